This is an optimization exercise on Yosys and OpenROAD, whose aim is small area, not a production implementation.
The RTL was checked by simulation tests, not by an equivalence proof against the original design.
The runs stand in the order in which they began. Some may have run side by side, so a run need not build on the results above it, and the first need not be the original design.
Some runs may be left out. An edit can pass the tests and still lose a function that they never use.
The clock cells of runs 9 to 14 come from the design's own scripts or RTL, not from TritonCTS.
No driver is modelled on the clock port, so clock power and skew are understated where the tree is cut down; a real chip needs a root buffer or a tree.
Power and IR drop assume default switching activity.

==> flow/design.v <==
`timescale 1ns / 1ps
module MyFIFO(  input wire clk,                                 
                input wire rst,
                input wire enable_read,                          
                input wire enable_write,                         
                input wire [8-1:0] value_to_write,      
                output reg [8-1:0] value_to_read        
                );
    reg [8-1:0]                FIFO_array [7-1:0];
    reg [3-1:0]    FIFO_tail_index;                 
    (*mark_debug = "true"*) wire [3-1:0] FIFO_tail_index_probe = FIFO_tail_index;
    (*mark_debug = "true"*) wire [8-1:0] FIFO_array_probe_0 = FIFO_array[0];
    (*mark_debug = "true"*) wire [8-1:0] FIFO_array_probe_1 = FIFO_array[1];
    (*mark_debug = "true"*) wire [8-1:0] FIFO_array_probe_2 = FIFO_array[2];
    (*mark_debug = "true"*) wire [8-1:0] FIFO_array_probe_3 = FIFO_array[3];
    (*mark_debug = "true"*) wire [8-1:0] FIFO_array_probe_4 = FIFO_array[4];
    (*mark_debug = "true"*) wire [8-1:0] FIFO_array_probe_5 = FIFO_array[5];
    (*mark_debug = "true"*) wire [8-1:0] FIFO_array_probe_6 = FIFO_array[6];
    genvar i;   
    generate                                                         
        for (i=1; i < 7; i=i+1) begin                   
            always @(posedge clk) begin                           
                if (rst) begin
                    FIFO_array[i] <= 8'd0;
                end
                else begin                                           
                    if (enable_read) begin
                        if (FIFO_tail_index > i+1)
                            FIFO_array[i] <= FIFO_array[i+1];        
                        if (enable_write) begin
                            if (FIFO_tail_index == i+1)
                                FIFO_array[i] <= value_to_write;     
                        end
                        else begin       
                            if (FIFO_tail_index == i+1)
                                FIFO_array[i] <= 8'd0;      
                        end                            
                    end      
                    else begin       
                        if (enable_write & (FIFO_tail_index == i))
                            FIFO_array[i] <= value_to_write;
                    end  
                end
            end  
        end  
    endgenerate
    always @(posedge clk) begin         
        if (rst) begin
            FIFO_array[0] <= 8'd0;
        end
        else begin                                           
            if (enable_read) begin
                if (FIFO_tail_index > 1)
                    FIFO_array[0] <= FIFO_array[1];        
                if (enable_write) begin
                    if (FIFO_tail_index <= 1)                   
                        FIFO_array[0] <= value_to_write;     
                end
                else begin       
                    if (FIFO_tail_index == 1)
                        FIFO_array[0] <= 8'd0;      
                end                            
            end      
            else begin       
                if (enable_write & (FIFO_tail_index == 0))
                    FIFO_array[0] <= value_to_write;
            end  
        end
    end  
    always @(posedge clk, posedge rst) begin                 
        if (rst) begin
            FIFO_tail_index <= 3'd0;
            value_to_read <= 8'd0;
        end 
        else begin                                           
            if (enable_read) begin
                value_to_read <= FIFO_array[0];              
                if (enable_write) begin
                    if (FIFO_tail_index == 0) begin
                        FIFO_tail_index <= FIFO_tail_index + 1;
                    end
                end                  
                else begin           
                    if (FIFO_tail_index != 0) begin
                        FIFO_tail_index <= FIFO_tail_index - 3'd1;
                    end
                end                  
            end                      
            else begin               
                if (enable_write) begin
                    if (FIFO_tail_index < 7) begin
                        FIFO_tail_index <= FIFO_tail_index + 3'd1;
                    end
                end                  
            end                      
        end
    end       
endmodule
module uart_rx(
input  wire       clk          ,
input  wire       resetn       ,  
input  wire       uart_rxd     ,  
input  wire       uart_rx_en   ,  
output wire       uart_rx_break,  
output wire       uart_rx_valid,  
output reg  [PAYLOAD_BITS-1:0] uart_rx_data    
);
parameter   BIT_RATE        = 9600;  
localparam  BIT_P           = 1_000_000_000 * 1/BIT_RATE;  
parameter   CLK_HZ          =    100_000_000;
localparam  CLK_P           = 1_000_000_000 * 1/CLK_HZ;  
parameter   PAYLOAD_BITS    = 8;
parameter   STOP_BITS       = 1;
localparam       CYCLES_PER_BIT     = BIT_P / CLK_P;
localparam       COUNT_REG_LEN      = 1+$clog2(CYCLES_PER_BIT);
reg rxd_reg;
reg rxd_reg_0;
reg [PAYLOAD_BITS-1:0] recieved_data;
reg [COUNT_REG_LEN-1:0] cycle_counter;
reg [3:0] bit_counter;
reg bit_sample;
reg [2:0] fsm_state;         
reg [2:0] n_fsm_state;       
localparam FSM_IDLE = 0;     
localparam FSM_START= 1;     
localparam FSM_RECV = 2;     
localparam FSM_STOP = 3;     
assign uart_rx_break = uart_rx_valid && ~|recieved_data;                     
assign uart_rx_valid = fsm_state == FSM_STOP && n_fsm_state == FSM_IDLE;     
always @(posedge clk) begin
    if(!resetn) begin
        uart_rx_data  <= {PAYLOAD_BITS{1'b0}};
    end else if (fsm_state == FSM_STOP) begin
        uart_rx_data  <= recieved_data;              
    end
end
wire next_bit     = cycle_counter == CYCLES_PER_BIT ||              
                        fsm_state       == FSM_STOP && 
                        cycle_counter   == CYCLES_PER_BIT/2;
wire payload_done = bit_counter   == PAYLOAD_BITS;                   
always @(*) begin : p_n_fsm_state        
    case(fsm_state)
        FSM_IDLE : n_fsm_state = rxd_reg      ? FSM_IDLE : FSM_START;        
        FSM_START: n_fsm_state = next_bit     ? FSM_RECV : FSM_START;        
        FSM_RECV : n_fsm_state = payload_done ? FSM_STOP : FSM_RECV;         
        FSM_STOP : n_fsm_state = next_bit     ? FSM_IDLE : FSM_STOP;         
        default  : n_fsm_state = FSM_IDLE;                                   
    endcase
end
integer i;
always @(posedge clk) begin : p_recieved_data
    if(!resetn) begin
        recieved_data <= {PAYLOAD_BITS{1'b0}};
    end else if(fsm_state == FSM_IDLE             ) begin
        recieved_data <= {PAYLOAD_BITS{1'b0}};
    end else if(fsm_state == FSM_RECV && next_bit ) begin        
        recieved_data[PAYLOAD_BITS-1] <= bit_sample;
        for ( i = PAYLOAD_BITS-2; i >= 0; i = i - 1) begin
            recieved_data[i] <= recieved_data[i+1];
        end
    end
end
always @(posedge clk) begin : p_bit_counter
    if(!resetn) begin
        bit_counter <= 4'b0;
    end else if(fsm_state != FSM_RECV) begin
        bit_counter <= {COUNT_REG_LEN{1'b0}};
    end else if(fsm_state == FSM_RECV && next_bit) begin
        bit_counter <= bit_counter + 1'b1;
    end
end
always @(posedge clk) begin : p_bit_sample
    if(!resetn) begin
        bit_sample <= 1'b0;
    end else if (cycle_counter == CYCLES_PER_BIT/2) begin
        bit_sample <= rxd_reg;
    end
end
always @(posedge clk) begin : p_cycle_counter
    if(!resetn) begin
        cycle_counter <= {COUNT_REG_LEN{1'b0}};
    end else if(next_bit) begin
        cycle_counter <= {COUNT_REG_LEN{1'b0}};
    end else if(fsm_state == FSM_START || 
                fsm_state == FSM_RECV  || 
                fsm_state == FSM_STOP   ) begin
        cycle_counter <= cycle_counter + 1'b1;
    end
end
always @(posedge clk) begin : p_fsm_state
    if(!resetn) begin
        fsm_state <= FSM_IDLE;
    end else begin
        fsm_state <= n_fsm_state;
    end
end
always @(posedge clk) begin : p_rxd_reg
    if(!resetn) begin
        rxd_reg     <= 1'b1;
        rxd_reg_0   <= 1'b1;
    end else if(uart_rx_en) begin
        rxd_reg     <= rxd_reg_0;
        rxd_reg_0   <= uart_rxd;
    end
end
endmodule
module uart_tx 
#(  parameter CLK_FREQ = 100_000_000,        
    BAUD_RATE = 9600                         
)
(
    input clk,
    input rst_n,             
    input start,             
    input [7:0]data,         
    output reg q              
);
localparam TICKS_PER_PULSE = CLK_FREQ/BAUD_RATE;         
localparam CNT_WIDTH = $clog2(TICKS_PER_PULSE+1);        
reg [CNT_WIDTH-1:0]cnt;                       
reg [3:0]bit_num;                    
wire bit_start = (cnt == TICKS_PER_PULSE);      
wire idle = (bit_num == 4'hF);       
reg [7:0] data_buffer;               
always @(posedge clk, negedge rst_n) begin
    if (!rst_n)
        data_buffer <= 8'd0;
    else begin
        if (bit_num == 4'hF)
            data_buffer <= data;
        else
            data_buffer <= data_buffer;
    end
end
always @(posedge clk, negedge rst_n) begin
    if (!rst_n) begin
        cnt <= 'd0;
    end
    else begin
        if (start && idle)
            cnt <= 'd0;
        else if (bit_start || idle)
            cnt <= 'd0;
        else
            cnt <= cnt + 'd1;
    end
end
always @(posedge clk, negedge rst_n) begin
    if (!rst_n) begin
        bit_num <= 4'hF;
        q <= 1'b1;
    end
    else begin
        if (start && idle) begin
            bit_num <= 4'h0;
            q <= 1'b0;  
        end
        else if (bit_start) begin
            case (bit_num)
            4'h0: begin bit_num <= 4'h1; q <= data_buffer[0]; end
            4'h1: begin bit_num <= 4'h2; q <= data_buffer[1]; end
            4'h2: begin bit_num <= 4'h3; q <= data_buffer[2]; end
            4'h3: begin bit_num <= 4'h4; q <= data_buffer[3]; end
            4'h4: begin bit_num <= 4'h5; q <= data_buffer[4]; end
            4'h5: begin bit_num <= 4'h6; q <= data_buffer[5]; end
            4'h6: begin bit_num <= 4'h7; q <= data_buffer[6]; end
            4'h7: begin bit_num <= 4'h8; q <= data_buffer[7]; end
            4'h8: begin bit_num <= 4'h9; q <= 1'b1; end              
            default: begin bit_num <= 4'hF; end
            endcase
        end
    end
end
endmodule
`timescale 1ns / 1ps
module uart_top(
    input wire          clk,
    input wire          rst_n,                     
    input wire          tx_start,        
    input wire [7:0]    tx_data,         
    output wire          tx,              
    input  wire         rx,       
    output wire         rx_valid,      
    output wire  [7:0]   rx_data        
    );
    uart_tx tx_module (
        .clk(clk),
        .rst_n(rst_n),             
        .start(tx_start),    
        .data(tx_data),         
        .q(tx)
    );  
    uart_rx rx_module (
        .clk(clk), 
        .resetn(rst_n), 
        .uart_rxd(rx), 
        .uart_rx_en(1'b1), 
        .uart_rx_valid(rx_valid), 
        .uart_rx_data(rx_data)
    );
endmodule
`timescale 1ns / 1ps
module UART_service(
    input wire clk,
    input wire rst,
    input wire [7:0] value_to_read,             
    output reg [7:0] tx_symbol,                 
    output reg tx_start,                        
    output reg [7:0] value_to_write,            
    input wire [7:0] rx_symbol,                  
    input wire rx_valid,                         
    output reg enable_read,                     
    output reg enable_write
    );
    localparam EMPTY = 3'd0;         
    localparam INSTRUCTION = 3'd1;   
    localparam DECODE = 3'd2;        
    localparam DATA = 3'd3;          
    localparam EXECUTE = 3'd4;          
    localparam RETURN = 3'd5;          
    localparam WAIT_READ = 3'd6;       
    reg [2:0] fsm_state;                   
    (*mark_debug = "true"*) wire [2:0] service_fsm_probe = fsm_state; 
    reg [7:0] instruction;             
    reg [7:0] data;                      
    always @ (posedge clk) begin
        if (rst) begin
            fsm_state <= EMPTY;
        end
        else begin
            case (fsm_state)
            EMPTY: begin
                if (rx_valid) 
                    fsm_state <= INSTRUCTION;
            end
            INSTRUCTION: fsm_state <= DECODE;
            DECODE: begin
                if (instruction == 8'h31)
                    fsm_state <= EXECUTE;
                else begin
                    if (rx_valid)
                        fsm_state <= DATA;
                end
            end
            DATA: fsm_state <= EXECUTE;
            EXECUTE: fsm_state <= WAIT_READ;
            WAIT_READ: fsm_state <= RETURN;
            RETURN: fsm_state <= EMPTY;
            default: fsm_state <= EMPTY;
            endcase
        end
    end
    always @ (posedge clk) begin
        if (rst) begin
            instruction <= 8'd0;
        end
        else begin
            if(fsm_state == INSTRUCTION)
                instruction <= rx_symbol;
        end
    end
    always @ (posedge clk) begin
        if (rst)
            data <= 8'd0;
        else begin
            if (fsm_state == DATA)
                data <= rx_symbol;
        end
    end
    always @ (posedge clk) begin
        if (rst) begin
            enable_read <= 1'b0;
            enable_write <= 1'b0;
            value_to_write <= 8'b0;
        end
        else begin
            if (fsm_state == EXECUTE) begin
                case (instruction)
                8'h30: begin enable_read <= 1'b0; enable_write <= 1'b1; value_to_write <= data; end  
                8'h31: begin enable_read <= 1'b1; enable_write <= 1'b0; end  
                8'h32: begin enable_read <= 1'b1; enable_write <= 1'b1; value_to_write <= data; end  
                default: begin enable_read <= 1'b0; enable_write <= 1'b0; value_to_write <= 8'b0; end
                endcase
            end
            else begin
                enable_read <= 1'b0;
                enable_write <= 1'b0;
                value_to_write <= 8'b0;
            end
        end
    end  
    always @ (posedge clk) begin
        if (rst) begin
            tx_start <= 1'b0;
            tx_symbol <= 8'd0;
        end 
        else begin
            if (fsm_state == RETURN) begin
                if (instruction == 8'h31 | instruction == 8'h32) begin
                    tx_start <= 1'b1;
                    tx_symbol <= value_to_read;
                end
            end
            else begin
                tx_start <= 1'b0;
                tx_symbol <= 8'd0;
            end
        end
    end
endmodule
`timescale 1ns / 1ps
module Top_FIFO_UART(
    input wire          clk,
    input wire          rst,
    output wire          tx,
    input  wire         rx
    );
    (*mark_debug = "true"*) wire rst_n = !rst;
    wire tx_start;
    wire [7:0] tx_data;
    wire rx_valid;
    wire [7:0] rx_data;
    uart_top uart (
    .clk(clk),
    .rst_n(rst_n),                     
    .tx_start(tx_start),        
    .tx_data(tx_data),         
    .tx(tx),              
    .rx(rx),       
    .rx_valid(rx_valid),      
    .rx_data(rx_data)        
    );
    wire [7:0] value_to_read;
    wire [7:0] value_to_write;
    wire enable_read;
    wire enable_write;
    UART_service Service (
    .clk(clk),
    .rst(rst),
    .value_to_read(value_to_read),             
    .tx_symbol(tx_data),                 
    .tx_start(tx_start),                        
    .value_to_write(value_to_write),            
    .rx_symbol(rx_data),                  
    .rx_valid(rx_valid),                         
    .enable_read(enable_read),                     
    .enable_write(enable_write)
    );
    MyFIFO FIFO (  
                .clk(clk),                                 
                .rst(rst),
                .enable_read(enable_read),                          
                .enable_write(enable_write),                         
                .value_to_write(value_to_write),      
                .value_to_read(value_to_read)        
                );
endmodule
==> flow/run.sh <==
#!/bin/bash
# synth_recipe.tcl (not shown) runs the flow's synth.tcl, then flattens the netlist and writes it again
# the make line also repeats each setting of config.mk as NAME=value (left out here)
make -C /OpenROAD-flow-scripts/flow DESIGN_CONFIG=/design/flow/config.mk WORK_HOME=/design/flow/orfs CLKGATE_MAP_FILE= SYNTH_SCRIPT=/design/flow/synth_recipe.tcl finish
==> flow/config.mk <==
export PLATFORM = sky130hd
export DESIGN_NAME = Top_FIFO_UART
export DESIGN_NICKNAME = Top_FIFO_UART
export VERILOG_FILES = /design/flow/design.v
export SDC_FILE = /design/flow/constraint.sdc
export NUM_CORES = 4
export LEC_CHECK = 0
export CAP_MARGIN = 20
export CORE_MARGIN = 2
export CORE_UTILIZATION = 40
export SLEW_MARGIN = 20
==> flow/constraint.sdc <==
create_clock -name core_clock -period 10.0 [get_ports {clk}]
set_input_delay 2.0000 -clock core_clock [delete_from_list [all_inputs] [get_ports {clk}]]
set_output_delay 2.0000 -clock core_clock [all_outputs]
set_load 0.01 [all_outputs]
==> results of run 1 <==
==> tightest hold or removal path, cell delays in order (launching register included) <==
cell     delay (ns)
dfxtp_1        0.31
nand2_1        0.05
a21oi_1        0.05
==> per-layer routing <==
| layer | part of all wire (%) | global-route usage [%] | vias up |
|---|---|---|---|
| li1 | - | - | 2904 |
| met1 | 50 | 24.1 | 2764 |
| met2 | 46 | 26.8 | 76 |
| met3 | 2.9 | 3.36 | 16 |
| met4 | 1.2 | 5.21 | 0 |
| met5 | 0 | 0 | - |
==> metrics by stage <==
stage / power (mW) / instances
2_1_floorplan: 0.723 / 813
3_3_place_gp: 0.728 / 1003
3_5_place_dp: 0.728 / 1003
4_1_cts: 1.38 / 1035
5_1_grt: 1.42 / 1035
6_report: 1.37 / 1035
==> final cells by class <==
cell class | instances | area share [%]
Sequential cell | 172 | 43.4
Timing Repair Buffer | 7 | 0.657
Clock buffer | 20 | 5.33
Clock inverter | 12 | 1.63
Multi-Input combinational cell | 569 | 44.6
Tap cell | 234 | 3.49
Inverter | 21 | 0.940
==> worst max path at each step <==
stage	startpoint	endpoint	slack, ns	depth (start not counted)
2_1_floorplan	rst	Service.tx_symbol[0]	6.03	4
3_3_place_gp	rst	Service.tx_symbol[4]	5.80	5
3_5_place_dp	rst	Service.tx_symbol[0]	5.79	5
4_1_cts	rst	Service.tx_start	6.24	5
5_1_grt	rst	Service.tx_start	6.03	5
6_report	rst	Service.tx_symbol[0]	6.29	5
==> cells in the mapped netlist (9+ instances only) <==
| master | instances | area (um^2) |
|---|---|---|
| dfxtp_1 | 134 | 2680 |
| nor2_1 | 98 | 368 |
| a21oi_1 | 63 | 315 |
| nand2_1 | 62 | 233 |
| clkbuf_1 | 46 | 173 |
| mux2i_1 | 41 | 410 |
| nand3_1 | 35 | 175 |
| dfrtp_1 | 33 | 826 |
| a222oi_1 | 29 | 290 |
| mux2_2 | 24 | 270 |
| inv_1 | 19 | 71.3 |
| xnor2_1 | 17 | 149 |
| o21ai_0 | 16 | 80.1 |
| nand2b_1 | 13 | 81.3 |
| nor3_1 | 13 | 65.1 |
| ha_1 | 12 | 150 |
| xor2_1 | 12 | 105 |
| nand4_1 | 11 | 68.8 |
| a22o_1 | 10 | 87.6 |
| a22oi_1 | 9 | 67.6 |
==> logic make-up after synthesis <==
logic type      count (synthesis)  synth area share, %
fa+ha+maj                      13                 2.09
flops                         172                 47.6
simple gates                  287                 18.5
xor+xnor                       29                 3.32
buf+inv                        72                 3.55
compound gates                173                 15.5
mux                            67                 9.49
==> report_power, final <==
part	switching (mW)	leakage, nW	total (mW)	internal [mW]
Combinational	0.0154	1.26	0.0205	0.00504
Sequential	0.00276	1.58	0.692	0.689
Clock	0.275	0.283	0.653	0.377
==> cell usage in the layout (no fill, tap or decap), types with 7 or more instances in the layout <==
cell type,n
a21oi_1,63
a222oi_1,29
a22o_1,10
a22oi_1,9
clkbuf_16,17
dfrtp_1,33
dfxtp_1,134
ha_1,12
inv_1,19
mux2_2,24
mux2i_1,41
nand2_1,62
nand2b_1,13
nand3_1,35
nand4_1,11
nor2_1,98
nor3_1,13
nor4_1,8
o21ai_0,16
o22ai_1,7
xnor2_1,17
xor2_1,12
==> run_results.csv, run 1 <==
group,metric,value,unit
flow_run,cap_viol_max_count,0,
route,drc,0,
grt,grt_first_pass_wirelength,28.2,mm
logic_synthesis,ys_seq_area_share,47.6,%
timing,max_freq,0.270,GHz
worst_setup_path,slowest_delay,0.68,ns
clocking,post_cts_resized,0,
worst_setup_path,worst_r2r_path_depth,6,
place,dp_hpwl,10.5,mm
die,ioPinCount,4,
finish,layout.nets,803,
finish,multi_input_area,3740,um^2
place,place.gp.congestion,0.808,
route,drt-total-wl,16.4,mm
timing,fin_worst_skew,0.00888,ns
clocking,cts_root_buf,"clkbuf_16",
grt,grt_pass1_vias,5481,
pwr,cellLeakagePower,3.12,nW
logic_synthesis,yosysUniqueCellTypes,64,
logic_synthesis,async_flop_share,22.1,%
route,wl_per_cell,15.8,um
worst_setup_path,start_kind,"input pin",
logic_synthesis,ys_ff_latch,172,
timing,layout_min_cycle_time,3.71,ns
route,first_iter_violations,438,
die,die_w,142,um
route,first_pass_iters,5,
grt,grt_max_degree,88,
logic_synthesis,synth_top_flop_cell,"dfxtp_1",
logic_synthesis,syn-instance-count,813,
clocking,post_cts_buffers,0,
worst_setup_path,timing.critical_path.to_type,"flip-flop",
finish,largest-register,"FIFO.FIFO_array",
timing,setup-tns-final,0,ns
route,vias,5760,
clocking,cts_sinks,172,
pwr,ir_drop,0.204,mV
worst_setup_path,cpMaxStageDelayCell,"buf_4",
die,core,18700,um^2
timing,post-route-period-util,37.1,%
place,placed_cell_area,7800,um^2
logic_synthesis,synth.yosys.warnings,5,
finish,largest_reg_flops,56,
die,rows,50,
place,dp_slack,5.79,ns
worst_setup_path,worstPathMaxFanout,87,
finish,syn_to_final_growth,9.65,%
worst_setup_path,r2r_slack,7.47,ns
logic_synthesis,syn_area,7650,um^2
finish,drive_gt1_share,9.11,%
worst_setup_path,required,10.30,ns
clocking,cts_tree,"done",
logic_synthesis,syn_avg_cell_area,9.41,um^2
finish,final_util,44.8,%
timing,layout_setup_ws,6.29,ns
timing,slew_violations,0,
timing,setup_viol,0,
route,routed_via_density,5.57,
route,ant_nets,0,
worst_setup_path,worstReg2RegEnd,"uart.rx_module.cycle_counter[8]",
timing,hold_viol_final,0,
run_status,status,"timing/DRC/antenna clean",
place,numPortBuffers,3,
timing,max_slew_margin,32.0,%
clocking,clock_path_buffers,2,
worst_setup_path,crit_family,"buffers and inverters",
grt,grt_use_total,17.2,%
clocking,path_clk_slew,0.06,ns
die,initial_core_util,40.9,%
worst_setup_path,crit_path_cell_trace,"buf_2 -> buf_4 -> inv_2 -> nand4_1 -> nor2_1",
clocking,cts_buffers,17,
timing,grt_setup_unrepaired,"false",
min_path,min_path_type,"reg2reg",
pwr,p_per_area,163,nW/um^2
die,die_h,142,um
finish,antenna_cells,0,
clocking,postCtsHoldBufs,0,
grt,grt-ovfl-total,0,
clocking,htree_levels,4,
worst_setup_path,critPathKind,"in2reg",
logic_synthesis,synth_nets,828,
timing,hold_slack,0.451,ns
min_path,hold-path-endpoint,"FIFO.FIFO_array[6][6]",
min_path,hold_start,"FIFO.FIFO_array[6][6]",
grt,antenna_found_initial,0,
timing,worst_pin_slew,1.01,ns
finish,design_area,8390,um^2
min_path,holdPathStages,2,
worst_setup_path,reg2reg_from,"uart.rx_module.cycle_counter[0]",
finish,fillCellCount,1824,
finish,top_regs,"FIFO.FIFO_array (56), uart.rx_module.cycle_counter (15), uart.tx_module.cnt (14)",
worst_setup_path,path_buf_inv,3,
clocking,worstSkewPairLatency,0.42,ns
finish,seq_area,3640,um^2
logic_synthesis,synth_edf_count,0,
worst_setup_path,cp.arrival,4.01,ns
die,dieArea,20200,um^2
==> run 2, diff against run 1 <==
==> flow/design.v (replaced) <==
module Top_FIFO_UART(
    input  wire clk,
    input  wire rst,
    output wire tx,
    input  wire rx
    );
    localparam [13:0] BIT_LAST = 14'd10416;    
    reg [63:0] ring;
    reg [5:0]  p;         
    reg [13:0] c;         
    reg [3:0]  k;         
    reg [2:0]  n;         
    reg        txm;       
    reg        dph;       
    reg        b0, b1;    
    reg        m;         
    reg        tx_r;
    reg        pf;        
    wire tap  = ring[63];
    wire c0   = (c == 14'd0);
    wire cmax = (c == BIT_LAST);
    wire idle = c0 & (k == 4'd0);
    wire fin  = c0 & k[3] & (txm ? k[1] : k[0]);         
    wire win  = k[3] ? (k[2:0] == 3'd0) : (k[2:0] != 3'd0);  
    wire [2:0] j = k[2:0] - 3'd1;
    wire hit  = (p[2:0] == j) & (p[5:3] == (txm ? 3'd0 : n));
    wire is0  = m & ~b0 & ~b1;
    wire is1  = m &  b0 & ~b1;
    wire is2  = m & ~b0 &  b1;
    wire full = (n == 3'd7);
    wire nz   = (n != 3'd0);
    wire ins   = ~txm & dph & win & hit & (is2 | (is0 & ~full));
    wire chain = fin & ~txm & (dph ? is2 : is1);         
    wire adv   = fin & txm & nz;                         
    always @(posedge clk)
        ring <= {ring[62:0], ins ? rx : tap};
    always @(posedge clk)
        if (txm & win & hit)
            pf <= tap;
    always @(posedge clk) begin
        if (rst)
            p <= 6'd0;
        else
            p <= p + (adv ? 6'd57 : 6'd1);
    end
    always @(posedge clk) begin
        if (rst) begin
            c <= 14'd0;
            k <= 4'd0;
        end else if (cmax) begin
            c <= 14'd0;
            k <= k + 4'd1;
        end else if (fin) begin
            c <= chain ? 14'd1 : 14'd0;
            k <= chain ? 4'd1 : 4'd0;
        end else if (!(idle & rx)) begin
            c <= c + 14'd1;
        end
    end
    always @(posedge clk) begin
        if (idle & ~rx & ~dph)
            m <= 1'b1;
        else if (~txm & ~dph & win) begin
            if (k == 4'd1) b0 <= rx;
            if (k == 4'd2) b1 <= rx;
            if (k[3] | (k[2] | (k[1] & k[0])))  
                if (rx != (k == 4'd5 || k == 4'd6))
                    m <= 1'b0;
        end
    end
    always @(posedge clk) begin
        if (rst) begin
            txm  <= 1'b0;
            dph  <= 1'b0;
            n    <= 3'd0;
            tx_r <= 1'b1;
        end else if (fin) begin
            if (txm) begin
                txm  <= 1'b0;
                tx_r <= 1'b1;
                if (nz) begin
                    if (b0) n <= n - 3'd1;      
                end else if (~b0)
                    n <= 3'd1;                  
            end else begin
                if (dph & is0 & ~full)
                    n <= n + 3'd1;
                if (chain) begin
                    txm  <= 1'b1;
                    tx_r <= 1'b0;               
                end
                dph <= ~dph & ~is1;
            end
        end else if (txm & c0)
            tx_r <= pf & nz;
    end
    assign tx = tx_r;
endmodule
==> run 2 against run 1 <==
Compared with the run above:
- still clean
- die area is 55% lower
- register-to-register slack gained 0.27 ns
- design area is 56% lower
- sequential share of layout area rose by 11 points
- synthesized cell count shrank 63%
- combinational power rose by 46%
- power fell by 51%
- critical endpoint is now c[2]
==> run_results.csv, run 2 <==
group,metric,value,unit
run_status,status,"timing/DRC/antenna clean",
route,first_pass_iters,4,
route,drt-total-wl,5.30,mm
timing,post-route-period-util,32.6,%
logic_synthesis,synth_top_family_by_area,"simple AND/OR/NAND/NOR gates",
logic_synthesis,synth-simple-area-share,17.8,%
logic_synthesis,synth_edf_count,3,
route,first_iter_violations,84,
logic_synthesis,netlist_top_cells_count,"dfxtp_1 (95), nor2_1 (37), ha_1 (14)",
clocking,cts_sinks,98,
route,routed_via_density,4.78,
logic_synthesis,synth_top_flop_cell,"dfxtp_1",
timing,worst_pin_slew,0.762,ns
worst_setup_path,cpMaxStageDelayCell,"clkdlybuf4s50_1",
worst_setup_path,slowest_delay,0.80,ns
pwr,p_comb_share,4.4,%
logic_synthesis,syn_avg_cell_area,11.2,um^2
logic_synthesis,syn-instance-count,298,
timing,grt_setup_unrepaired,"false",
clocking,cts_tree,"done",
timing,layout_min_cycle_time,3.26,ns
clocking,path_clk_slew,0.11,ns
finish,mostFrequentLayoutCell,"dfxtp_1",
timing,max_freq,0.307,GHz
timing,setup_viol,0,
logic_synthesis,synth_nets,315,
clocking,clock_path_buffers,2,
logic_synthesis,netlist_top_cells_area,"dfxtp_1 (57%), ha_1 (5.3%), nor2_1 (4.2%)",
finish,syn_to_final_growth,10.2,%
finish,layout.nets,324,
clocking,cts_buffers,9,
worst_setup_path,crit_path_cell_trace,"clkdlybuf4s50_1 -> or2_2 -> nor2_1",
finish,largest-register,"ring",
place,numPortBuffers,3,
die,rows,33,
timing,fin_worst_skew,0.0173,ns
worst_setup_path,required,10.30,ns
logic_synthesis,yosysTopAreaCellShare,57.1,%
timing,setup-tns-final,0,ns
logic_synthesis,syn_area,3330,um^2
finish,final_util,45.1,%
logic_synthesis,synthXorXnorAreaFrac,6.57,%
pwr,internal_power,505,uW
die,die_w,95.3,um
grt,antenna_found_initial,0,
place,place.gp.congestion,0.723,
grt,grt_use_total,13.1,%
grt,grt_max_degree,21,
finish,antenna_cells,0,
timing,hold_viol_final,0,
logic_synthesis,async_flop_share,0,%
flow_run,cap_viol_max_count,0,
worst_setup_path,cp.arrival,3.56,ns
logic_synthesis,synth_adder_area_share,5.26,%
min_path,min_path_type,"reg2reg",
worst_setup_path,timing.critical_path.to_type,"flip-flop",
worst_setup_path,start_kind,"input pin",
logic_synthesis,synth_top_area_cell,"dfxtp_1",
clocking,cts_root_buf,"clkbuf_8",
pwr,power,676,uW
logic_synthesis,yosysMostFrequentCell,"dfxtp_1",
clocking,post_cts_buffers,0,
logic_synthesis,synth.yosys.warnings,1,
timing,slew_violations,0,
finish,final_cell_mix,"dfxtp_1 (95), nor2_1 (37), ha_1 (14)",
route,wl_per_cell,12.7,um
die,ioPinCount,4,
die,dieArea,9080,um^2
die,initial_core_util,41.0,%
timing,max_slew_margin,49.0,%
finish,largest_reg_flops,64,
finish,drive_gt1_share,8.33,%
clocking,worstSkewPairLatency,0.37,ns
logic_synthesis,synth_compound_area_share,4.84,%
clocking,htree_levels,3,
pwr,switching_power,171,uW
logic_synthesis,synth_mux_area_share,3.76,%
die,core,8130,um^2
route,ant_nets,0,
logic_synthesis,ys_seq_area_share,59.8,%
grt,grt_first_pass_wirelength,9.04,mm
worst_setup_path,worstPathMaxFanout,20,
route,vias,1994,
logic_synthesis,ys_ff_latch,98,
worst_setup_path,critPathKind,"in2reg",
logic_synthesis,yosysUniqueCellTypes,42,
pwr,ir_drop,0.0916,mV
pwr,cellLeakagePower,1.42,nW
finish,top_regs,"ring (64), c (14), p (6)",
route,drc,0,
grt,grt_pass1_vias,1877,
grt,grt-ovfl-total,0,
pwr,power_frac_clock,36.5,%
pwr,swShare,25.3,%
clocking,post_cts_resized,0,
clocking,postCtsHoldBufs,0,
pwr,seq_power_share,59.1,%
die,die_h,95.3,um
pwr,p_per_area,184,nW/um^2
place,dp_hpwl,3.50,mm
[run 2: cell count changes in the layout (fill, tap and decap cells not counted), moves of 10 or more]
cell | before | now
dfxtp_1 | 134 | 95
o21ai_0 | 16 | 6
dfrtp_1 | 33 | 0
a21oi_1 | 63 | 6
mux2i_1 | 41 | 8
nand2_1 | 62 | 11
a222oi_1 | 29 | 0
mux2_2 | 24 | 2
nand3_1 | 35 | 10
a22o_1 | 10 | 0
clkbuf_16 | 17 | 0
nand2b_1 | 13 | 2
nor2_1 | 98 | 37
[run 2: final cells by class]
| cell class | count | area (um^2) |
|---|---|---|
| Clock buffer | 9 | 124 |
| Inverter | 13 | 48.8 |
| Clock inverter | 7 | 72.6 |
| Timing Repair Buffer | 3 | 30.0 |
| Tap cell | 105 | 131 |
| Sequential cell | 98 | 1990 |
| Fill cell | 765 | 4460 |
| Multi-Input combinational cell | 182 | 1270 |
[run 2: cells by family (layout without fill, tap and decap cells)]
group                      Yosys count  count (layout)
xor gates and xnor gates            25              25
buffers and inverters               18              32
DFF                                 98              98
and+or+nand+nor                    106             106
muxes                               12              12
AOI/OAI and AO/OA                   25              25
adders and majority gates           14              14
[run 2: worst paths after layout]
| kind | start | to | slack [ns] | cells after the start |
|---|---|---|---|---|
| worst max-delay path | rst | c[2] | 6.74 | 3 |
| worst min-delay path | ring[7] | ring[8] | 0.33 | 0 |
| worst max register to register | txm | n[0] | 7.74 | 5 |
| worst min register to register | ring[7] | ring[8] | 0.33 | 0 |
[run 2: layer usage]
metal / share of wire, % / wire [um] / GRT usage, %
met5: 0 / 0 / 0
met1: 53 / 2790 / 17.8
met4: 1.4 / 76 / 6.52
met2: 42 / 2250 / 19.1
met3: 3.6 / 189 / 3.40
[run 2: power groups by stage]
stage | combinational [mW] | sequential (mW) | clock (mW)
after floorplan | 0.0234 | 0.407 | 0
after global placement | 0.0301 | 0.408 | 0
after detailed placement | 0.0301 | 0.408 | 0
after CTS | 0.0302 | 0.399 | 0.253
after global routing | 0.0338 | 0.400 | 0.265
final | 0.0299 | 0.399 | 0.247
[run 2: metrics by stage]
step	setup slack, ns	instances	hold WS [ns]	area, um^2
5_1_grt	6.62	417	0.337	3670
3_3_place_gp	6.38	401	0.312	3470
4_1_cts	6.73	417	0.333	3670
6_report	6.74	417	0.326	3670
3_5_place_dp	6.35	401	0.312	3470
2_1_floorplan	7.25	298	0.310	3330
[run 2: critical path, delay by kind of cell]
family | cells | cell delay (ns)
buffers and inverters | 1 | 0.80
AND/OR/NAND/NOR | 2 | 0.76
==> run 3, diff against run 2 <==
==> flow/design.v (replaced) <==
module Top_FIFO_UART(
    input  wire clk,
    input  wire rst,
    output wire tx,
    input  wire rx
    );
    reg [63:0] ring;
    reg [5:0]  q;         
    reg [7:0]  d;         
    reg [3:0]  k;         
    reg [2:0]  n;         
    reg        txm;       
    reg        dph;       
    reg        b0, b1;    
    reg        tx_r;
    wire       tap  = ring[63];
    wire [3:0] kp1  = k + 4'd1;
    wire       idle = k[3] & ~k[0];
    wire       win  = ~k[3] & ~d[7];                    
    wire       hitb = (q == {2'b00, kp1});
    wire       bnd  = ~idle & hitb & d[7] & d[5] & d[1];    
    wire       go   = idle & (q == 6'd63) & (txm | ~rx);
    wire       last = bnd & (k == 4'd7);                
    wire is0  = ~b0 & ~b1;
    wire is1  =  b0 & ~b1;
    wire is2  = ~b0 &  b1;
    wire full = (n == 3'd7);
    wire nz   = (n != 3'd0);
    wire ins   = ~txm & dph & win & (q == {n, k[2:0]}) & (is2 | (is0 & ~full));
    wire chain = last & ~txm & (dph ? is2 : is1);       
    wire adv   = last & txm & nz;                       
    always @(posedge clk)
        ring <= {ring[62:0], ins ? rx : tap};
    always @(posedge clk) begin
        if (rst)
            q <= 6'd0;
        else
            q <= q + (adv ? 6'd9 : 6'd17);
    end
    always @(posedge clk) begin
        if (go | bnd)
            d <= 8'd0;
        else if (hitb)
            d <= d + 8'd1;
    end
    always @(posedge clk) begin
        if (rst)
            k <= 4'd8;
        else if (go)
            k <= 4'd15;
        else if (bnd)
            k <= kp1;
    end
    always @(posedge clk) begin
        if (~txm & ~dph & win) begin
            if (k == 4'd0) b0 <= rx;
            if (k == 4'd1) b1 <= rx;
            if (k[2] | k[1])
                if (rx != (k == 4'd4 || k == 4'd5)) begin
                    b0 <= 1'b1;
                    b1 <= 1'b1;
                end
        end
    end
    always @(posedge clk) begin
        if (rst) begin
            txm  <= 1'b0;
            dph  <= 1'b0;
            n    <= 3'd0;
            tx_r <= 1'b1;
        end else if (go) begin
            if (txm)
                tx_r <= 1'b0;                   
        end else if (last) begin
            if (txm) begin
                txm  <= 1'b0;
                tx_r <= 1'b1;                   
                if (nz) begin
                    if (b0) n <= n - 3'd1;      
                end else if (b1)
                    n <= 3'd1;                  
            end else begin
                if (dph & is0 & ~full)
                    n <= n + 3'd1;
                txm <= chain;
                dph <= ~dph & ~is1;
            end
        end else if (bnd & txm)
            tx_r <= tap & nz;
    end
    assign tx = tx_r;
endmodule
==> run 3 against run 2 <==
Compared with the run above:
- design area is 10% lower
- critical path depth is 2 higher
- power is 9.5% lower
- critical path type unchanged
- largest power group unchanged
- highest routed layer unchanged
==> run_results.csv, run 3 <==
group,metric,value,unit
timing,max_freq,0.288,GHz
logic_synthesis,ys_seq_area_share,60.7,%
clocking,htree_levels,3,
finish,final_cell_mix,"dfxtp_1 (88), ha_1 (12), inv_1 (11), nor2_1 (11), clkbuf_8 (10)",
logic_synthesis,yosysUniqueCellTypes,55,
place,dp_hpwl,3.04,mm
flow_run,cap_viol_max_count,0,
pwr,p_per_area,185,nW/um^2
route,routed_via_density,4.86,
timing,max_slew_margin,52.2,%
die,core,7250,um^2
place,placed_cell_area,3110,um^2
clocking,postCtsHoldBufs,0,
grt,grt_use_total,12.9,%
worst_setup_path,worstPathMaxFanout,11,
die,ioPinCount,4,
logic_synthesis,syn_avg_cell_area,11.9,um^2
timing,layout_min_cycle_time,3.47,ns
logic_synthesis,yosysTopAreaCellShare,58.7,%
worst_setup_path,cp.arrival,3.74,ns
logic_synthesis,synth.yosys.warnings,1,
min_path,holdPathStages,0,
timing,post-route-period-util,34.7,%
route,drc,0,
finish,top_regs,"ring (64), d (8), q (6)",
logic_synthesis,synth_edf_count,2,
timing,hold_viol_final,0,
finish,mostFrequentLayoutCell,"dfxtp_1",
route,wl_per_cell,13.1,um
finish,seq_area,1820,um^2
finish,largest_reg_flops,64,
grt,antenna_found_initial,0,
route,drt-total-wl,4.73,mm
worst_setup_path,critPathKind,"in2reg",
grt,grt-ovfl-total,0,
timing,setup_viol,0,
run_status,status,"timing/DRC/antenna clean",
logic_synthesis,synth_nets,267,
pwr,cellLeakagePower,1.24,nW
worst_setup_path,r2r_slack,6.77,ns
finish,multi_input_area,1090,um^2
finish,design_area,3300,um^2
worst_setup_path,endpoint,"k[1]",
logic_synthesis,netlist_top_cells_count,"dfxtp_1 (88), ha_1 (12), inv_1 (11), nor2_1 (11), nand2_1 (9)",
clocking,cts_root_buf,"clkbuf_8",
route,ant_nets,0,
timing,worst_pin_slew,0.715,ns
grt,grt_max_degree,18,
finish,antenna_cells,0,
logic_synthesis,synth_top_area_cell,"dfxtp_1",
logic_synthesis,netlist_top_cells_area,"dfxtp_1 (59%), ha_1 (5.0%), xnor2_1 (2.3%)",
die,rows,31,
clocking,cts_sinks,90,
clocking,cts_buffers,9,
finish,syn_to_final_growth,9.84,%
grt,grt_first_pass_wirelength,8.32,mm
worst_setup_path,timing.critical_path.to_type,"flip-flop",
timing,layout_setup_ws,6.53,ns
worst_setup_path,worst_r2r_path_depth,12,
logic_synthesis,ys_ff_latch,90,
finish,layout.nets,272,
place,place.gp.congestion,0.759,
finish,fillCellCount,689,
pwr,ir_drop,0.0766,mV
clocking,worstSkewPairLatency,0.35,ns
logic_synthesis,async_flop_share,0,%
finish,largest-register,"ring",
logic_synthesis,yosysMostFrequentCell,"dfxtp_1",
timing,grt_setup_unrepaired,"false",
finish,drive_gt1_share,11.5,%
place,dp_slack,6.20,ns
worst_setup_path,start_kind,"input pin",
die,initial_core_util,41.4,%
route,first_pass_iters,4,
finish,final_util,45.5,%
logic_synthesis,syn-instance-count,252,
route,vias,1756,
clocking,post_cts_buffers,0,
die,die_h,90.6,um
timing,slew_violations,0,
place,numPortBuffers,3,
clocking,clock_path_buffers,2,
timing,fin_worst_skew,0.00867,ns
die,dieArea,8210,um^2
worst_setup_path,cp-startpoint,"rx",
logic_synthesis,syn_area,3000,um^2
clocking,path_clk_slew,0.09,ns
clocking,post_cts_resized,0,
route,first_iter_violations,75,
die,die_w,90.6,um
logic_synthesis,synth_top_flop_cell,"dfxtp_1",
min_path,min_path_type,"reg2reg",
clocking,cts_tree,"done",
worst_setup_path,required,10.27,ns
worst_setup_path,worstReg2RegEnd,"q[5]",
grt,grt_pass1_vias,1695,
worst_setup_path,reg2reg_from,"k[0]",
timing,setup-tns-final,0,ns
run 3: cell count changes in the layout (fill, tap and decap cells not counted), moves of 3 or more:
cell,before,now
mux2i_1,8,3
a31o_1,0,3
xor2_1,12,8
nor3_1,9,2
clkinv_4,3,0
a32o_1,0,5
nand3_1,10,4
xnor2_1,13,8
nand4_1,6,3
o21ai_2,0,4
nor2_1,37,11
dfxtp_1,95,88
run 3: logic make-up (layout without fill, tap and decap cells):
logic type | Yosys count | in the layout | share of synthesized area, %
multiplexers | 4 | 4 | 1.38
buffers and inverters | 21 | 31 | 3.13
XOR/XNOR | 16 | 16 | 4.67
adder cells (fa/ha/maj) | 12 | 12 | 5.00
AO/OA/AOI/OAI | 47 | 47 | 12.5
flip-flops | 90 | 90 | 60.7
AND/OR/NAND/NOR | 62 | 62 | 12.7
run 3: critical path: stages:
cell and delay [ns]:
clkdlybuf4s50_1 0.53, a211oi_1 0.36, nand2_1 0.31, and4b_1 0.32, a311oi_2 0.22
run 3: worst min path at each step:
stage | from | to | slack [ns]
after global placement | ring[9] | ring[10] | 0.31
final | ring[43] | ring[44] | 0.33
after detailed placement | ring[13] | ring[14] | 0.31
after floorplan | ring[9] | ring[10] | 0.31
after CTS | ring[37] | ring[38] | 0.33
after global routing | ring[4] | ring[5] | 0.34
run 3: layer usage:
layer  track usage, %  vias up  wire [um]
met1             17.4      827       2460
met4             6.15        0        100
met2             18.3       13       2040
met3             4.51        9        139
met5                0        -          0
li1                 -      907          -
run 3: stage by stage:
stage               instances  power [mW]  hold slack [ns]
global placement          345       0.391            0.312
CTS                       361       0.621            0.333
floorplan                 252       0.387            0.310
global route              361       0.637            0.339
finish                    361       0.611            0.331
detailed placement        345       0.392            0.312
run 3: cell type report:
class                   count  share of cell area (%)
flip-flops and latches     90                    55.3
clock inverters             6                    1.48
inverters                  11                    1.25
multi-input cells         141                    32.9
well taps                  99                    3.76
clock buffers              10                    4.17
repair buffers              4                    1.14
run 3: power by group:
group          switching, mW  internal [mW]
registers            0.00449          0.363
logic                0.00829        0.00795
clock network          0.128          0.100
==> run 4, diff against run 3 <==
--- a/flow/config.mk
+++ b/flow/config.mk
@@ -5,6 +5,7 @@
 export SDC_FILE = /design/flow/constraint.sdc
 export NUM_CORES = 4
 export LEC_CHECK = 0
+export ABC_AREA = 1
 export CAP_MARGIN = 20
 export CORE_MARGIN = 2
 export CORE_UTILIZATION = 40
==> run 4 against run 3 <==
Compared with the run above:
- cell count grew 22%
- via count grew 15%
- setup slack better by 0.22 ns
- count of clock-buffer cells in the layout did not move
- still clean on timing, DRC and antenna
- clock skew is 0.0050 ns higher
- sequential share of layout area fell by 1.0 points
==> run_results.csv, run 4 <==
group,metric,value,unit
route,ant_nets,0,
finish,syn_to_final_growth,10.9,%
finish,antenna_cells,0,
timing,grt_setup_unrepaired,"false",
pwr,p_per_area,187,nW/um^2
worst_setup_path,start_kind,"flip-flop",
finish,mostFrequentLayoutCell,"dfxtp_1",
route,first_iter_violations,81,
route,routed_via_density,4.59,
logic_synthesis,async_flop_share,0,%
pwr,swShare,21.8,%
logic_synthesis,netlist_top_cells_count,"dfxtp_1 (88), nand2_1 (57), inv_1 (31)",
route,drt-total-wl,5.07,mm
logic_synthesis,syn-instance-count,326,
logic_synthesis,synth_edf_count,2,
worst_setup_path,required,8.00,ns
pwr,switching_power,137,uW
timing,post-route-period-util,32.5,%
worst_setup_path,worstPathMaxFanout,2,
place,place.gp.congestion,0.850,
die,rows,31,
worst_setup_path,crit_family,"buffers and inverters",
timing,worst_pin_slew,0.385,ns
clocking,htree_levels,3,
grt,antenna_found_initial,0,
die,die_w,91.0,um
run_status,status,"timing/DRC/antenna clean",
grt,grt-ovfl-total,0,
pwr,cellLeakagePower,1.41,nW
place,dp_hpwl,3.45,mm
clocking,post_cts_buffers,0,
logic_synthesis,ys_ff_latch,90,
logic_synthesis,yosysMostFrequentCell,"dfxtp_1",
finish,largest_reg_flops,64,
timing,max_slew_margin,74.3,%
clocking,postCtsHoldBufs,0,
clocking,cts_tree,"done",
worst_setup_path,cpMaxStageDelayCell,"clkdlybuf4s50_1",
logic_synthesis,ys_seq_area_share,60.1,%
worst_setup_path,path_buf_inv,1,
grt,grt_pass1_vias,1954,
logic_synthesis,yosysUniqueCellTypes,34,
finish,fillCellCount,743,
finish,design_area,3360,um^2
finish,seq_area,1820,um^2
route,wl_per_cell,11.5,um
die,core,7290,um^2
clocking,clock_path_buffers,2,
finish,top_regs,"ring (64), d (8), q (6)",
pwr,ir_drop,0.0976,mV
die,initial_core_util,41.6,%
place,numPortBuffers,3,
timing,fin_worst_skew,0.0137,ns
logic_synthesis,syn_avg_cell_area,9.30,um^2
route,first_pass_iters,4,
timing,setup_viol,0,
clocking,path_clk_slew,0.09,ns
worst_setup_path,timing.critical_path.to_type,"output port",
flow_run,cap_viol_max_count,0,
clocking,post_cts_resized,0,
finish,largest-register,"ring",
min_path,min_path_type,"reg2reg",
finish,layout.nets,350,
pwr,internal_power,492,uW
pwr,seq_power_share,58.0,%
logic_synthesis,syn_area,3030,um^2
logic_synthesis,yosysTopAreaCellShare,58.1,%
timing,hold_viol_final,0,
die,ioPinCount,4,
clocking,cts_sinks,90,
finish,drive_gt1_share,9.41,%
timing,layout_min_cycle_time,3.25,ns
route,drc,0,
logic_synthesis,netlist_top_cells_area,"dfxtp_1 (58%), nand2_1 (7.1%), ha_1 (5.0%)",
route,vias,2013,
clocking,worstSkewPairLatency,0.35,ns
timing,max_freq,0.308,GHz
timing,setup-tns-final,0,ns
logic_synthesis,synth.yosys.warnings,1,
clocking,cts_buffers,9,
die,die_h,91.0,um
clocking,cts_root_buf,"clkbuf_8",
finish,multi_input_area,1020,um^2
worst_setup_path,cp.arrival,1.25,ns
worst_setup_path,slowest_delay,0.55,ns
place,placed_cell_area,3150,um^2
timing,slew_violations,0,
finish,final_cell_mix,"dfxtp_1 (88), nand2_1 (57), inv_1 (31)",
grt,grt_max_degree,17,
pwr,power_frac_clock,40.0,%
logic_synthesis,synth_nets,341,
worst_setup_path,crit_path_cell_trace,"clkdlybuf4s50_1",
logic_synthesis,synth_top_flop_cell,"dfxtp_1",
logic_synthesis,synth_top_area_cell,"dfxtp_1",
worst_setup_path,critPathKind,"reg2out",
die,dieArea,8290,um^2
grt,grt_first_pass_wirelength,9.05,mm
grt,grt_use_total,13.7,%
pwr,p_comb_share,2.0,%
==> run 4: cells by family after synthesis <==
group / count (synthesis) / share of synthesized area, %
compound gates: 43 / 7.80
fa+ha+maj: 12 / 4.95
xor+xnor: 7 / 2.02
simple gates: 129 / 19.0
flops: 90 / 60.1
buf+inv: 45 / 6.07
==> run 4: final timing paths <==
| kind | endpoint | slack [ns] | cells past startpoint | from |
|---|---|---|---|---|
| setup reg to reg | q[5] | 7.06 | 16 | k[1] |
| hold / removal | ring[40] | 0.33 | 0 | ring[39] |
| setup / recovery | tx | 6.75 | 1 | tx_r |
| hold reg to reg | ring[40] | 0.33 | 0 | ring[39] |
==> run 4: metrics by stage <==
stage	util (%)	power, mW	setup slack, ns	instances	hold slack [ns]
floorplan	-	0.382	7.30	326	0.310
global placement	43.2	0.385	6.60	423	0.313
detailed placement	43.2	0.386	6.57	423	0.312
CTS	46.1	0.637	6.71	439	0.329
global route	46.1	0.654	6.61	439	0.336
finish	46.1	0.628	6.75	439	0.327
==> run 4: area by class of cell <==
class	count	area share, %
flip-flops and latches	90	54.2
multi-input cells	191	30.5
inverters	40	4.47
clock buffers	10	4.10
well taps	99	3.69
clock inverters	6	2.16
repair buffers	3	0.894
==> run 4: per-layer routing <==
metal | up-vias | share of wire (%) | GRT usage, %
met2 | 30 | 41 | 19.1
met3 | 4 | 3.1 | 4.32
met4 | 0 | 1.3 | 7.20
li1 | 1071 | - | -
met1 | 908 | 55 | 19.0
met5 | - | 0 | 0
==> run 4: power by group through the flow <==
stage                     Clock [mW]  Sequential [mW]  Combinational (mW)
after global routing           0.274            0.366              0.0146
final                          0.251            0.365              0.0125
after CTS                      0.260            0.365              0.0124
after detailed placement           0            0.373              0.0124
after floorplan                    0            0.372             0.00964
after global placement             0            0.373              0.0119
==> run 5, diff against run 4 <==
--- a/flow/config.mk
+++ b/flow/config.mk
@@ -6,7 +6,8 @@
 export NUM_CORES = 4
 export LEC_CHECK = 0
 export ABC_AREA = 1
+export ABC_CLOCK_PERIOD_IN_PS = 10000
 export CAP_MARGIN = 20
 export CORE_MARGIN = 2
-export CORE_UTILIZATION = 40
+export CORE_UTILIZATION = 70
 export SLEW_MARGIN = 20
==> run 5 against run 4 <==
Compared with the run above:
- still clean
- wire length increased by 3.8%
- setup slack improved by 0.023 ns
- fmax increased by 0.72%
- combinational power about the same
- design area decreased by 2.5%
- clock power decreased by 9.2%
- area after synthesis unchanged
- clock skew decreased by 0.0021 ns
- die area decreased by 41%
- non-clock buffer count unchanged
- critical endpoint unchanged
==> run_results.csv, run 5 <==
group,metric,value,unit
die,initial_core_util,74.2,%
min_path,holdPathStages,0,
route,first_iter_violations,169,
route,drc,0,
pwr,ir_drop,0.140,mV
route,first_pass_iters,4,
finish,fillCellCount,249,
pwr,power,605,uW
logic_synthesis,synth_compound_area_share,7.80,%
timing,setup-tns-final,0,ns
place,dp_hpwl,3.65,mm
logic_synthesis,syn-instance-count,326,
logic_synthesis,ys_ff_latch,90,
finish,largest-register,"ring",
worst_setup_path,path_buf_inv,1,
finish,layout.nets,350,
logic_synthesis,synth.yosys.warnings,1,
clocking,post_cts_resized,0,
finish,largest_reg_flops,64,
worst_setup_path,worstReg2RegEnd,"q[5]",
timing,hold_slack,0.323,ns
worst_setup_path,reg2reg_from,"k[0]",
min_path,hold_start,"ring[52]",
pwr,swShare,22.0,%
route,drt-total-wl,5.26,mm
worst_setup_path,crit_family,"buffers and inverters",
logic_synthesis,synth_top_flop_cell,"dfxtp_1",
worst_setup_path,timing.critical_path.to_type,"output port",
worst_setup_path,crit_path_cell_trace,"clkdlybuf4s50_1",
timing,setup_viol,0,
die,core,4090,um^2
logic_synthesis,syn_avg_cell_area,9.30,um^2
finish,mostFrequentLayoutCell,"dfxtp_1",
logic_synthesis,yosysTopAreaCellShare,58.1,%
pwr,p_per_area,185,nW/um^2
min_path,min_path_type,"reg2reg",
clocking,path_clk_slew,0.08,ns
worst_setup_path,worstPathMaxFanout,2,
grt,grt_pass1_vias,2044,
logic_synthesis,synth_top_family_by_area,"simple AND/OR/NAND/NOR gates",
logic_synthesis,syn_area,3030,um^2
clocking,postCtsHoldBufs,0,
logic_synthesis,synth_top_area_cell,"dfxtp_1",
logic_synthesis,yosysMostFrequentCell,"dfxtp_1",
flow_run,cap_viol_max_count,0,
pwr,switching_power,133,uW
finish,layoutNonFillerInstCount,390,
logic_synthesis,synth_edf_count,2,
finish,design_area,3280,um^2
place,placedCellCount,374,
grt,grt_max_degree,16,
worst_setup_path,r2r_slack,6.93,ns
clocking,cts_sinks,90,
finish,multi_input_area,1020,um^2
timing,max_freq,0.310,GHz
place,placed_cell_area,3090,um^2
worst_setup_path,required,8.00,ns
min_path,hold-path-endpoint,"ring[53]",
logic_synthesis,synth_adder_area_share,4.95,%
grt,antenna_found_initial,0,
route,ant_nets,0,
run_status,status,"timing/DRC/antenna clean",
worst_setup_path,start_kind,"flip-flop",
grt,grt-ovfl-total,0,
route,wl_per_cell,13.5,um
finish,drive_gt1_share,9.12,%
logic_synthesis,synth-simple-area-share,19.0,%
logic_synthesis,netlist_top_cells_area,"dfxtp_1 (58%), nand2_1 (7.1%), ha_1 (5.0%)",
timing,layout_min_cycle_time,3.23,ns
worst_setup_path,cpMaxStageDelayCell,"clkdlybuf4s50_1",
pwr,p_comb_share,2.1,%
grt,grt_first_pass_wirelength,9.25,mm
die,dieArea,4870,um^2
clocking,post_cts_buffers,0,
finish,syn_to_final_growth,8.13,%
pwr,cellLeakagePower,1.39,nW
route,routed_via_density,5.38,
die,die_w,69.8,um
grt,grt_use_total,24.3,%
clocking,cts_root_buf,"clkbuf_8",
logic_synthesis,async_flop_share,0,%
worst_setup_path,slowest_delay,0.53,ns
worst_setup_path,worst_r2r_path_depth,16,
finish,final_cell_mix,"dfxtp_1 (88), nand2_1 (57), inv_1 (31)",
timing,post-route-period-util,32.3,%
route,vias,2097,
clocking,cts_buffers,9,
die,die_h,69.8,um
logic_synthesis,synthXorXnorAreaFrac,2.02,%
logic_synthesis,netlist_top_cells_count,"dfxtp_1 (88), nand2_1 (57), inv_1 (31)",
worst_setup_path,cp.arrival,1.23,ns
timing,fin_worst_skew,0.0116,ns
logic_synthesis,yosysUniqueCellTypes,34,
pwr,power_frac_clock,37.6,%
place,numPortBuffers,3,
clocking,htree_levels,3,
die,rows,23,
logic_synthesis,ys_seq_area_share,60.1,%
pwr,internal_power,472,uW
finish,seq_area,1820,um^2
clocking,clock_path_buffers,2,
worst_setup_path,critPathKind,"reg2out",
timing,grt_setup_unrepaired,"false",
clocking,cts_tree,"done",
clocking,worstSkewPairLatency,0.35,ns
place,place.gp.congestion,0.907,
timing,slew_violations,0,
finish,antenna_cells,0,
timing,worst_pin_slew,0.361,ns
timing,hold_viol_final,0,
timing,max_slew_margin,75.9,%
logic_synthesis,synth_mux_area_share,0,%
pwr,seq_power_share,60.3,%
finish,top_regs,"ring (64), d (8), q (6)",
logic_synthesis,synth_nets,341,
die,ioPinCount,4,
-- run 5: cell counts after synthesis --
Identical to the previous run, type by type.
-- run 5: final cells by class --
type | instances | share of cell area (%)
flip-flops and latches | 90 | 55.6
multi-input cells | 191 | 31.3
clock buffers | 12 | 4.73
inverters | 40 | 4.58
well taps | 50 | 1.91
clock inverters | 4 | 0.993
repair buffers | 3 | 0.916
-- run 5: per-stage QoR --
| step | worst slack, ns | util [%] |
|---|---|---|
| global placement | 6.66 | 75.6 |
| global route | 6.73 | 80.2 |
| floorplan | 7.30 | - |
| CTS | 6.76 | 80.2 |
| detailed placement | 6.60 | 75.6 |
| finish | 6.77 | 80.2 |
-- run 5: worst max path at each step --
stage,startpoint,to,slack [ns],cells after the start
6_report,tx_r,tx,6.77,1
5_1_grt,tx_r,tx,6.73,1
4_1_cts,tx_r,tx,6.76,1
3_5_place_dp,rst,q[3],6.60,4
3_3_place_gp,rx,k[1],6.66,7
2_1_floorplan,rx,k[0],7.30,6
-- run 5: metal layers --
metal,global-route usage (%),share of wire [%]
met1,31.6,47
met2,37.5,45
met3,7.70,5.8
met4,10.0,1.9
met5,0,0
-- run 5: power by group through the flow --
| stage | combinational (mW) | clock [mW] | sequential [mW] |
|---|---|---|---|
| floorplan | 0.00964 | 0 | 0.372 |
| global placement | 0.0118 | 0 | 0.373 |
| detailed placement | 0.0125 | 0 | 0.373 |
| CTS | 0.0125 | 0.232 | 0.365 |
| global route | 0.0146 | 0.245 | 0.365 |
| finish | 0.0126 | 0.228 | 0.365 |
-- run 5: logic make-up (layout without fill, tap and decap cells) --
group / count (synthesis) / count (layout)
buffers and inverters: 45 / 59
AO/OA/AOI/OAI: 43 / 43
flip-flops: 90 / 90
XOR/XNOR: 7 / 7
AND/OR/NAND/NOR: 129 / 129
adder cells (fa/ha/maj): 12 / 12
==> run 6, diff against run 5 <==
==> flow/flow/run.sh (new file) <==
#!/bin/bash
set -euo pipefail
H=$(pwd)
MY_ABC_SCRIPT=$H/flow/area.abc make -C "$FLOW_HOME" DESIGN_CONFIG=$H/config.mk WORK_HOME=$H/orfs \
  CLKGATE_MAP_FILE= SYNTH_SCRIPT=$H/flow/synth.tcl ADDER_MAP_FILE= synth > $H/synth.log 2>&1
bash standard.sh > $H/layout.log 2>&1
==> flow/flow/area.abc (new file) <==
strash
&get -n
&fraig -x
&put
dc2
strash
&get -n
&dch -f
&nf -R 1000
&put
==> flow/flow/synth.tcl (new file) <==
proc synth {args} { yosys synth -nofsm -noshare {*}$args }
proc abc {args} {
  set i [lsearch -exact $args -script]
  if { $i >= 0 && [info exists ::env(MY_ABC_SCRIPT)] } {
    set args [lreplace $args [expr {$i+1}] [expr {$i+1}] $::env(MY_ABC_SCRIPT)]
  }
  yosys abc {*}$args
}
source $::env(SCRIPTS_DIR)/synth.tcl
# left out here: clear keep_hierarchy, flatten, clean up, hide names made inside functions, write 1_2_yosys.v
==> flow/standard.sh (new file) <==
#!/bin/bash
# synth_recipe.tcl (not shown) runs the flow's synth.tcl, then flattens the netlist and writes it again
# the make line also repeats each setting of config.mk as NAME=value (left out here)
make -C /OpenROAD-flow-scripts/flow DESIGN_CONFIG=/design/flow/config.mk WORK_HOME=/design/flow/orfs CLKGATE_MAP_FILE= SYNTH_SCRIPT=/design/flow/synth_recipe.tcl "${@:-finish}"
==> flow/config.mk (replaced) <==
export PLATFORM = sky130hd
export DESIGN_NAME = Top_FIFO_UART
export DESIGN_NICKNAME = Top_FIFO_UART
export VERILOG_FILES = /design/flow/design.v
export SDC_FILE = /design/flow/constraint.sdc
export NUM_CORES = 4
export LEC_CHECK = 0
export CAP_MARGIN = 20
export CORE_MARGIN = 2
export CORE_UTILIZATION = 40
export SLEW_MARGIN = 20
removed: flow/run.sh
==> run 6 against run 5 <==
Compared with the run above:
- still clean
- core utilization shrank 34 points
- non-clock buffer count is the same
- power increased by 0.56%
- critical path depth increased by 5
- register-to-register slack got worse by 0.24 ns
- global-route usage down 12 points
- largest cell class unchanged
- highest routed layer unchanged
==> run_results.csv, run 6 <==
group,metric,value,unit
run_status,status,"timing/DRC/antenna clean",
finish,layout.nets,236,
logic_synthesis,ys_seq_area_share,71.5,%
logic_synthesis,synth.yosys.warnings,1,
timing,max_freq,0.289,GHz
flow_run,cap_viol_max_count,0,
finish,design_area,2870,um^2
route,wl_per_cell,11.6,um
clocking,worstSkewPairLatency,0.34,ns
worst_setup_path,start_kind,"input pin",
worst_setup_path,cpMaxStageDelayCell,"a2111o_1",
route,first_iter_violations,51,
worst_setup_path,crit_top_cell,"nand2_1",
finish,mostFrequentLayoutCell,"dfxtp_1",
timing,setup-tns-final,0,ns
place,place.gp.congestion,0.791,
logic_synthesis,synth_compound_area_share,9.77,%
die,die_w,83.8,um
clocking,cts_sinks,90,
clocking,cts_root_buf,"clkbuf_8",
route,drt-total-wl,3.65,mm
clocking,cts_tree,"done",
logic_synthesis,synth_top_area_cell,"dfxtp_1",
timing,max_slew_margin,57.1,%
route,ant_nets,0,
route,routed.top_layer,"met4",
worst_setup_path,cp-startpoint,"rx",
worst_setup_path,cp.arrival,3.68,ns
finish,largest-register,"ring",
place,placedCellCount,299,
finish,drive_gt1_share,5.88,%
pwr,ir_drop,0.154,mV
min_path,min_path_type,"reg2reg",
worst_setup_path,critPathKind,"in2reg",
clocking,clock_path_buffers,2,
logic_synthesis,synth_top_flop_cell,"dfxtp_1",
logic_synthesis,synth_mux_area_share,0.442,%
pwr,p_per_area,212,nW/um^2
logic_synthesis,synth_nets,222,
worst_setup_path,worstPathMaxFanout,11,
clocking,htree_levels,3,
route,first_pass_iters,4,
logic_synthesis,netlist_top_cells_count,"dfxtp_1 (88), a21oi_1 (20), nor2_1 (20)",
pwr,cellLeakagePower,1.08,nW
clocking,path_clk_slew,0.09,ns
die,ioPinCount,4,
die,dieArea,7020,um^2
die,core,6240,um^2
die,die_h,83.8,um
grt,grt_first_pass_wirelength,6.32,mm
finish,antenna_cells,0,
logic_synthesis,syn-instance-count,219,
logic_synthesis,syn_avg_cell_area,11.6,um^2
timing,slew_violations,0,
logic_synthesis,yosysMostFrequentCell,"dfxtp_1",
die,rows,29,
clocking,post_cts_buffers,0,
place,numPortBuffers,3,
clocking,postCtsHoldBufs,0,
grt,grt-ovfl-total,0,
finish,syn_to_final_growth,12.6,%
grt,grt_max_degree,17,
route,met1Wirelength,1.94,mm
timing,worst_pin_slew,0.642,ns
logic_synthesis,synth_top_family_by_area,"simple AND/OR/NAND/NOR gates",
timing,grt_setup_unrepaired,"false",
worst_setup_path,crit_path_cell_trace,"clkdlybuf4s50_1 -> a2111o_1 -> nand2_1 -> nand2_1 -> a21oi_1 -> o21ai_0",
logic_synthesis,async_flop_share,0,%
clocking,cts_buffers,9,
logic_synthesis,synth_adder_area_share,0,%
worst_setup_path,reg2reg_from,"k[1]",
route,vias,1505,
logic_synthesis,ys_ff_latch,90,
finish,largest_reg_flops,64,
worst_setup_path,required,10.23,ns
grt,grt_pass1_vias,1342,
finish,layoutNonFillerInstCount,315,
route,met3_length,170,um
logic_synthesis,yosysUniqueCellTypes,30,
die,initial_core_util,40.8,%
min_path,hold_start,"ring[22]",
timing,layout_min_cycle_time,3.45,ns
finish,final_cell_mix,"dfxtp_1 (88), nor2_1 (20), a21oi_1 (20)",
logic_synthesis,netlist_top_cells_area,"dfxtp_1 (69%), a21oi_1 (3.9%), nor2_1 (2.9%)",
route,drc,0,
timing,post-route-period-util,34.5,%
logic_synthesis,synth_edf_count,2,
timing,hold_slack,0.325,ns
grt,grt_use_total,11.8,%
worst_setup_path,timing.critical_path.to_type,"flip-flop",
timing,fin_worst_skew,0.00931,ns
grt,antenna_found_initial,0,
route,wl_met2,1.51,mm
clocking,post_cts_resized,0,
route,routed_via_density,4.78,
logic_synthesis,syn_area,2550,um^2
place,placed_cell_area,2670,um^2
logic_synthesis,yosysTopAreaCellShare,69.2,%
timing,layout_setup_ws,6.55,ns
place,dp_hpwl,2.29,mm
logic_synthesis,synthXorXnorAreaFrac,4.81,%
finish,top_regs,"ring (64), d (8), q (6)",
worst_setup_path,slowest_delay,0.53,ns
place,dp_slack,6.18,ns
timing,hold_viol_final,0,
logic_synthesis,synth-simple-area-share,12.3,%
timing,setup_viol,0,
## run 6: per-layer routing
| layer | track usage (%) | vias to the layer above |
|---|---|---|
| li1 | - | 788 |
| met1 | 16.7 | 693 |
| met2 | 15.0 | 20 |
| met3 | 5.34 | 4 |
| met4 | 5.72 | 0 |
| met5 | 0 | - |
## run 6: metrics by stage
| step | total power [mW] | utilization, % |
|---|---|---|
| final | 0.609 | 46.0 |
| after global routing | 0.634 | 46.0 |
| after CTS | 0.617 | 46.0 |
| after detailed placement | 0.380 | 42.8 |
| after global placement | 0.380 | 42.8 |
| after floorplan | 0.377 | - |
## run 6: area by class of cell
type                       count  area [um^2]
inverter                       8         30.0
clock inverter                 5         63.8
multi-input combinational    121          696
sequential                    90         1820
clock buffer                  11          131
fill                         573         3370
tap                           77         96.3
timing repair buffer           3         30.0
## run 6: path summary, 6_finish.rpt
check | to | slack, ns | depth (start not counted)
max | tx_r | 6.55 | 6
min | ring[23] | 0.33 | 0
max reg2reg | n[2] | 6.69 | 11
min reg2reg | ring[23] | 0.33 | 0
## run 6: critical path, delay by kind of cell
kind	cells	cell delay [ns]
AOI/OAI and AO/OA	3	0.77
buffers and inverters	1	0.50
and+or+nand+nor	2	0.42
## run 6: kinds of logic after synthesis
kind of cell,after synthesis
muxes,1
AOI/OAI and AO/OA,41
and+or+nand+nor,65
DFF,90
xor gates and xnor gates,14
buffers and inverters,8
## run 6: power breakdown
part	leakage, nW	total, mW	internal [mW]	switching [mW]
combinational	0.254	0.00764	0.00363	0.00401
clock	0.0994	0.237	0.118	0.119
sequential	0.729	0.364	0.361	0.00229
==> run 7, diff against run 6 <==
==> flow/flow/run.sh (replaced) <==
#!/bin/bash
set -euo pipefail
H=$(pwd)
MY_ABC_SCRIPT=$H/flow/area.abc make -C "$FLOW_HOME" DESIGN_CONFIG=$H/config.mk WORK_HOME=$H/orfs \
  CLKGATE_MAP_FILE= SYNTH_SCRIPT=$H/flow/synth.tcl ADDER_MAP_FILE= synth > $H/synth.log 2>&1
bash standard.sh \
  "CTS_ARGS=-sink_clustering_enable -repair_clock_nets -dont_use_dummy_load -buf_list sky130_fd_sc_hd__clkbuf_16 -sink_clustering_size 50 -sink_clustering_max_diameter 300" \
  "BUFFER_PORTS_ARGS=-buffer_cell sky130_fd_sc_hd__buf_1" \
  finish > $H/layout.log 2>&1
--- a/flow/config.mk
+++ b/flow/config.mk
@@ -7,5 +7,5 @@
 export LEC_CHECK = 0
 export CAP_MARGIN = 20
 export CORE_MARGIN = 2
-export CORE_UTILIZATION = 40
+export CORE_UTILIZATION = 70
 export SLEW_MARGIN = 20
==> run 7 against run 6 <==
Compared with the run above:
- still clean on timing, DRC and antenna
- non-clock buffer count unchanged
- sequential share of layout area increased by 0.61 points
- sequential power is essentially flat
- hold slack worse by 0.014 ns
- register-to-register slack worse by 0.52 ns
- count of clock-buffer cells in the layout is 2 lower
- design area decreased by 0.96%
- core utilization increased by 37 points
- largest power group unchanged
- highest routed layer unchanged
==> run_results.csv, run 7 <==
group,metric,value,unit
route,first_iter_violations,242,
worst_setup_path,start_kind,"flip-flop",
place,dp_hpwl,3.02,mm
clocking,path_clk_slew,0.06,ns
place,numPortBuffers,3,
place,place.gp.congestion,0.885,
logic_synthesis,synth_edf_count,2,
timing,fin_worst_skew,0.0148,ns
min_path,hold_start,"ring[38]",
route,ant_nets,0,
timing,max_slew_margin,47.7,%
route,routed_via_density,6.29,
clocking,worstSkewPairLatency,0.34,ns
logic_synthesis,syn-instance-count,219,
worst_setup_path,worstReg2RegEnd,"n[2]",
pwr,ir_drop,0.239,mV
logic_synthesis,netlist_top_cells_area,"dfxtp_1 (69%), a21oi_1 (3.9%), nor2_1 (2.9%)",
die,initial_core_util,74.6,%
logic_synthesis,synth.yosys.warnings,1,
worst_setup_path,crit_family,"simple AND/OR/NAND/NOR gates",
route,vias,1741,
route,first_pass_iters,5,
logic_synthesis,syn_avg_cell_area,11.6,um^2
worst_setup_path,r2r_slack,6.17,ns
finish,mostFrequentLayoutCell,"dfxtp_1",
clocking,htree_levels,3,
grt,grt_first_pass_wirelength,8.96,mm
die,core,3420,um^2
clocking,cts_buffers,9,
route,drt-total-wl,5.48,mm
timing,hold_viol_final,0,
grt,grt_use_total,30.1,%
logic_synthesis,synth_nets,222,
grt,grt-ovfl-total,0,
worst_setup_path,crit_path_cell_trace,"xnor2_1 -> a2111oi_0 -> o21ai_0 -> nor3_1 -> nand3_1 -> nor2_1 -> nand2_1 -> nor2_1 -> nand3_1 -> a211o_1 -> a21oi_1",
logic_synthesis,synth_top_area_cell,"dfxtp_1",
finish,fillCellCount,160,
finish,layout.nets,236,
die,rows,21,
logic_synthesis,netlist_top_cells_count,"dfxtp_1 (88), a21oi_1 (20), nor2_1 (20)",
timing,setup_viol,0,
logic_synthesis,yosysUniqueCellTypes,30,
worst_setup_path,reg2reg_from,"k[0]",
logic_synthesis,ys_ff_latch,90,
route,drc,0,
logic_synthesis,ys_seq_area_share,71.5,%
logic_synthesis,yosysMostFrequentCell,"dfxtp_1",
logic_synthesis,syn_area,2550,um^2
route,wl_per_cell,19.8,um
grt,grt_max_degree,17,
grt,grt_pass1_vias,1719,
die,dieArea,4140,um^2
worst_setup_path,cpMaxStageDelayCell,"dfxtp_1",
worst_setup_path,path_buf_inv,0,
timing,layout_min_cycle_time,3.83,ns
worst_setup_path,worstPathMaxFanout,8,
clocking,post_cts_buffers,0,
flow_run,cap_viol_max_count,0,
logic_synthesis,synth_top_flop_cell,"dfxtp_1",
timing,worst_pin_slew,0.784,ns
clocking,cts_tree,"done",
timing,setup-tns-final,0,ns
min_path,hold-path-endpoint,"ring[39]",
finish,largest-register,"ring",
pwr,p_per_area,227,nW/um^2
clocking,clock_path_buffers,2,
finish,drive_gt1_share,3.90,%
finish,syn_to_final_growth,11.5,%
clocking,cts_root_buf,"clkbuf_16",
worst_setup_path,required,10.23,ns
logic_synthesis,yosysTopAreaCellShare,69.2,%
timing,grt_setup_unrepaired,"false",
finish,antenna_cells,0,
die,die_w,64.3,um
min_path,holdPathStages,0,
clocking,cts_sinks,90,
timing,slew_violations,0,
run_status,status,"timing/DRC/antenna clean",
pwr,power,646,uW
die,die_h,64.3,um
finish,final_cell_mix,"dfxtp_1 (88), nor2_1 (20), a21oi_1 (20)",
pwr,cellLeakagePower,1.08,nW
worst_setup_path,worst_r2r_path_depth,11,
min_path,min_path_type,"reg2reg",
clocking,postCtsHoldBufs,0,
clocking,post_cts_resized,0,
timing,post-route-period-util,38.3,%
worst_setup_path,cp.arrival,4.06,ns
finish,largest_reg_flops,64,
timing,max_freq,0.261,GHz
die,ioPinCount,4,
worst_setup_path,slowest_delay,0.57,ns
grt,antenna_found_initial,0,
worst_setup_path,critPathKind,"reg2reg",
logic_synthesis,async_flop_share,0,%
finish,top_regs,"ring (64), d (8), q (6)",
worst_setup_path,timing.critical_path.to_type,"flip-flop",
[run 7: changes by cell type in the layout (fill, tap and decap cells not counted), moves of 2 or more]
cell             change
clkinv_4             -2
clkbuf_8             -9
clkdlybuf4s50_1      -3
buf_1                +3
clkbuf_16            +9
clkbuf_1             -2
[run 7: worst max-delay path by stage]
| stage | startpoint | to | slack [ns] | depth (start not counted) |
|---|---|---|---|---|
| after global placement | rx | tx_r | 6.64 | 6 |
| after detailed placement | rx | tx_r | 6.57 | 6 |
| after CTS | k[0] | n[2] | 6.30 | 11 |
| final | k[0] | n[2] | 6.17 | 11 |
| after global routing | k[0] | n[2] | 5.89 | 11 |
| after floorplan | rx | tx_r | 6.89 | 5 |
[run 7: power breakdown]
group	switching [mW]	leakage, nW	total, mW	internal (mW)
combinational	0.00546	0.245	0.00858	0.00311
sequential	0.00272	0.729	0.365	0.362
clock	0.114	0.111	0.272	0.158
[run 7: cell families (layout without fill, tap and decap cells)]
logic type | after synthesis | in the layout | share of synthesized area [%]
muxes | 1 | 1 | 0.442
and+or+nand+nor | 65 | 65 | 12.3
xor gates and xnor gates | 14 | 14 | 4.81
DFF | 90 | 90 | 71.5
buffers and inverters | 8 | 20 | 1.18
AOI/OAI and AO/OA | 41 | 41 | 9.77
[run 7: layout make-up]
type                    count  area, um^2  share of cell area (%)
multi-input cells         121         696                    24.5
flip-flops and latches     90        1820                    64.1
clock buffers               9         225                    7.93
inverters                   8        30.0                    1.06
repair buffers              3        11.3                   0.396
well taps                  46        57.6                    2.03
[run 7: layer usage]
| layer | share of wire, % | GRT usage (%) | up-vias |
|---|---|---|---|
| li1 | - | - | 777 |
| met1 | 39 | 35.7 | 812 |
| met2 | 48 | 49.0 | 126 |
| met3 | 9.8 | 12.9 | 26 |
| met4 | 3.8 | 10.9 | 0 |
| met5 | 0 | 0 | - |
[run 7: stage by stage]
stage / util (%) / instance area [um^2] / hold slack [ns] / std cells / setup WS (ns)
6_report: 83.2 / 2840 / 0.311 / 277 / 6.17
5_1_grt: 83.2 / 2840 / 0.315 / 277 / 5.89
4_1_cts: 83.2 / 2840 / 0.316 / 277 / 6.30
3_5_place_dp: 76.6 / 2620 / 0.313 / 268 / 6.57
3_3_place_gp: 76.6 / 2620 / 0.313 / 268 / 6.64
2_1_floorplan: - / 2550 / 0.310 / 219 / 6.89
==> run 8, diff against run 7 <==
==> flow/flow/run.sh (replaced) <==
#!/bin/bash
set -euo pipefail
H=$(pwd)
MY_ABC_SCRIPT=$H/flow/area.abc make -C "$FLOW_HOME" DESIGN_CONFIG=$H/config.mk WORK_HOME=$H/orfs \
  CLKGATE_MAP_FILE= SYNTH_SCRIPT=$H/flow/synth.tcl ADDER_MAP_FILE= synth > $H/synth.log 2>&1
bash standard.sh \
  "CTS_ARGS=-sink_clustering_enable -repair_clock_nets -dont_use_dummy_load -buf_list sky130_fd_sc_hd__clkbuf_8" \
  "BUFFER_PORTS_ARGS=-buffer_cell sky130_fd_sc_hd__buf_1" \
  finish > $H/layout.log 2>&1
--- a/flow/config.mk
+++ b/flow/config.mk
@@ -7,5 +7,5 @@
 export LEC_CHECK = 0
 export CAP_MARGIN = 20
 export CORE_MARGIN = 2
-export CORE_UTILIZATION = 70
+export CORE_UTILIZATION = 40
 export SLEW_MARGIN = 20
==> run 8 against run 7 <==
Compared with the run above:
- still clean
- register-to-register slack better by 0.60 ns
- first-iteration DRC count is 74% lower
- count of clock-buffer cells in the layout stayed put
- sequential cell count stayed put
- die area is 70% higher
- clock skew is 0.019 ns higher
- fmax is 18% higher
- core utilization is 39 points lower
- clock power is 33% lower
- setup slack better by 0.60 ns
- wire length is 34% lower
- global-route usage is 18 points lower
- largest cell class unchanged
- largest power group unchanged
==> run_results.csv, run 8 <==
group,metric,value,unit
run_status,status,"timing/DRC/antenna clean",
die,die_h,83.8,um
logic_synthesis,syn-instance-count,219,
clocking,cts_sinks,90,
worst_setup_path,r2r_slack,6.77,ns
flow_run,cap_viol_max_count,0,
place,dp_hpwl,2.22,mm
pwr,cellLeakagePower,1.04,nW
timing,post-route-period-util,32.3,%
die,dieArea,7020,um^2
worst_setup_path,path_buf_inv,0,
timing,worst_pin_slew,0.748,ns
logic_synthesis,synth_nets,222,
worst_setup_path,cp.arrival,3.51,ns
logic_synthesis,syn_area,2550,um^2
clocking,post_cts_resized,0,
grt,grt_first_pass_wirelength,6.40,mm
worst_setup_path,required,10.28,ns
die,die_w,83.8,um
route,drt-total-wl,3.62,mm
clocking,htree_levels,3,
pwr,power,553,uW
logic_synthesis,ys_ff_latch,90,
timing,layout_min_cycle_time,3.23,ns
worst_setup_path,reg2reg_from,"k[0]",
pwr,p_per_area,199,nW/um^2
grt,antenna_found_initial,0,
timing,max_slew_margin,50.1,%
pwr,ir_drop,0.120,mV
worst_setup_path,start_kind,"flip-flop",
grt,grt-ovfl-total,0,
clocking,post_cts_buffers,0,
logic_synthesis,yosysTopAreaCellShare,69.2,%
route,routed_via_density,4.79,
die,core,6240,um^2
route,ant_nets,0,
clocking,cts_root_buf,"clkbuf_8",
worst_setup_path,crit_path_cell_trace,"xnor2_1 -> a2111oi_0 -> o21ai_0 -> nor3_1 -> nand3_1 -> nor2_1 -> nand2_1 -> nor2_1 -> nand3_1 -> a211o_1 -> a21oi_1",
route,drc,0,
logic_synthesis,netlist_top_cells_area,"dfxtp_1 (69%), a21oi_1 (3.9%), nor2_1 (2.9%)",
route,first_iter_violations,63,
finish,top_regs,"ring (64), d (8), q (6)",
clocking,postCtsHoldBufs,0,
finish,seq_area,1820,um^2
logic_synthesis,synth_top_flop_cell,"dfxtp_1",
die,initial_core_util,40.8,%
min_path,min_path_type,"reg2reg",
clocking,cts_buffers,9,
worst_setup_path,worstReg2RegEnd,"n[2]",
timing,setup-tns-final,0,ns
place,numPortBuffers,3,
grt,grt_use_total,11.8,%
timing,setup_viol,0,
logic_synthesis,synth_top_area_cell,"dfxtp_1",
clocking,cts_tree,"done",
finish,largest-register,"ring",
clocking,clock_path_buffers,2,
grt,grt_pass1_vias,1392,
clocking,path_clk_slew,0.09,ns
logic_synthesis,synth_edf_count,2,
finish,layout.nets,236,
place,place.gp.congestion,0.768,
logic_synthesis,syn_avg_cell_area,11.6,um^2
route,vias,1476,
die,rows,29,
timing,hold_viol_final,0,
min_path,hold-path-endpoint,"ring[5]",
logic_synthesis,yosysUniqueCellTypes,30,
worst_setup_path,worst_r2r_path_depth,11,
worst_setup_path,timing.critical_path.to_type,"flip-flop",
clocking,worstSkewPairLatency,0.35,ns
timing,slew_violations,0,
finish,fillCellCount,580,
finish,mostFrequentLayoutCell,"dfxtp_1",
logic_synthesis,synth.yosys.warnings,1,
logic_synthesis,netlist_top_cells_count,"dfxtp_1 (88), a21oi_1 (20), nor2_1 (20)",
worst_setup_path,slowest_delay,0.50,ns
logic_synthesis,async_flop_share,0,%
route,first_pass_iters,4,
worst_setup_path,worstPathMaxFanout,8,
worst_setup_path,crit_family,"simple AND/OR/NAND/NOR gates",
finish,antenna_cells,0,
min_path,hold_start,"ring[4]",
worst_setup_path,cpMaxStageDelayCell,"dfxtp_1",
finish,multi_input_area,696,um^2
grt,grt_max_degree,17,
worst_setup_path,critPathKind,"reg2reg",
logic_synthesis,ys_seq_area_share,71.5,%
min_path,holdPathStages,0,
timing,grt_setup_unrepaired,"false",
finish,drive_gt1_share,3.90,%
finish,syn_to_final_growth,9.09,%
timing,max_freq,0.309,GHz
die,ioPinCount,4,
finish,largest_reg_flops,64,
finish,final_cell_mix,"dfxtp_1 (88), nor2_1 (20), a21oi_1 (20)",
logic_synthesis,yosysMostFrequentCell,"dfxtp_1",
route,wl_per_cell,11.8,um
timing,fin_worst_skew,0.0336,ns
==> run 8: cell counts after synthesis <==
Identical to the previous run, type by type.
==> run 8: worst max path at each step <==
stage | cells past startpoint | endpoint | startpoint | slack [ns]
6_report | 11 | n[2] | k[0] | 6.77
5_1_grt | 11 | n[2] | k[1] | 6.34
4_1_cts | 11 | n[2] | k[0] | 6.72
3_5_place_dp | 6 | tx_r | rx | 6.51
3_3_place_gp | 6 | tx_r | rx | 6.60
2_1_floorplan | 5 | tx_r | rx | 6.89
==> run 8: where the power goes <==
group	internal, mW	total, mW	switching, mW
Combinational	0.00310	0.00714	0.00404
Sequential	0.362	0.364	0.00235
Clock	0.0805	0.181	0.101
==> run 8: layout make-up <==
| cell class | instances | share of cell area [%] |
|---|---|---|
| clock buffers | 9 | 4.46 |
| multi-input cells | 121 | 25.0 |
| inverters | 8 | 1.08 |
| flip-flops and latches | 90 | 65.6 |
| repair buffers | 3 | 0.405 |
| well taps | 77 | 3.47 |
==> run 8: logic make-up (layout without fill, tap and decap cells) <==
family          after synthesis  count (layout)  share of synthesized area (%)
compound gates               41              41                           9.77
xor+xnor                     14              14                           4.81
buf+inv                       8              20                           1.18
flops                        90              90                           71.5
mux                           1               1                          0.442
simple gates                 65              65                           12.3
==> run 8: through the flow <==
step           util, %  hold slack [ns]  area, um^2  setup slack, ns  instances
6_report          44.5            0.311        2780             6.77        308
5_1_grt           44.5            0.326        2780             6.34        308
4_1_cts           44.5            0.314        2780             6.72        308
3_5_place_dp      42.5            0.312        2660             6.51        299
3_3_place_gp      42.5            0.310        2660             6.60        299
2_1_floorplan        -            0.310        2550             6.89        219
==> run 8: per-layer routing <==
layer | vias up | share of wire [%] | wire, um | global-route usage, %
li1 | 777 | - | - | -
met4 | 0 | 1.0 | 38 | 4.84
met2 | 24 | 40 | 1440 | 16.1
met5 | - | 0 | 0 | 0
met3 | 5 | 5.0 | 181 | 5.84
met1 | 670 | 54 | 1960 | 15.8
==> run 9, diff against run 8 <==
==> flow/design.v (replaced) <==
module Top_FIFO_UART(
    input  wire clk,
    input  wire rst,
    output wire tx,
    input  wire rx
    );
    reg [63:0] ring;
    reg [5:0]  a;         
    reg [7:0]  d;         
    reg [3:0]  k;         
    reg [2:0]  nm;        
    reg        txm;       
    reg        dph;       
    reg        b0, b1;    
    reg        tx_r;
    wire       tap  = ring[63];
    wire       idle = k[3] & ~k[0];
    wire       win  = ~k[3] & ~d[7];                    
    wire       bnd  = (a == 6'd0) & d[7] & d[5] & d[1];    
    wire       go   = idle & (a == 6'd63) & (txm | ~rx);
    wire       last = bnd & (k == 4'd7);                
    wire is0  = ~b0 & ~b1;
    wire is1  =  b0 & ~b1;
    wire is2  = ~b0 &  b1;
    wire full = (nm == 3'd6);
    wire nz   = (nm != 3'd7);
    wire ins   = ~txm & win & (a == {nm, 3'd7});
    wire chain = last & ~txm & (dph ? is2 : is1);       
    wire adv   = last & txm & nz;                       
    always @(posedge clk)
        ring <= {ring[62:0], ins ? rx : tap};
    always @(posedge clk)
        if (rst) a <= 0; else a <= a + {2'b01, last & ~adv, 2'b00, ~bnd | last};
    always @(posedge clk) begin
        if (idle | bnd)
            d <= 8'd0;
        else if (a == 6'd0)
            d <= d + 8'd1;
    end
    always @(posedge clk) begin
        if (rst)
            k <= 4'd8;
        else if (go)
            k <= 4'd15;
        else if (bnd)
            k <= k + 4'd1;
    end
    always @(posedge clk) begin
        if (~txm & ~dph & win) begin
            if (k == 4'd0) b0 <= rx;
            if (k == 4'd1) b1 <= rx;
            if (k[2] | k[1])
                if (rx != (k == 4'd4 || k == 4'd5)) begin
                    b0 <= 1'b1;
                    b1 <= 1'b1;
                end
        end
    end
    always @(posedge clk) begin
        if (rst) begin
            txm  <= 1'b0;
            dph  <= 1'b0;
            nm   <= 3'd7;
            tx_r <= 1'b1;
        end else if (go) begin
            if (txm)
                tx_r <= 1'b0;                   
        end else if (last) begin
            if (txm) begin
                txm  <= 1'b0;
                tx_r <= 1'b1;                   
                if (nz) begin
                    if (b0) nm <= nm - 3'd1;    
                end else if (b1)
                    nm <= 3'd0;                 
            end else begin
                if (dph & is0 & ~full)
                    nm <= nm + 3'd1;
                txm <= chain;
                dph <= ~dph & ~is1;
            end
        end else if (bnd & txm)
            tx_r <= tap & nz;
    end
    assign tx = tx_r;
endmodule
==> flow/flow/run.sh (replaced) <==
#!/bin/bash
# The standard layout (standard.sh), with three changes that leave the
# registers exactly as the standard synthesis makes them:
#  - synthesis maps the logic with an area-oriented ABC script (area.abc)
#    and without the half/full-adder cells;
#  - the port buffers are the smallest buffer;
#  - the clock port drives four clock buffers, each at the centre of a
#    group of nearby registers, which drive the registers (cts.tcl),
#    instead of TritonCTS's tree.
set -euo pipefail
H=$(pwd)
ARGS=("BUFFER_PORTS_ARGS=-buffer_cell sky130_fd_sc_hd__buf_1")
MY_ABC_SCRIPT=$H/flow/area.abc make -C "$FLOW_HOME" DESIGN_CONFIG=$H/config.mk WORK_HOME=$H/orfs \
  CLKGATE_MAP_FILE= SYNTH_SCRIPT=$H/flow/synth.tcl ADDER_MAP_FILE= synth > $H/synth.log 2>&1
bash standard.sh "${ARGS[@]}" place > $H/place.log 2>&1
MY_CLK_BUF=sky130_fd_sc_hd__clkbuf_16 MY_CLK_N=4 make -C "$FLOW_HOME" DESIGN_CONFIG=$H/config.mk WORK_HOME=$H/orfs \
  "${ARGS[@]}" RUN_SCRIPT=$H/flow/cts.tcl RUN_LOG_NAME_STEM=4_1_cts run > $H/cts.log 2>&1
bash standard.sh "${ARGS[@]}" finish > $H/finish.log 2>&1
==> flow/flow/cts.tcl (new file) <==
# Clock buffering in place of TritonCTS: the registers are split into
# MY_CLK_N groups by position (k-means); the clock port drives one clock
# buffer (MY_CLK_BUF) at the centre of each group, which drives the group's
# register clock pins. Otherwise as ORFS's cts.tcl (timing repair, detailed
# placement, outputs 4_1_cts.odb and 4_cts.sdc).
utl::set_metrics_stage "cts__{}"
source $::env(SCRIPTS_DIR)/load.tcl
erase_non_stage_variables cts
load_design 3_place.odb 3_place.sdc

set block [ord::get_db_block]
set dbu [$block getDbUnitsPerMicron]
set regs {}
foreach inst [$block getInsts] {
  if { [[$inst getMaster] isSequential] } {
    set bb [$inst getBBox]
    lappend regs [list [$inst getName] \
      [expr {([$bb xMin] + [$bb xMax]) / 2.0 / $dbu}] \
      [expr {([$bb yMin] + [$bb yMax]) / 2.0 / $dbu}]]
  }
}
# k-means on register positions, one clock buffer per cluster
set k $::env(MY_CLK_N)
set regs [lsort -real -index 1 $regs]
set n [llength $regs]
set cents {}
for {set i 0} {$i < $k} {incr i} {
  set r [lindex $regs [expr {int(($i + 0.5) * $n / $k)}]]
  lappend cents [list [lindex $r 1] [lindex $r 2]]
}
for {set it 0} {$it < 50} {incr it} {
  set sums {}
  for {set i 0} {$i < $k} {incr i} { lappend sums {0 0 0} }
  set assign {}
  foreach r $regs {
    set best 0; set bd 1e30
    for {set i 0} {$i < $k} {incr i} {
      set c [lindex $cents $i]
      set dd [expr {abs([lindex $r 1] - [lindex $c 0]) + abs([lindex $r 2] - [lindex $c 1])}]
      if { $dd < $bd } { set bd $dd; set best $i }
    }
    lappend assign $best
    set s [lindex $sums $best]
    lset sums $best [list [expr {[lindex $s 0] + [lindex $r 1]}] [expr {[lindex $s 1] + [lindex $r 2]}] [expr {[lindex $s 2] + 1}]]
  }
  set newc {}
  for {set i 0} {$i < $k} {incr i} {
    set s [lindex $sums $i]
    if { [lindex $s 2] > 0 } {
      lappend newc [list [expr {[lindex $s 0] / [lindex $s 2]}] [expr {[lindex $s 1] / [lindex $s 2]}]]
    } else {
      lappend newc [lindex $cents $i]
    }
  }
  set cents $newc
}
for {set i 0} {$i < $k} {incr i} {
  set pins {}
  foreach r $regs a $assign {
    if { $a == $i } { lappend pins [get_pins "[lindex $r 0]/CLK"] }
  }
  if { [llength $pins] == 0 } { continue }
  set c [lindex $cents $i]
  puts "clock buffer $i: [llength $pins] registers at $c"
  insert_buffer -buffer_cell $::env(MY_CLK_BUF) -net clk -load_pins $pins \
    -location $c -buffer_name clkbuf_leaf_$i -net_name clknet_leaf_$i
}
set_propagated_clock [all_clocks]

set_placement_padding -global \
  -left $::env(CELL_PAD_IN_SITES_DETAIL_PLACEMENT) \
  -right $::env(CELL_PAD_IN_SITES_DETAIL_PLACEMENT)
detailed_placement
log_cmd estimate_parasitics -placement
report_check_types -max_slew -max_capacitance -violators
if { !$::env(SKIP_CTS_REPAIR_TIMING) } {
  repair_timing_helper
  detailed_placement
}
check_placement -verbose
report_metrics 4 "cts final"
orfs_write_db $::env(RESULTS_DIR)/4_1_cts.odb
orfs_write_sdc $::env(RESULTS_DIR)/4_cts.sdc
==> run 9 against run 8 <==
Compared with the run above:
- sequential cell count stayed put
- cell count down 7.8%
- count of clock-buffer cells in the layout is 5 lower
- largest power group unchanged
- critical endpoint is now tx_r
- first-iteration DRC count shrank 16%
- critical path depth is 4 lower
- power down 5.5%
- core utilization increased by 0.23 points
==> run_results.csv, run 9 <==
group,metric,value,unit
logic_synthesis,synth_nets,205,
clocking,worstSkewPairLatency,0.15,ns
logic_synthesis,syn_avg_cell_area,12.1,um^2
finish,largest-register,"ring",
finish,layoutNonFillerInstCount,284,
timing,setup_viol,0,
worst_setup_path,reg2reg_from,"a[5]",
place,placedCellCount,280,
finish,final_cell_mix,"dfxtp_1 (88), a21oi_1 (22), nor2_1 (15)",
clocking,post_cts_buffers,0,
worst_setup_path,cpMaxStageDelayCell,"or4_1",
clocking,path_clk_slew,0.09,ns
logic_synthesis,yosysTopAreaCellShare,72.1,%
flow_run,cap_viol_max_count,0,
route,drc,0,
worst_setup_path,slowest_delay,0.48,ns
die,rows,28,
min_path,min_path_type,"reg2reg",
logic_synthesis,synth_top_area_cell,"dfxtp_1",
logic_synthesis,yosysUniqueCellTypes,30,
timing,grt_setup_unrepaired,"false",
place,place.gp.congestion,0.773,
finish,syn_to_final_growth,8.39,%
finish,final_util,44.8,%
place,placed_cell_area,2550,um^2
die,die_h,82.2,um
finish,drive_gt1_share,1.91,%
logic_synthesis,synth.yosys.warnings,1,
min_path,hold-path-endpoint,"ring[30]",
finish,top_regs,"ring (64), d (8), a (6)",
pwr,ir_drop,0.130,mV
pwr,cellLeakagePower,0.977,nW
grt,antenna_found_initial,0,
logic_synthesis,syn-instance-count,202,
grt,grt_use_total,10.4,%
clocking,post_cts_resized,0,
worst_setup_path,crit_family,"simple AND/OR/NAND/NOR gates",
worst_setup_path,r2r_slack,7.14,ns
timing,hold_slack,0.328,ns
worst_setup_path,crit_top_cell,"nand2_1",
timing,slew_violations,0,
die,ioPinCount,4,
logic_synthesis,synth_top_flop_cell,"dfxtp_1",
timing,max_slew_margin,40.8,%
timing,hold_viol_final,0,
die,die_w,82.2,um
die,dieArea,6750,um^2
grt,grt_max_degree,27,
pwr,power,522,uW
logic_synthesis,ys_ff_latch,90,
route,first_iter_violations,53,
timing,worst_pin_slew,0.879,ns
worst_setup_path,worstPathMaxFanout,5,
worst_setup_path,worst_r2r_path_depth,8,
logic_synthesis,synth_edf_count,2,
timing,setup-tns-final,0,ns
place,dp_hpwl,2.17,mm
die,initial_core_util,41.3,%
timing,fin_worst_skew,0.00927,ns
worst_setup_path,required,10.03,ns
worst_setup_path,path_buf_inv,2,
worst_setup_path,start_kind,"input pin",
place,numPortBuffers,3,
timing,layout_min_cycle_time,3.25,ns
min_path,hold_start,"ring[29]",
grt,grt-ovfl-total,0,
timing,max_freq,0.307,GHz
finish,largest_reg_flops,64,
finish,antenna_cells,0,
timing,layout_setup_ws,6.75,ns
finish,design_area,2650,um^2
worst_setup_path,worstReg2RegEnd,"nm[2]",
worst_setup_path,crit_path_cell_trace,"buf_1 -> clkinv_1 -> o21ai_0 -> or4_1 -> nand2_1 -> nand2_1 -> a221o_1",
logic_synthesis,syn_area,2440,um^2
route,drt-total-wl,3.32,mm
worst_setup_path,timing.critical_path.to_type,"flip-flop",
die,core,5920,um^2
logic_synthesis,netlist_top_cells_area,"dfxtp_1 (72%), a21oi_1 (4.5%), edfxtp_1 (2.5%)",
logic_synthesis,ys_seq_area_share,74.5,%
finish,layout.nets,214,
run_status,status,"timing/DRC/antenna clean",
logic_synthesis,yosysMostFrequentCell,"dfxtp_1",
route,vias,1331,
clocking,postCtsHoldBufs,0,
route,ant_nets,0,
route,wl_per_cell,11.7,um
grt,grt_pass1_vias,1213,
finish,mostFrequentLayoutCell,"dfxtp_1",
pwr,p_per_area,197,nW/um^2
worst_setup_path,critPathKind,"in2reg",
worst_setup_path,cp.arrival,3.29,ns
route,first_pass_iters,4,
grt,grt_first_pass_wirelength,5.72,mm
min_path,holdPathStages,0,
place,dp_slack,6.59,ns
timing,post-route-period-util,32.5,%
logic_synthesis,netlist_top_cells_count,"dfxtp_1 (88), a21oi_1 (22), nor2_1 (15)",
logic_synthesis,async_flop_share,0,%
route,routed_via_density,4.69,
==> run 9: changes by cell type in the layout (fill, tap and decap cells not counted), moves of 4 or more <==
| cell | before | now |
|---|---|---|
| clkbuf_8 | 9 | 0 |
| xor2_1 | 7 | 1 |
| xnor2_1 | 7 | 3 |
| nand3_1 | 6 | 2 |
| clkinv_1 | 8 | 3 |
| nor2_1 | 20 | 15 |
| clkbuf_16 | 0 | 4 |
==> run 9: power breakdown <==
part	total (mW)	internal (mW)	switching [mW]
sequential	0.362	0.361	0.00180
combinational	0.00549	0.00244	0.00306
clock	0.154	0.0728	0.0816
total	0.522	0.436	0.0864
==> run 9: area by class of cell <==
cell class                 count  area (um^2)
sequential                    90         1820
timing repair buffer           3         11.3
inverter                       3         11.3
multi-input combinational    109          612
clock buffer                   4          100
fill                         553         3270
tap                           75         93.8
==> run 9: cells by family after synthesis <==
logic type / count (synthesis) / synth area share [%]
simple gates: 59 / 12.0
buf+inv: 3 / 0.461
xor+xnor: 4 / 1.43
flops: 90 / 74.5
compound gates: 46 / 11.6
==> run 9: routing by layer <==
layer	part of all wire [%]	wire [um]	GRT usage, %
met5	0	0	0
met4	1.5	51	1.33
met3	3.7	122	1.41
met2	39	1290	15.4
met1	56	1860	16.3
==> run 9: how the worst max path moves through the flow <==
stage	from	endpoint	slack [ns]	depth (start not counted)
after global routing	rx	tx_r	6.69	7
after global placement	rx	tx_r	6.63	7
after detailed placement	rx	tx_r	6.59	7
final	rx	tx_r	6.75	7
after CTS	rx	tx_r	6.75	7
after floorplan	rx	tx_r	6.78	6
==> run 10, diff against run 9 <==
==> flow/flow/run.sh (replaced) <==
#!/bin/bash
# The standard layout (standard.sh), with three changes that leave the
# registers exactly as the standard synthesis makes them:
#  - synthesis maps the logic with an area-oriented ABC script (area.abc)
#    and without the half/full-adder cells;
#  - the port buffers are the smallest buffer;
#  - the clock port drives three clock buffers, each at the centre of a
#    group of nearby registers, which drive the registers (cts.tcl),
#    instead of TritonCTS's tree.
set -euo pipefail
H=$(pwd)
ARGS=("BUFFER_PORTS_ARGS=-buffer_cell sky130_fd_sc_hd__buf_1")
MY_ABC_SCRIPT=$H/flow/area.abc make -C "$FLOW_HOME" DESIGN_CONFIG=$H/config.mk WORK_HOME=$H/orfs \
  CLKGATE_MAP_FILE= SYNTH_SCRIPT=$H/flow/synth.tcl ADDER_MAP_FILE= synth > $H/synth.log 2>&1
bash standard.sh "${ARGS[@]}" place > $H/place.log 2>&1
MY_CLK_BUFS="sky130_fd_sc_hd__clkbuf_16 sky130_fd_sc_hd__clkbuf_16 sky130_fd_sc_hd__clkbuf_16" make -C "$FLOW_HOME" DESIGN_CONFIG=$H/config.mk WORK_HOME=$H/orfs \
  "${ARGS[@]}" RUN_SCRIPT=$H/flow/cts.tcl RUN_LOG_NAME_STEM=4_1_cts run > $H/cts.log 2>&1
bash standard.sh "${ARGS[@]}" finish > $H/finish.log 2>&1
==> flow/flow/cts.tcl (replaced) <==
utl::set_metrics_stage "cts__{}"
source $::env(SCRIPTS_DIR)/load.tcl
erase_non_stage_variables cts
load_design 3_place.odb 3_place.sdc

set block [ord::get_db_block]
set dbu [$block getDbUnitsPerMicron]
set regs {}
foreach inst [$block getInsts] {
  if { [[$inst getMaster] isSequential] } {
    set bb [$inst getBBox]
    lappend regs [list [$inst getName] \
      [expr {([$bb xMin] + [$bb xMax]) / 2.0 / $dbu}] \
      [expr {([$bb yMin] + [$bb yMax]) / 2.0 / $dbu}]]
  }
}
# Registers are grouped by position (k-means with group sizes capped in
# proportion to each buffer's drive), one clock buffer per group.
set bufs $::env(MY_CLK_BUFS)
set k [llength $bufs]
set n [llength $regs]
set wsum 0
foreach b $bufs { regexp {_(\d+)$} $b -> w; set wsum [expr {$wsum + $w}] }
set caps {}
foreach b $bufs { regexp {_(\d+)$} $b -> w; lappend caps [expr {int(ceil(double($n) * $w / $wsum))}] }
set regs [lsort -real -index 1 $regs]
set cents {}
for {set i 0} {$i < $k} {incr i} {
  set r [lindex $regs [expr {int(($i + 0.5) * $n / $k)}]]
  lappend cents [list [lindex $r 1] [lindex $r 2]]
}
proc cdist { r c } {
  return [expr {abs([lindex $r 1] - [lindex $c 0]) + abs([lindex $r 2] - [lindex $c 1])}]
}
for {set it 0} {$it < 50} {incr it} {
  # assign registers in order of how much they prefer their best group
  set order {}
  foreach r $regs {
    set ds {}
    for {set i 0} {$i < $k} {incr i} { lappend ds [cdist $r [lindex $cents $i]] }
    set sd [lsort -real $ds]
    lappend order [list [expr {[lindex $sd 0] - [lindex $sd end]}] $r $ds]
  }
  set order [lsort -real -index 0 $order]
  set cnt {}
  for {set i 0} {$i < $k} {incr i} { lappend cnt 0 }
  set assign {}
  foreach o $order {
    set ds [lindex $o 2]
    set best -1; set bd 1e30
    for {set i 0} {$i < $k} {incr i} {
      if { [lindex $cnt $i] < [lindex $caps $i] && [lindex $ds $i] < $bd } {
        set bd [lindex $ds $i]; set best $i
      }
    }
    lset cnt $best [expr {[lindex $cnt $best] + 1}]
    lappend assign [list [lindex $o 1] $best]
  }
  set newc {}
  for {set i 0} {$i < $k} {incr i} {
    set sx 0; set sy 0; set m 0
    foreach ra $assign {
      if { [lindex $ra 1] == $i } {
        set r [lindex $ra 0]
        set sx [expr {$sx + [lindex $r 1]}]; set sy [expr {$sy + [lindex $r 2]}]; incr m
      }
    }
    if { $m > 0 } { lappend newc [list [expr {$sx / $m}] [expr {$sy / $m}]] } else { lappend newc [lindex $cents $i] }
  }
  set cents $newc
}
for {set i 0} {$i < $k} {incr i} {
  set pins {}
  foreach ra $assign {
    if { [lindex $ra 1] == $i } { lappend pins [get_pins "[lindex [lindex $ra 0] 0]/CLK"] }
  }
  if { [llength $pins] == 0 } { continue }
  set c [lindex $cents $i]
  puts "clock buffer $i ([lindex $bufs $i]): [llength $pins] registers at $c"
  insert_buffer -buffer_cell [lindex $bufs $i] -net clk -load_pins $pins \
    -location $c -buffer_name clkbuf_leaf_$i -net_name clknet_leaf_$i
}
set_propagated_clock [all_clocks]

set_placement_padding -global \
  -left $::env(CELL_PAD_IN_SITES_DETAIL_PLACEMENT) \
  -right $::env(CELL_PAD_IN_SITES_DETAIL_PLACEMENT)
detailed_placement
log_cmd estimate_parasitics -placement
report_check_types -max_slew -max_capacitance -violators
if { !$::env(SKIP_CTS_REPAIR_TIMING) } {
  repair_timing_helper
  detailed_placement
}
check_placement -verbose
report_metrics 4 "cts final"
orfs_write_db $::env(RESULTS_DIR)/4_1_cts.odb
orfs_write_sdc $::env(RESULTS_DIR)/4_cts.sdc
==> run 10 against run 9 <==
Compared with the run above:
- sequential cell count stayed put
- sequential power hardly changed
- still clean
- clock skew is 0.0034 ns lower
- core utilization is 0.42 points lower
- hold slack better by 0.0033 ns
==> run_results.csv, run 10 <==
group,metric,value,unit
timing,setup-tns-final,0,ns
grt,grt_max_degree,31,
route,routed_via_density,4.75,
finish,seq_area,1820,um^2
finish,layout.nets,213,
logic_synthesis,netlist_top_cells_count,"dfxtp_1 (88), a21oi_1 (22), nor2_1 (15)",
pwr,p_per_area,193,nW/um^2
logic_synthesis,synth.yosys.warnings,1,
route,first_iter_violations,63,
timing,post-route-period-util,32.2,%
worst_setup_path,critPathKind,"in2reg",
die,core,5920,um^2
finish,largest_reg_flops,64,
die,die_h,82.2,um
die,rows,28,
timing,worst_pin_slew,0.869,ns
clocking,worstSkewPairLatency,0.16,ns
logic_synthesis,synth_top_area_cell,"dfxtp_1",
pwr,cellLeakagePower,0.965,nW
clocking,path_clk_slew,0.11,ns
logic_synthesis,async_flop_share,0,%
timing,max_slew_margin,41.5,%
finish,drive_gt1_share,1.44,%
worst_setup_path,crit_path_cell_trace,"buf_1 -> clkinv_1 -> o21ai_0 -> or4_1 -> nand2_1 -> nand2_1 -> a221o_1",
timing,grt_setup_unrepaired,"false",
logic_synthesis,syn_avg_cell_area,12.1,um^2
logic_synthesis,yosysTopAreaCellShare,72.1,%
die,initial_core_util,41.3,%
grt,grt_use_total,10.1,%
logic_synthesis,synth_nets,205,
finish,syn_to_final_growth,7.37,%
timing,fin_worst_skew,0.00591,ns
worst_setup_path,cpMaxStageDelayCell,"or4_1",
route,first_pass_iters,4,
logic_synthesis,syn_area,2440,um^2
route,vias,1343,
worst_setup_path,timing.critical_path.to_type,"flip-flop",
grt,antenna_found_initial,0,
timing,layout_min_cycle_time,3.22,ns
finish,antenna_cells,0,
clocking,postCtsHoldBufs,0,
timing,max_freq,0.310,GHz
logic_synthesis,yosysUniqueCellTypes,30,
route,drc,0,
clocking,post_cts_resized,0,
timing,slew_violations,0,
grt,grt_pass1_vias,1187,
logic_synthesis,netlist_top_cells_area,"dfxtp_1 (72%), a21oi_1 (4.5%), edfxtp_1 (2.5%)",
timing,layout_setup_ws,6.78,ns
finish,mostFrequentLayoutCell,"dfxtp_1",
route,ant_nets,0,
finish,fillCellCount,554,
grt,grt_first_pass_wirelength,5.64,mm
logic_synthesis,synth_edf_count,2,
logic_synthesis,ys_seq_area_share,74.5,%
place,numPortBuffers,3,
finish,largest-register,"ring",
timing,hold_viol_final,0,
finish,multi_input_area,612,um^2
finish,top_regs,"ring (64), d (8), a (6)",
worst_setup_path,cp.arrival,3.29,ns
finish,final_cell_mix,"dfxtp_1 (88), a21oi_1 (22), nor2_1 (15)",
worst_setup_path,worst_r2r_path_depth,8,
finish,final_util,44.3,%
die,dieArea,6750,um^2
route,drt-total-wl,3.28,mm
logic_synthesis,ys_ff_latch,90,
worst_setup_path,start_kind,"input pin",
place,dp_slack,6.59,ns
worst_setup_path,slowest_delay,0.48,ns
worst_setup_path,crit_family,"simple AND/OR/NAND/NOR gates",
die,die_w,82.2,um
run_status,status,"timing/DRC/antenna clean",
logic_synthesis,syn-instance-count,202,
grt,grt-ovfl-total,0,
route,wl_per_cell,11.6,um
pwr,ir_drop,0.171,mV
flow_run,cap_viol_max_count,0,
logic_synthesis,synth_top_flop_cell,"dfxtp_1",
logic_synthesis,yosysMostFrequentCell,"dfxtp_1",
worst_setup_path,worstPathMaxFanout,5,
place,place.gp.congestion,0.773,
die,ioPinCount,4,
worst_setup_path,cp.depth,7,
timing,setup_viol,0,
worst_setup_path,crit_top_cell,"nand2_1",
worst_setup_path,path_buf_inv,2,
worst_setup_path,required,10.06,ns
clocking,post_cts_buffers,0,
pwr,power,506,uW
min_path,min_path_type,"reg2reg",
min_path,holdPathStages,0,
place,dp_hpwl,2.17,mm
## run 10: cell counts after synthesis
No cell type changed its count.
## run 10: worst register-to-register path, stage by stage (launching register included)
cell and delay (ns):
dfxtp_1 0.38, or4_1 0.52, nor3_1 0.33, nand4_1 0.23, or2_0 0.30, nor2_1 0.22
o211ai_1 0.23, o21a_1 0.22, or3_1 0.34
## run 10: path summary, 6_finish.rpt
| kind | startpoint | to | slack (ns) |
|---|---|---|---|
| min | ring[43] | ring[44] | 0.33 |
| max reg2reg | a[5] | nm[2] | 7.11 |
| min reg2reg | ring[43] | ring[44] | 0.33 |
| max | rx | tx_r | 6.78 |
## run 10: logic make-up after synthesis
family          share of synthesized area [%]
flops                                    74.5
buf+inv                                 0.461
xor+xnor                                 1.43
compound gates                           11.6
simple gates                             12.0
## run 10: final cells by class
type | count | area share, %
timing repair buffer | 3 | 0.429
multi-input combinational | 109 | 23.3
sequential | 90 | 69.4
tap | 75 | 3.57
inverter | 3 | 0.429
clock buffer | 3 | 2.86
## run 10: stage by stage
step | hold WS (ns) | cell area, um^2 | instances
after floorplan | 0.310 | 2440 | 202
final | 0.332 | 2630 | 283
after global routing | 0.340 | 2630 | 283
after global placement | 0.311 | 2550 | 280
after detailed placement | 0.312 | 2550 | 280
## run 10: power by group
part	internal, mW	switching, mW
clock	0.0555	0.0821
sequential	0.361	0.00186
combinational	0.00244	0.00311
total	0.419	0.0871
## run 10: layer usage
layer,part of all wire (%),vias up,routed length (um),global-route usage (%)
met2,40,12,1300,15.3
met3,2.2,5,72,0.761
met4,1.7,0,55,1.17
met1,56,606,1850,16.2
met5,0,-,0,0
li1,-,720,-,-
==> run 11, diff against run 10 <==
--- a/flow/flow/run.sh
+++ b/flow/flow/run.sh
@@ -13,6 +13,6 @@
 MY_ABC_SCRIPT=$H/flow/area.abc make -C "$FLOW_HOME" DESIGN_CONFIG=$H/config.mk WORK_HOME=$H/orfs \
   CLKGATE_MAP_FILE= SYNTH_SCRIPT=$H/flow/synth.tcl ADDER_MAP_FILE= synth > $H/synth.log 2>&1
 bash standard.sh "${ARGS[@]}" place > $H/place.log 2>&1
-MY_CLK_BUFS="sky130_fd_sc_hd__clkbuf_16 sky130_fd_sc_hd__clkbuf_16 sky130_fd_sc_hd__clkbuf_16" make -C "$FLOW_HOME" DESIGN_CONFIG=$H/config.mk WORK_HOME=$H/orfs \
+MY_CLK_BUFS="sky130_fd_sc_hd__clkbuf_16 sky130_fd_sc_hd__clkbuf_16 sky130_fd_sc_hd__clkbuf_8" make -C "$FLOW_HOME" DESIGN_CONFIG=$H/config.mk WORK_HOME=$H/orfs \
   "${ARGS[@]}" RUN_SCRIPT=$H/flow/cts.tcl RUN_LOG_NAME_STEM=4_1_cts run > $H/cts.log 2>&1
 bash standard.sh "${ARGS[@]}" finish > $H/finish.log 2>&1
==> run 11 against run 10 <==
Compared with the run above:
- hold slack lost 0.0061 ns
- critical path type unchanged
- highest routed layer unchanged
- fmax shrank 0.16%
- critical path depth is the same
==> run_results.csv, run 11 <==
group,metric,value,unit
timing,slew_violations,0,
logic_synthesis,netlist_top_cells_area,"dfxtp_1 (72%), a21oi_1 (4.5%), edfxtp_1 (2.5%)",
grt,met3_usage,0.870,%
min_path,min_path_type,"reg2reg",
die,die_h,82.2,um
clocking,worstSkewPairLatency,0.18,ns
route,routed_via_density,4.75,
logic_synthesis,synth_nets,205,
timing,setup-tns-final,0,ns
pwr,ir_drop,0.151,mV
grt,grt-ovfl-total,0,
route,drt-total-wl,3.27,mm
worst_setup_path,r2r_slack,7.13,ns
finish,layout.nets,213,
logic_synthesis,syn_avg_cell_area,12.1,um^2
pwr,cellLeakagePower,0.959,nW
clocking,post_cts_resized,0,
worst_setup_path,worstReg2RegEnd,"nm[2]",
route,vias,1343,
grt,grtUsageMet2,15.2,%
finish,drive_gt1_share,1.44,%
timing,max_freq,0.310,GHz
finish,multi_input_area,612,um^2
timing,fin_worst_skew,0.0198,ns
logic_synthesis,syn-instance-count,202,
logic_synthesis,synth.yosys.warnings,1,
place,dp_hpwl,2.17,mm
finish,antenna_cells,0,
finish,largest-register,"ring",
timing,hold_viol_final,0,
clocking,path_clk_slew,0.12,ns
finish,top_regs,"ring (64), d (8), a (6)",
flow_run,cap_viol_max_count,0,
logic_synthesis,ys_seq_area_share,74.5,%
worst_setup_path,timing.critical_path.to_type,"flip-flop",
place,numPortBuffers,3,
clocking,post_cts_buffers,0,
finish,seq_area,1820,um^2
route,wl_per_cell,11.5,um
die,rows,28,
die,core,5920,um^2
route,ant_nets,0,
logic_synthesis,synth_top_flop_cell,"dfxtp_1",
timing,grt_setup_unrepaired,"false",
finish,final_cell_mix,"dfxtp_1 (88), a21oi_1 (22), nor2_1 (15)",
timing,post-route-period-util,32.3,%
die,die_w,82.2,um
run_status,status,"timing/DRC/antenna clean",
worst_setup_path,critPathKind,"in2reg",
finish,fillCellCount,555,
die,dieArea,6750,um^2
logic_synthesis,synth_top_area_cell,"dfxtp_1",
die,ioPinCount,4,
worst_setup_path,worst_r2r_path_depth,8,
grt,grt_max_degree,37,
finish,syn_to_final_growth,6.91,%
route,first_pass_iters,4,
worst_setup_path,start_kind,"input pin",
die,initial_core_util,41.3,%
pwr,p_per_area,190,nW/um^2
logic_synthesis,netlist_top_cells_count,"dfxtp_1 (88), a21oi_1 (22), nor2_1 (15)",
finish,final_util,44.1,%
logic_synthesis,yosysUniqueCellTypes,30,
grt,grt_pass1_vias,1197,
grt,grt_first_pass_wirelength,5.64,mm
worst_setup_path,endpoint,"tx_r",
timing,layout_setup_ws,6.77,ns
worst_setup_path,required,10.06,ns
worst_setup_path,worstPathMaxFanout,5,
place,dp_slack,6.59,ns
route,drc,0,
grt,antenna_found_initial,0,
finish,largest_reg_flops,64,
logic_synthesis,async_flop_share,0,%
worst_setup_path,reg2reg_from,"a[5]",
finish,mostFrequentLayoutCell,"dfxtp_1",
grt,grt_use_total,10.2,%
clocking,postCtsHoldBufs,0,
pwr,power,495,uW
timing,worst_pin_slew,0.874,ns
timing,layout_min_cycle_time,3.23,ns
grt,top_usage_layer,"met1",
logic_synthesis,ys_ff_latch,90,
logic_synthesis,synth_edf_count,2,
logic_synthesis,syn_area,2440,um^2
worst_setup_path,cp.arrival,3.28,ns
timing,setup_viol,0,
logic_synthesis,yosysTopAreaCellShare,72.1,%
place,place.gp.congestion,0.773,
grt,use_met1,16.1,%
route,first_iter_violations,60,
logic_synthesis,yosysMostFrequentCell,"dfxtp_1",
worst_setup_path,cp-startpoint,"rx",
timing,max_slew_margin,41.1,%
-- run 11: cell count changes in the layout (fill, tap and decap cells not counted) --
cell / previous run / this run
clkbuf_16: 3 / 2
clkbuf_8: 0 / 1
-- run 11: cell families after synthesis --
logic type | after synthesis | synth area share, %
xor+xnor | 4 | 1.43
buf+inv | 3 | 0.461
compound gates | 46 | 11.6
simple gates | 59 | 12.0
flops | 90 | 74.5
-- run 11: how the worst min path moves through the flow --
stage,from,to,slack [ns],cells after the start
floorplan,ring[9],ring[10],0.31,0
global placement,ring[58],ring[59],0.31,0
detailed placement,ring[62],ring[63],0.31,0
CTS,ring[43],ring[44],0.33,0
global route,ring[43],ring[44],0.34,0
finish,ring[2],ring[3],0.33,0
-- run 11: final cells by class --
class | instances | share of cell area, %
multi-input combinational | 109 | 23.4
timing repair buffer | 3 | 0.431
clock buffer | 3 | 2.44
inverter | 3 | 0.431
tap | 75 | 3.59
sequential | 90 | 69.7
-- run 11: layer usage --
metal | vias up | wire length, um
met2 | 12 | 1310
met5 | - | 0
met3 | 5 | 71
li1 | 716 | -
met1 | 610 | 1810
met4 | 0 | 72
-- run 11: where the power goes --
group	internal, mW	switching (mW)
Clock	0.0467	0.0804
Combinational	0.00244	0.00306
Sequential	0.361	0.00178
-- run 11: metrics by stage --
| stage | hold WS (ns) | area, um^2 | instances |
|---|---|---|---|
| finish | 0.325 | 2610 | 283 |
| global placement | 0.311 | 2550 | 280 |
| detailed placement | 0.312 | 2550 | 280 |
| floorplan | 0.310 | 2440 | 202 |
| global route | 0.337 | 2610 | 283 |
-- run 11: worst max-delay path, cell delays in order --
cell	delay (ns)
buf_1	0.07
clkinv_1	0.09
o21ai_0	0.07
or4_1	0.48
nand2_1	0.12
nand2_1	0.07
a221o_1	0.37
==> run 12, diff against run 11 <==
--- a/flow/design.v
+++ b/flow/design.v
@@ -30,7 +30,7 @@
     always @(posedge clk)
         ring <= {ring[62:0], ins ? rx : tap};
     always @(posedge clk)
-        if (rst) a <= 0; else a <= a + {2'b01, last & ~adv, 2'b00, ~bnd | last};
+        a <= a + {2'b01, last & ~adv, 2'b00, ~bnd | last};
     always @(posedge clk) begin
         if (idle | bnd)
             d <= 8'd0;
==> run 12 against run 11 <==
Compared with the run above:
- still clean on timing, DRC and antenna
- hold slack gained 0.012 ns
- fmax grew 4.8%
- critical path depth grew 1
- sequential share of layout area grew 0.067 points
- setup slack gained 0.15 ns
- first-iteration DRC count is the same
- cell count shrank 0.71%
- critical path type unchanged
==> run_results.csv, run 12 <==
group,metric,value,unit
run_status,status,"timing/DRC/antenna clean",
grt,grt-ovfl-total,0,
finish,top_regs,"ring (64), d (8), a (6)",
worst_setup_path,cp.arrival,3.12,ns
logic_synthesis,synth_edf_count,2,
grt,grt_first_pass_wirelength,5.62,mm
route,first_pass_iters,4,
timing,worst_pin_slew,0.950,ns
logic_synthesis,synth_top_flop_cell,"dfxtp_1",
worst_setup_path,worstPathMaxFanout,5,
die,core,5920,um^2
die,initial_core_util,41.3,%
clocking,post_cts_resized,0,
min_path,holdPathStages,0,
clocking,post_cts_buffers,0,
finish,antenna_cells,0,
logic_synthesis,netlist_top_cells_area,"dfxtp_1 (72%), a21oi_1 (3.3%), nor2_1 (3.1%)",
worst_setup_path,crit_family,"simple AND/OR/NAND/NOR gates",
die,die_w,82.1,um
worst_setup_path,required,10.05,ns
finish,drive_gt1_share,1.46,%
timing,post-route-period-util,30.8,%
flow_run,cap_viol_max_count,0,
worst_setup_path,critPathKind,"in2reg",
place,numPortBuffers,3,
route,vias,1331,
timing,slew_violations,0,
grt,top_usage_layer,"met2",
grt,grt_pass1_vias,1246,
logic_synthesis,async_flop_share,0,%
timing,fin_worst_skew,0.0172,ns
finish,final_cell_mix,"dfxtp_1 (88), nor2_1 (20), a21oi_1 (16)",
finish,syn_to_final_growth,6.92,%
logic_synthesis,synth_top_area_cell,"dfxtp_1",
worst_setup_path,crit_top_cell,"nand2_1",
place,dp_hpwl,2.11,mm
place,place.gp.congestion,0.715,
die,rows,28,
die,dieArea,6750,um^2
timing,layout_min_cycle_time,3.08,ns
min_path,min_path_type,"reg2reg",
worst_setup_path,slowest_delay,0.19,ns
route,drt-total-wl,3.15,mm
logic_synthesis,yosysTopAreaCellShare,72.1,%
logic_synthesis,syn_avg_cell_area,12.2,um^2
worst_setup_path,start_kind,"input pin",
timing,max_freq,0.325,GHz
route,routed_via_density,4.74,
grt,antenna_found_initial,0,
worst_setup_path,worstReg2RegEnd,"tx_r",
worst_setup_path,worst_r2r_path_depth,11,
die,die_h,82.1,um
route,ant_nets,0,
logic_synthesis,syn_area,2440,um^2
min_path,hold_start,"ring[15]",
timing,max_slew_margin,36.0,%
logic_synthesis,syn-instance-count,200,
worst_setup_path,cpMaxStageDelayCell,"nand4_1",
logic_synthesis,yosysUniqueCellTypes,30,
grt,grtUsageMet2,17.0,%
clocking,path_clk_slew,0.11,ns
grt,met3_usage,1.09,%
route,drc,0,
timing,setup-tns-final,0,ns
clocking,worstSkewPairLatency,0.17,ns
logic_synthesis,yosysMostFrequentCell,"dfxtp_1",
finish,mostFrequentLayoutCell,"dfxtp_1",
worst_setup_path,r2r_slack,6.96,ns
route,wl_per_cell,11.2,um
logic_synthesis,netlist_top_cells_count,"dfxtp_1 (88), nor2_1 (20), a21oi_1 (16)",
logic_synthesis,synth_nets,203,
die,ioPinCount,4,
clocking,postCtsHoldBufs,0,
worst_setup_path,timing.critical_path.to_type,"flip-flop",
route,first_iter_violations,60,
grt,grt_use_total,10.1,%
finish,largest-register,"ring",
grt,use_met1,14.7,%
finish,largest_reg_flops,64,
logic_synthesis,ys_ff_latch,90,
logic_synthesis,ys_seq_area_share,74.6,%
min_path,hold-path-endpoint,"ring[16]",
logic_synthesis,synth.yosys.warnings,1,
worst_setup_path,crit_path_cell_trace,"buf_1 -> nor2b_1 -> nor3_1 -> nand4_1 -> nand2_1 -> nand2_1 -> a21oi_1 -> o21ai_0",
finish,layout.nets,211,
grt,grt_max_degree,37,
timing,grt_setup_unrepaired,"false",
finish,fillCellCount,541,
timing,setup_viol,0,
worst_setup_path,reg2reg_from,"a[5]",
worst_setup_path,path_buf_inv,1,
timing,hold_viol_final,0,
## run 12: kinds of logic after synthesis
| family | Yosys count | share of synthesized area [%] |
|---|---|---|
| flip-flops | 90 | 74.6 |
| AO/OA/AOI/OAI | 32 | 7.69 |
| AND/OR/NAND/NOR | 63 | 12.6 |
| multiplexers | 2 | 0.871 |
| buffers and inverters | 2 | 0.307 |
| XOR/XNOR | 11 | 3.94 |
## run 12: area by class of cell
class,instances,area (um^2),share of cell area [%]
Clock buffer,3,63.8,2.44
Inverter,2,7.51,0.287
Multi-Input combinational cell,108,613,23.5
Sequential cell,90,1820,69.8
Tap cell,75,93.8,3.59
Timing Repair Buffer,3,11.3,0.431
## run 12: metrics by stage
step                      setup WS, ns  area [um^2]  std cells  util (%)  hold WS (ns)
after floorplan                   7.09         2440        200         -         0.310
after global placement            6.84         2550        278      43.0         0.311
after detailed placement          6.75         2550        278      43.0         0.313
after global routing              6.64         2610        281      44.1         0.340
final                             6.92         2610        281      44.1         0.338
## run 12: how the worst max path moves through the flow
stage | start | end | slack [ns] | cells after the start
after detailed placement | rx | tx_r | 6.75 | 8
after global routing | a[5] | tx_r | 6.64 | 11
after global placement | rx | tx_r | 6.84 | 8
final | rx | tx_r | 6.92 | 8
after floorplan | rx | tx_r | 7.09 | 7
after CTS | rx | tx_r | 6.93 | 8
## run 12: routing by layer
metal	wire (um)	part of all wire, %
met1	1690	54
met2	1340	43
met3	96	3.0
met4	15	0.48
met5	0	0
Power of run 12 is not shown: the default activity estimate is doubtful for this run.
==> run 13, diff against run 12 <==
--- a/flow/flow/run.sh
+++ b/flow/flow/run.sh
@@ -13,6 +13,6 @@
 MY_ABC_SCRIPT=$H/flow/area.abc make -C "$FLOW_HOME" DESIGN_CONFIG=$H/config.mk WORK_HOME=$H/orfs \
   CLKGATE_MAP_FILE= SYNTH_SCRIPT=$H/flow/synth.tcl ADDER_MAP_FILE= synth > $H/synth.log 2>&1
 bash standard.sh "${ARGS[@]}" place > $H/place.log 2>&1
-MY_CLK_BUFS="sky130_fd_sc_hd__clkbuf_16 sky130_fd_sc_hd__clkbuf_16 sky130_fd_sc_hd__clkbuf_8" make -C "$FLOW_HOME" DESIGN_CONFIG=$H/config.mk WORK_HOME=$H/orfs \
+MY_CLK_BUFS="sky130_fd_sc_hd__clkbuf_8 sky130_fd_sc_hd__clkbuf_8 sky130_fd_sc_hd__clkbuf_8 sky130_fd_sc_hd__clkbuf_8" make -C "$FLOW_HOME" DESIGN_CONFIG=$H/config.mk WORK_HOME=$H/orfs \
   "${ARGS[@]}" RUN_SCRIPT=$H/flow/cts.tcl RUN_LOG_NAME_STEM=4_1_cts run > $H/cts.log 2>&1
 bash standard.sh "${ARGS[@]}" finish > $H/finish.log 2>&1
--- a/flow/config.mk
+++ b/flow/config.mk
@@ -7,5 +7,6 @@
 export LEC_CHECK = 0
 export CAP_MARGIN = 20
 export CORE_MARGIN = 2
-export CORE_UTILIZATION = 40
+export CORE_UTILIZATION = 70
+export PLACE_DENSITY = 0.9
 export SLEW_MARGIN = 20
==> run 13 against run 12 <==
Compared with the run above:
- still clean on timing, DRC and antenna
- global-route usage grew 11 points
- area after synthesis unchanged
- synthesized cell count unchanged
- clock skew decreased by 0.0081 ns
- cell count down 10%
- count of clock-buffer cells in the layout rose by 1
==> run_results.csv, run 13 <==
group,metric,value,unit
logic_synthesis,synth.yosys.warnings,1,
grt,grt_max_degree,24,
grt,grt_first_pass_wirelength,6.87,mm
worst_setup_path,worstReg2RegEnd,"tx_r",
timing,setup-tns-final,0,ns
logic_synthesis,synth_top_flop_cell,"dfxtp_1",
logic_synthesis,synth_nets,203,
route,routed_via_density,5.69,
worst_setup_path,required,10.06,ns
logic_synthesis,yosysTopAreaCellShare,72.1,%
place,dp_slack,6.78,ns
finish,layout.nets,212,
die,core,3340,um^2
finish,mostFrequentLayoutCell,"dfxtp_1",
logic_synthesis,syn_area,2440,um^2
route,first_iter_violations,136,
finish,syn_to_final_growth,5.07,%
timing,layout_min_cycle_time,3.40,ns
timing,slew_violations,0,
grt,grt_pass1_vias,1474,
min_path,hold-path-endpoint,"ring[24]",
clocking,post_cts_buffers,0,
die,initial_core_util,73.2,%
logic_synthesis,synth_top_area_cell,"dfxtp_1",
finish,largest-register,"ring",
die,ioPinCount,4,
timing,hold_viol_final,0,
finish,fillCellCount,205,
logic_synthesis,netlist_top_cells_area,"dfxtp_1 (72%), a21oi_1 (3.3%), nor2_1 (3.1%)",
clocking,path_clk_slew,0.12,ns
logic_synthesis,async_flop_share,0,%
place,numPortBuffers,3,
worst_setup_path,reg2reg_from,"a[5]",
finish,final_cell_mix,"dfxtp_1 (88), nor2_1 (20), a21oi_1 (16)",
route,first_pass_iters,4,
timing,worst_pin_slew,0.881,ns
worst_setup_path,critPathKind,"reg2reg",
die,die_w,63.1,um
logic_synthesis,yosysUniqueCellTypes,30,
worst_setup_path,slowest_delay,0.54,ns
finish,largest_reg_flops,64,
worst_setup_path,worst_r2r_path_depth,11,
finish,drive_gt1_share,1.93,%
route,drt-total-wl,4.08,mm
die,rows,21,
route,wl_per_cell,16.1,um
clocking,worstSkewPairLatency,0.17,ns
grt,grt_use_total,21.5,%
place,place.gp.congestion,0.906,
route,ant_nets,0,
logic_synthesis,synth_edf_count,2,
timing,max_slew_margin,40.7,%
grt,grt-ovfl-total,0,
logic_synthesis,ys_seq_area_share,74.6,%
timing,setup_viol,0,
die,dieArea,3980,um^2
place,dp_hpwl,2.62,mm
worst_setup_path,start_kind,"flip-flop",
clocking,postCtsHoldBufs,0,
die,die_h,63.1,um
logic_synthesis,syn_avg_cell_area,12.2,um^2
finish,top_regs,"ring (64), d (8), a (6)",
logic_synthesis,syn-instance-count,200,
worst_setup_path,r2r_slack,6.60,ns
timing,post-route-period-util,34.0,%
min_path,hold_start,"ring[23]",
route,drc,0,
clocking,post_cts_resized,0,
worst_setup_path,timing.critical_path.to_type,"flip-flop",
min_path,holdPathStages,0,
run_status,status,"timing/DRC/antenna clean",
timing,grt_setup_unrepaired,"false",
flow_run,cap_viol_max_count,0,
grt,antenna_found_initial,0,
worst_setup_path,cpMaxStageDelayCell,"or4_1",
logic_synthesis,ys_ff_latch,90,
worst_setup_path,crit_path_cell_trace,"or4_1 -> nor3_1 -> nand4_1 -> nor3_1 -> a21oi_1 -> nor2_1 -> nand4_1 -> nand2_1 -> nand2_1 -> a21oi_1 -> o21ai_0",
timing,fin_worst_skew,0.00911,ns
worst_setup_path,cp.arrival,3.46,ns
timing,layout_setup_ws,6.60,ns
route,vias,1440,
logic_synthesis,yosysMostFrequentCell,"dfxtp_1",
worst_setup_path,worstPathMaxFanout,6,
logic_synthesis,netlist_top_cells_count,"dfxtp_1 (88), nor2_1 (20), a21oi_1 (16)",
min_path,min_path_type,"reg2reg",
timing,max_freq,0.294,GHz
timing,hold_slack,0.336,ns
finish,antenna_cells,0,
-- run 13: cell counts after synthesis --
Identical to the previous run, type by type.
-- run 13: final cells by class --
| cell class | count | area, um^2 | share of cell area (%) |
|---|---|---|---|
| clock buffers | 4 | 55.1 | 2.15 |
| inverters | 2 | 7.51 | 0.293 |
| multi-input cells | 108 | 613 | 23.9 |
| flip-flops and latches | 90 | 1820 | 71.0 |
| well taps | 46 | 57.6 | 2.24 |
| repair buffers | 3 | 11.3 | 0.439 |
-- run 13: cells by family after synthesis --
family | after synthesis | synth area share (%)
buf+inv | 2 | 0.307
xor+xnor | 11 | 3.94
compound gates | 32 | 7.69
mux | 2 | 0.871
simple gates | 63 | 12.6
flops | 90 | 74.6
-- run 13: routing by layer --
layer  global-route usage (%)  part of all wire [%]
met5                        0                     0
met4                     4.17                   2.3
met3                     2.68                   5.5
met1                     26.8                    41
met2                     40.2                    52
-- run 13: worst max-delay path by stage --
stage	from	endpoint	slack (ns)	cells after the start
finish	a[5]	tx_r	6.60	11
global route	a[5]	tx_r	6.40	11
CTS	a[5]	tx_r	6.67	11
detailed placement	rx	tx_r	6.78	8
global placement	rx	tx_r	6.86	8
floorplan	rx	tx_r	7.09	7
-- run 13: critical path, delay by kind of cell (launching register included) --
family           cells  cell delay, ns
AO/OA/AOI/OAI        3            0.54
AND/OR/NAND/NOR      8            2.35
flip-flops           1            0.39
-- run 13: stage by stage --
stage	instances	area, um^2	utilization (%)
after global routing	253	2570	76.9
after floorplan	200	2440	-
final	253	2570	76.9
after detailed placement	249	2510	75.3
after global placement	249	2510	75.3
Power of run 13 is not shown: the default activity estimate is doubtful for this run.
==> run 14, diff against run 13 <==
--- a/flow/flow/run.sh
+++ b/flow/flow/run.sh
@@ -4,7 +4,7 @@
 #  - synthesis maps the logic with an area-oriented ABC script (area.abc)
 #    and without the half/full-adder cells;
 #  - the port buffers are the smallest buffer;
-#  - the clock port drives three clock buffers, each at the centre of a
+#  - the clock port drives four clock buffers, each at the centre of a
 #    group of nearby registers, which drive the registers (cts.tcl),
 #    instead of TritonCTS's tree.
 set -euo pipefail
==> run 14 against run 13 <==
Compared with the run above:
- area after synthesis unchanged
- critical path depth unchanged
- non-clock buffer count stayed put
- cell count unchanged
- wire length stayed put
- first-iteration DRC count unchanged
- synthesized cell count unchanged
- critical endpoint unchanged
- via count unchanged
- critical path type unchanged
- design area unchanged
- setup slack is the same
- hold slack unchanged
==> run_results.csv, run 14 <==
group,metric,value,unit
finish,antenna_cells,0,
worst_setup_path,cp.arrival,3.46,ns
finish,layout.nets,212,
die,rows,21,
route,ant_nets,0,
die,core,3340,um^2
place,numPortBuffers,3,
worst_setup_path,r2r_slack,6.60,ns
min_path,hold-path-endpoint,"ring[24]",
timing,layout_min_cycle_time,3.40,ns
logic_synthesis,syn_area,2440,um^2
grt,grt-ovfl-total,0,
die,die_w,63.1,um
finish,design_area,2570,um^2
die,die_h,63.1,um
place,dp_hpwl,2.62,mm
timing,post-route-period-util,34.0,%
worst_setup_path,worstPathMaxFanout,6,
place,place.gp.congestion,0.906,
logic_synthesis,yosysTopAreaCellShare,72.1,%
route,first_iter_violations,136,
route,first_pass_iters,4,
die,ioPinCount,4,
logic_synthesis,yosysMostFrequentCell,"dfxtp_1",
logic_synthesis,synth_nets,203,
grt,grt_first_pass_wirelength,6.87,mm
finish,top_regs,"ring (64), d (8), a (6)",
logic_synthesis,async_flop_share,0,%
finish,final_util,76.9,%
route,drc,0,
clocking,post_cts_resized,0,
die,initial_core_util,73.2,%
route,routed_via_density,5.69,
run_status,status,"timing/DRC/antenna clean",
timing,setup_viol,0,
worst_setup_path,critPathKind,"reg2reg",
logic_synthesis,syn-instance-count,200,
logic_synthesis,yosysUniqueCellTypes,30,
grt,grt_use_total,21.5,%
logic_synthesis,syn_avg_cell_area,12.2,um^2
min_path,hold_start,"ring[23]",
clocking,post_cts_buffers,0,
timing,slew_violations,0,
timing,worst_pin_slew,0.881,ns
worst_setup_path,timing.critical_path.to_type,"flip-flop",
timing,grt_setup_unrepaired,"false",
timing,max_slew_margin,40.7,%
timing,setup-tns-final,0,ns
min_path,min_path_type,"reg2reg",
worst_setup_path,worst_r2r_path_depth,11,
logic_synthesis,synth_edf_count,2,
route,drt-total-wl,4.08,mm
timing,fin_worst_skew,0.00911,ns
clocking,worstSkewPairLatency,0.17,ns
route,wl_per_cell,16.1,um
worst_setup_path,reg2reg_from,"a[5]",
finish,largest_reg_flops,64,
route,vias,1440,
logic_synthesis,netlist_top_cells_count,"dfxtp_1 (88), nor2_1 (20), a21oi_1 (16)",
logic_synthesis,synth.yosys.warnings,1,
logic_synthesis,ys_ff_latch,90,
die,dieArea,3980,um^2
grt,antenna_found_initial,0,
grt,grt_max_degree,24,
worst_setup_path,worstReg2RegEnd,"tx_r",
logic_synthesis,synth_top_area_cell,"dfxtp_1",
place,placed_cell_area,2510,um^2
timing,max_freq,0.294,GHz
min_path,holdPathStages,0,
worst_setup_path,required,10.06,ns
finish,largest-register,"ring",
clocking,path_clk_slew,0.12,ns
logic_synthesis,ys_seq_area_share,74.6,%
flow_run,cap_viol_max_count,0,
logic_synthesis,netlist_top_cells_area,"dfxtp_1 (72%), a21oi_1 (3.3%), nor2_1 (3.1%)",
finish,syn_to_final_growth,5.07,%
timing,hold_viol_final,0,
finish,mostFrequentLayoutCell,"dfxtp_1",
finish,layoutNonFillerInstCount,253,
finish,final_cell_mix,"dfxtp_1 (88), nor2_1 (20), a21oi_1 (16)",
worst_setup_path,start_kind,"flip-flop",
clocking,postCtsHoldBufs,0,
grt,grt_pass1_vias,1474,
logic_synthesis,synth_top_flop_cell,"dfxtp_1",
place,placedCellCount,249,
finish,drive_gt1_share,1.93,%
-- run 14: cell counts after synthesis --
No cell type changed its count.
-- run 14: kinds of logic (layout without fill, tap and decap cells) --
group                     count (synthesis)  after routing  share of synthesized area, %
DFF                                      90             90                          74.6
and+or+nand+nor                          63             63                          12.6
AOI/OAI and AO/OA                        32             32                          7.69
xor gates and xnor gates                 11             11                          3.94
muxes                                     2              2                         0.871
buffers and inverters                     2              9                         0.307
-- run 14: worst max path at each step --
stage               cells after the start  endpoint  start  slack [ns]
floorplan                               7      tx_r     rx        7.09
global placement                        8      tx_r     rx        6.86
detailed placement                      8      tx_r     rx        6.78
CTS                                    11      tx_r   a[5]        6.67
global route                           11      tx_r   a[5]        6.40
finish                                 11      tx_r   a[5]        6.60
-- run 14: stage by stage --
step           hold WS, ns  worst slack (ns)
6_report             0.336              6.60
3_5_place_dp         0.313              6.78
5_1_grt              0.346              6.40
2_1_floorplan        0.310              7.09
3_3_place_gp         0.313              6.86
-- run 14: critical path, cell delays in order, from the launching register on --
cell and delay [ns]:
dfxtp_1 0.39, or4_1 0.54, nor3_1 0.30, nand4_1 0.29, nor3_1 0.49, a21oi_1 0.20, nor2_1 0.28, nand4_1 0.22
nand2_1 0.16, nand2_1 0.07, a21oi_1 0.21, o21ai_0 0.13
-- run 14: final cells by class --
class | instances | area, um^2
timing repair buffer | 3 | 11.3
clock buffer | 4 | 55.1
sequential | 90 | 1820
inverter | 2 | 7.51
fill | 205 | 771
multi-input combinational | 108 | 613
tap | 46 | 57.6
-- run 14: layer usage --
layer  up-vias  routed length, um  GRT usage, %
met5         -                  0             0
met3        12                225          2.68
met1       672               1650          26.8
met4         0                 95          4.17
met2        55               2110          40.2
li1        701                  -             -
Power of run 14 is not shown: the default activity estimate is doubtful for this run.

## what the ideal ports hide
In the flow no input, the clock included, has a driving cell. The finished layouts below were timed again as built, in two steps.
Step 1 (the two cells are an assumption about what drives the block):
set clk [get_ports {clk}]
set_driving_cell -lib_cell sky130_fd_sc_hd__clkbuf_16 $clk
set_driving_cell -lib_cell sky130_fd_sc_hd__buf_2 [delete_from_list [all_inputs] $clk]
Step 2 times the ports against the registers' clock, not the clock port: input delays grow and output delays shrink by t, the midpoint of the rising clock arrivals with the driver on.
a / b / c = ideal ports / drivers / drivers and shift; a / b = the first two.
| run | shift t [ns] | setup slack, ns | worst data-port slew with drivers (ns) |
|---|---|---|---|
| run 1 | 0.468 | 6.292 / 6.319 / 5.852 | 0.03 |
| run 2 | 0.384 | 6.740 / 6.738 / 6.360 | 0.03 |
| run 3 | 0.379 | 6.533 / 6.542 / 6.163 | 0.03 |
| run 4 | 0.370 | 6.751 / 6.721 / 6.548 | 0.03 |
| run 5 | 0.373 | 6.774 / 6.748 / 6.574 | 0.04 |
| run 6 | 0.366 | 6.546 / 6.552 / 6.186 | 0.03 |
| run 7 | 0.358 | 6.169 / 6.169 / 6.169 | 0.03 |
| run 8 | 0.354 | 6.766 / 6.766 / 6.513 | 0.03 |
| run 9 | 0.216 | 6.746 / 6.798 / 6.582 | 0.03 |
| run 10 | 0.218 | 6.777 / 6.815 / 6.597 | 0.03 |
| run 11 | 0.225 | 6.772 / 6.810 / 6.584 | 0.03 |
| run 12 | 0.216 | 6.921 / 6.951 / 6.734 | 0.03 |
| run 13 | 0.220 | 6.598 / 6.598 / 6.598 | 0.03 |
| run 14 | 0.220 | 6.598 / 6.598 / 6.598 | 0.03 |
After both steps every run listed still meets setup and hold. The setup slack of run 1, which loses most, moves by +0.027 ns with the drivers and by -0.440 ns with both steps.
